What follows belongs to an exercise in optimizing a design on an open flow for small area, a short achievable clock period and few clock cycles; a production flow would make more cautious choices.
Only simulation tests tie the RTL to the original design; equivalence was not proved.
Order is by start time. A run may have started before the one above it ended, and the first run may already hold edits.
Not every run is shown, and edits may drop behaviour that the tests do not exercise.
Power figures rest on the tool's default switching activity, not on a simulated workload.

==> design/flow/design.v <==
`timescale 1ps/1ps
module g_inv  (output wire y, input wire a);
  not U_INV (y, a);
endmodule
module g_and2 (output wire y, input wire a, b);
  and U_AND2 (y, a, b);
endmodule
module g_and3 (output wire y, input wire a, b, c);
  and U_AND3 (y, a, b, c);
endmodule
module g_and4 (output wire y, input wire a, b, c, d);
  and U_AND4 (y, a, b, c, d);
endmodule
module g_or2  (output wire y, input wire a, b);
  or U_OR2  (y, a, b);
endmodule
module g_or3  (output wire y, input wire a, b, c);
  or U_OR3  (y, a, b, c);
endmodule
module g_or4  (output wire y, input wire a, b, c, d);
  or U_OR4  (y, a, b, c, d);
endmodule
`timescale 1ps/1ps
module mux2_1(output logic y, input logic a,b,s);
  logic ns, a0, a1;
  g_inv  U0(ns, s);
  g_and2 U1(a0, a, ns);
  g_and2 U2(a1, b, s);
  g_or2  U3(y, a0, a1);
endmodule
module mux2_64(output logic [63:0] y,
               input  logic [63:0] a,b,
               input  logic        s);
  genvar i;
  generate for (i=0;i<64;i++) begin: loop
    mux2_1 M(y[i], a[i], b[i], s);
	end 
  endgenerate
endmodule
module mux2_32(
  output logic [31:0] out,
  input  logic [31:0] i0,
  input  logic [31:0] i1,
  input  logic        sel
);
  genvar b;
  generate
    for (b = 0; b < 32; b++) begin : MUXBITS
      mux2_1 M(.y (out[b]),.a (i0[b]),.b (i1[b]),.s (sel));
    end
  endgenerate
endmodule
`timescale 1ps/1ps
module mux32_1bit(output logic y, input logic [31:0] d, input logic [4:0] s);
  logic [15:0] L0; genvar i;
  generate for (i=0;i<16;i++) begin: G0
    mux2_1 M(L0[i], d[2*i], d[2*i+1], s[0]);
  end endgenerate
  logic [7:0] L1; 
  generate for (i=0;i<8;i++) begin: G1
    mux2_1 M(L1[i], L0[2*i], L0[2*i+1], s[1]);
  end endgenerate
  logic [3:0] L2; 
  generate for (i=0;i<4;i++) begin: G2
    mux2_1 M(L2[i], L1[2*i], L1[2*i+1], s[2]);
  end endgenerate
  logic [1:0] L3; 
  generate for (i=0;i<2;i++) begin: G3
    mux2_1 M(L3[i], L2[2*i], L2[2*i+1], s[3]);
  end endgenerate
  mux2_1 M4(y, L3[0], L3[1], s[4]);
endmodule
module mux32_64(output logic [63:0] y,
                input  logic [31:0][63:0] d,
                input  logic [4:0]        s);
  genvar n, k;
  generate
    for (n=0; n<64; n++) begin: B
      logic [31:0] slice;
      for (k=0; k<32; k++) begin: K
        assign slice[k] = d[k][n];
      end
      mux32_1bit M(y[n], slice, s);
    end
  endgenerate
endmodule
`timescale 1ps/1ps
module dec2to4(output logic [3:0] y, input logic en, input logic [1:0] a);
  logic na1,na0; 
  g_inv I1(na1,a[1]); 
  g_inv I0(na0,a[0]);
  g_and3 A0(y[0], en, na1, na0);
  g_and3 A1(y[1], en, na1, a[0]);
  g_and3 A2(y[2], en, a[1], na0);
  g_and3 A3(y[3], en, a[1], a[0]);
endmodule
module dec3to8(output logic [7:0] y, input logic en, input logic [2:0] a);
  logic na2,na1,na0;
  g_inv I2(na2,a[2]); 
  g_inv I1(na1,a[1]); 
  g_inv I0(na0,a[0]);
  g_and4 A0(y[0], en, na2,na1,na0);
  g_and4 A1(y[1], en, na2,na1,a[0] );
  g_and4 A2(y[2], en, na2,a[1] ,na0);
  g_and4 A3(y[3], en, na2,a[1] ,a[0] );
  g_and4 A4(y[4], en, a[2] ,na1,na0);
  g_and4 A5(y[5], en, a[2] ,na1,a[0] );
  g_and4 A6(y[6], en, a[2] ,a[1] ,na0);
  g_and4 A7(y[7], en, a[2] ,a[1] ,a[0] );
endmodule
module dec5to32(output logic [31:0] y, input logic en, input logic [4:0] a);
  logic [3:0] d_hi; logic [7:0] d_lo; 
  genvar i,j;
  dec2to4 DHI(d_hi, en,   a[4:3]);
  dec3to8 DLO(d_lo, 1'b1, a[2:0]);
	generate
	  for (i=0; i<4; i++) begin: HI
		 for (j=0; j<8; j++) begin: LO
			g_and2 A( y[i*8 + j], d_hi[i], d_lo[j] );
		 end
	  end
	endgenerate
endmodule
`timescale 1ps/1ps
module D_FF (q, d, reset, clk);
 output reg q;
 input d, reset, clk;
 always_ff @(posedge clk)
 if (reset)
 q <= 0;  
 else
 q <= d;  
endmodule
module reg1_en(output logic q,
               input  logic d, en, reset, clk);
  logic d_next;
  mux2_1 M(.y(d_next), .a(q), .b(d), .s(en));
  D_FF   F(.q(q), .d(d_next), .reset(reset), .clk(clk));
endmodule
module reg64_en(
  output logic [63:0] q,
  input  logic [63:0] d,
  input  logic        en,
  input  logic        reset,
  input  logic        clk);
  genvar i;
  generate
    for (i = 0; i < 64; i++) begin : G
      reg1_en R(q[i], d[i], en, reset, clk);
    end
  endgenerate
endmodule
module regN_en #(parameter int N = 1)(
  output logic [N-1:0] q,
  input  logic [N-1:0] d,
  input  logic         en,
  input  logic         reset,
  input  logic         clk);
  genvar i;
  generate
    for (i = 0; i < N; i++) begin : GEN_REGN
      reg1_en R(q[i], d[i], en, reset, clk);
    end
  endgenerate
endmodule
`timescale 1ps/1ps
module regfile(
  output logic [63:0] ReadData1,
  output logic [63:0] ReadData2,
  input  logic [63:0] WriteData,
  input  logic [4:0]  ReadRegister1,
  input  logic [4:0]  ReadRegister2,
  input  logic [4:0]  WriteRegister,
  input  logic        RegWrite,
  input  logic        clk
);
  wire reset = 1'b0;  
  logic [31:0] wen_raw, wen;
  dec5to32 DEC(wen_raw, RegWrite, WriteRegister);
  assign wen[30:0] = wen_raw[30:0];
  assign wen[31]   = 1'b0;
  logic [31:0][63:0] regs_q;
  assign regs_q[31] = 64'b0;
  genvar r;
  generate for (r=0;r<31;r++) begin: REGS
    reg64_en RX(regs_q[r], WriteData, wen[r], reset, clk);
  end endgenerate
  mux32_64 RD1(ReadData1, regs_q, ReadRegister1);
  mux32_64 RD2(ReadData2, regs_q, ReadRegister2);
endmodule
`timescale 1ps/1ps
module adder1bit (
    output logic sum,
    output logic cout,
    input  logic a, b, cin
);
    logic axb, g1, g2;
    xor U1(axb, a, b);
    xor U2(sum, axb, cin);
    and U3(g1, a, b);
    and U4(g2, axb, cin);
    or U5(cout, g1, g2);
endmodule
module Big_adder64(
  output logic [63:0] sum,
  output logic        cout,
  output logic        cin_msb,
  input  logic [63:0] a,
  input  logic [63:0] b,
  input  logic        cin
);
  logic [63:0] c;
  adder1bit FA0 (.sum(sum[0]),  .cout(c[0]),  .a(a[0]),  .b(b[0]),  .cin(cin));
  genvar i;
  generate
    for (i=1; i<63; i++) begin : G
      adder1bit FA (.sum(sum[i]), .cout(c[i]), .a(a[i]), .b(b[i]), .cin(c[i-1]));
    end
  endgenerate
  adder1bit FA63(.sum(sum[63]), .cout(cout), .a(a[63]), .b(b[63]), .cin(c[62]));
  assign cin_msb = c[62];
endmodule
`timescale 1ps / 1ps
    module
    or_reduce64(output logic out_or, input logic [63:0] din);
logic [31:0] l1;
logic [15:0] l2;
logic [7:0] l3;
logic [3:0] l4;
logic [1:0] l5;
genvar i;
generate for (i = 0; i < 32; i = i + 1) begin : L1 
or OR1(l1[i], din[2 * i], din[2 * i + 1]);
end endgenerate
    generate for (i = 0; i < 16; i = i + 1) begin : L2 
	 or OR2(l2[i], l1[2 * i], l1[2 * i + 1]);
end endgenerate
    generate for (i = 0; i < 8; i = i + 1) begin : L3 
	 or OR3(l3[i], l2[2 * i], l2[2 * i + 1]);
end endgenerate
    generate for (i = 0; i < 4; i = i + 1) begin : L4 
	 or OR4(l4[i], l3[2 * i], l3[2 * i + 1]);
end endgenerate
    generate for (i = 0; i < 2; i = i + 1) begin : L5 
	 or OR5(l5[i], l4[2 * i], l4[2 * i + 1]);
end endgenerate
    or OR6(out_or, l5[0], l5[1]);
endmodule
module alu (
    input  logic [63:0] A,
    input  logic [63:0] B,
    input  logic [2:0]  ALUControl,
    output logic [63:0] Result,
    output logic        Zero,
    output logic        Overflow,
    output logic        CarryOut,
    output logic        Negative
);
    logic n0, n1, n2;
    not N0(n0, ALUControl[0]);
    not N1(n1, ALUControl[1]);
    not N2(n2, ALUControl[2]);
    logic sel_b, sel_add, sel_sub, sel_and, sel_or, sel_xor;
    and D_B   (sel_b,   n2, n1, n0);                     
    and D_ADD (sel_add, n2, ALUControl[1], n0);          
    and D_SUB (sel_sub, n2, ALUControl[1], ALUControl[0]);  
    and D_AND (sel_and, ALUControl[2], n1, n0);          
    and D_OR  (sel_or,  ALUControl[2], n1, ALUControl[0]);  
    and D_XOR (sel_xor, ALUControl[2], ALUControl[1], n0);  
    logic sel_sum;   
    or S_SUM(sel_sum, sel_add, sel_sub);
    logic invert_b;
    assign invert_b = sel_sub;
    logic [63:0] and_ab, or_ab, xor_ab, b_pass;
    genvar i;
    generate
        for (i=0; i<64; i++) begin : GEN_LOGIC
            and GAND(and_ab[i], A[i], B[i]);
            or GOR (or_ab[i],  A[i], B[i]);
            xor GXR (xor_ab[i], A[i], B[i]);
            assign b_pass[i] = B[i];
        end
    endgenerate
    logic [64:0] c;
    logic [63:0] b_mod, sum;
    assign c[0] = sel_sub;  
    generate
        for (i=0; i<64; i++) begin : GEN_ADD
            xor XB(b_mod[i], B[i], invert_b);  
            adder1bit FA(.sum(sum[i]), .cout(c[i+1]), .a(A[i]), .b(b_mod[i]), .cin(c[i]));
        end
    endgenerate
    logic [63:0] b_sel, and_sel, or_sel, xor_sel, sum_sel;
    logic [63:0] or1, or2, or3;
    generate
        for (i=0; i<64; i++) begin : GEN_RES
            and SB(b_sel[i],   b_pass[i], sel_b);
            and SA(and_sel[i], and_ab[i], sel_and);
            and SO(or_sel[i],  or_ab[i],  sel_or);
            and SX(xor_sel[i], xor_ab[i], sel_xor);
            and SS(sum_sel[i], sum[i],    sel_sum);
            or O1(or1[i], b_sel[i], and_sel[i]);     
            or O2(or2[i], or_sel[i], xor_sel[i]);   
            or O3(or3[i], or1[i],   or2[i]);         
            or OR(Result[i], or3[i], sum_sel[i]);    
        end
    endgenerate
    logic carry_raw;
    assign carry_raw = c[64];
    and COG(CarryOut, carry_raw, sel_sum);
    logic ovf_core;
    xor OVX(ovf_core, c[63], c[64]);
    and OVG(Overflow, ovf_core, sel_sum);
    assign Negative = Result[63];
    logic any1;
    or_reduce64 RED(any1, Result);
    not ZN(Zero, any1);
endmodule
module shifter(
	input logic		[63:0]	value,
	input logic					direction,  
	input	logic		[5:0]		distance,
	output logic	[63:0]	result
	);
	always_comb begin
		if (direction == 0)
			result = value << distance;
		else
			result = value >> distance;
	end
endmodule
`timescale 1ns / 10ps
    module
    controller(input logic [31:0] instr, input logic N, Z, C, V,   
               output logic [2:0] alu_ctl, output logic do_setflags, output logic RegWrite,
               output logic Reg2Loc, output logic ALUSrc, output logic MemWrite,
               output logic MemToReg, output logic is_branch, output logic UncondBr,
               output logic IsCBZ, output logic IsLSR);
logic [10:0] op11;
assign op11 = instr [31:21];
logic [9:0] op10;
assign op10 = instr [31:22];
logic [7:0] op8;
assign op8 = instr [31:24];
logic [5:0] op6;
assign op6 = instr [31:26];
logic [3:0] cond;
assign cond = instr [3:0];
logic dec_ADDI;
assign dec_ADDI = (op10 == 10'b1001000100);   
logic dec_ADDS;
assign dec_ADDS = (op11 == 11'b10101011000);   
logic dec_SUBS;
assign dec_SUBS = (op11 == 11'b11101011000);   
logic dec_AND;
assign dec_AND = (op11 == 11'b10001010000);   
logic dec_EOR;
assign dec_EOR = (op11 == 11'b11001010000);   
logic dec_LSR;
assign dec_LSR = (op11 == 11'b11010011010);   
logic dec_LDUR;
assign dec_LDUR = (op11 == 11'b11111000010);   
logic dec_STUR;
assign dec_STUR = (op11 == 11'b11111000000);   
logic dec_B;
assign dec_B = (op6 == 6'b000101);   
logic dec_BLT;
assign dec_BLT = (op8 == 8'b01010100) && (cond == 4'b1011);   
logic dec_CBZ;
assign dec_CBZ = (op8 == 8'b10110100);   
always_comb begin
    alu_ctl = 3'b010;   
do_setflags = 1'b0;
RegWrite = 1'b0;
Reg2Loc = 1'b0;   
ALUSrc = 1'b0;    
MemWrite = 1'b0;
MemToReg = 1'b0;
is_branch = 1'b0;
UncondBr = 1'b0;
IsCBZ = 1'b0;
IsLSR = 1'b0;
if (dec_ADDI) begin RegWrite = 1'b1;
ALUSrc = 1'b1;      
alu_ctl = 3'b010;   
end else if (dec_ADDS) begin RegWrite = 1'b1;
do_setflags = 1'b1;
ALUSrc = 1'b0;   
alu_ctl = 3'b010;
end else if (dec_SUBS) begin RegWrite = 1'b1;
do_setflags = 1'b1;
ALUSrc = 1'b0;
alu_ctl = 3'b011;   
end else if (dec_AND) begin RegWrite = 1'b1;
ALUSrc = 1'b0;
alu_ctl = 3'b100;
end else if (dec_EOR) begin RegWrite = 1'b1;
ALUSrc = 1'b0;
alu_ctl = 3'b110;
end else if (dec_LSR) begin RegWrite = 1'b1;
IsLSR = 1'b1;   
end else if (dec_LDUR) begin RegWrite = 1'b1;
ALUSrc = 1'b1;      
MemToReg = 1'b1;    
alu_ctl = 3'b010;   
end else if (dec_STUR) begin RegWrite = 1'b0;
ALUSrc = 1'b1;   
MemWrite = 1'b1;
Reg2Loc = 1'b1;   
alu_ctl = 3'b010;
end else if (dec_B) begin is_branch = 1'b1;
UncondBr = 1'b1;                                
end else if (dec_BLT) begin is_branch = 1'b1;   
UncondBr = 1'b0;                                
end else if (dec_CBZ) begin IsCBZ = 1'b1;       
Reg2Loc = 1'b1;                                 
end end
    endmodule
module forwarding_unit(input logic [4 : 0] idex_rs1, input logic [4 : 0] idex_rs2,
                       input logic [4 : 0] exmem_rd, input logic [4 : 0] memwb_rd,
                       input logic exmem_regwrite, input logic memwb_regwrite,
                       input logic exmem_memread,   
                       output logic [1 : 0] forwardA, output logic [1 : 0] forwardB);
localparam logic [4:0] XZR_IDX = 5'd31;
always_comb begin
    forwardA = 2'b00;
forwardB = 2'b00;
if (exmem_regwrite && !exmem_memread && (exmem_rd != XZR_IDX))
  begin if (exmem_rd == idex_rs1) forwardA = 2'b10;
if (exmem_rd == idex_rs2) forwardB = 2'b10;
end
    if (memwb_regwrite && (memwb_rd != XZR_IDX))
        begin if ((memwb_rd == idex_rs1) && (forwardA == 2'b00)) forwardA = 2'b01;
if ((memwb_rd == idex_rs2) && (forwardB == 2'b00)) forwardB = 2'b01;
end end endmodule
`timescale 1ns / 10ps
    module
    pipecpu(input logic clk, input logic reset,
            output logic [63:0] imem_addr, input logic [31:0] imem_data,
            output logic [63:0] dmem_addr, output logic dmem_we, output logic dmem_re,
            output logic [63:0] dmem_wdata, input logic [63:0] dmem_rdata);
logic N_q, Z_q, C_q, V_q;
logic [63:0] pc_q_if, pc_next, pc_plus4_if;
logic [31:0] instr_if;
reg64_en PC_IF(.q(pc_q_if), .d(pc_next), .en(1'b1), .reset(reset), .clk(clk));
logic [63:0] PC_q;
logic [31:0] Instruction;
assign PC_q = pc_q_if;
assign Instruction = instr_if;
alu ADD_PC4(.A(pc_q_if), .B(64'd4), .ALUControl(3'b010), .Result(pc_plus4_if), .Zero(), .Overflow(),
            .CarryOut(), .Negative());
assign imem_addr = pc_q_if;
assign instr_if = imem_data;
logic [63:0] ifid_pc_q;
logic [31:0] ifid_instr_q;
logic ex_branch_taken;
logic [31:0] ifid_instr_next;
logic [31:0] nop_instr;
assign nop_instr = 32'h910003FF;
reg64_en IFID_PC(.q(ifid_pc_q), .d(pc_q_if), .en(1'b1), .reset(reset), .clk(clk));
mux2_32 IFID_FLUSH_MUX(.out(ifid_instr_next), .i0(instr_if), .i1(nop_instr), .sel(ex_branch_taken));
regN_en #(.N(32))IFID_IR(.q(ifid_instr_q), .d(ifid_instr_next), .en(1'b1), .reset(reset),
                         .clk(clk));
logic [63:0] pc_id;
logic [31:0] instr_id;
assign pc_id = ifid_pc_q;
assign instr_id = ifid_instr_q;
logic [4:0] Rd_id, Rn_id, Rm_id;
logic [5:0] Shamt_id;
logic [11:0] Imm12_id;
logic [18:0] CondAddr19_id;
logic [25:0] BrAddr26_id;
logic [8:0] DAddr9_id;
assign Rd_id = instr_id [4:0];
assign Rn_id = instr_id [9:5];
assign Rm_id = instr_id [20:16];
assign Shamt_id = instr_id [15:10];
assign Imm12_id = instr_id [21:10];
assign CondAddr19_id = instr_id [23:5];
assign BrAddr26_id = instr_id [25:0];
assign DAddr9_id = instr_id [20:12];
logic [63:0] SE_Imm12_id, SE_DAddr9_id, SE_CondAddr_id, SE_BrAddr_id;
assign SE_Imm12_id = {52'b0, Imm12_id};                                     
assign SE_DAddr9_id = {{55 {DAddr9_id[8]}}, DAddr9_id};                     
assign SE_CondAddr_id = {{45 {CondAddr19_id[18]}}, CondAddr19_id, 2'b00};   
assign SE_BrAddr_id = {{37 {BrAddr26_id[25]}}, BrAddr26_id, 2'b00};         
logic [2:0] ALUOp_id;
logic do_setflags_id;
logic RegWrite_id, Reg2Loc_id, ALUSrc_id;
logic MemWrite_id, MemToReg_id;
logic is_branch_id, UncondBr_id, IsCBZ_id, IsLSR_id;
controller CTRL_ID(.instr(instr_id), .N(N_q), .Z(Z_q), .C(C_q), .V(V_q), .alu_ctl(ALUOp_id),
                   .do_setflags(do_setflags_id), .RegWrite(RegWrite_id), .Reg2Loc(Reg2Loc_id),
                   .ALUSrc(ALUSrc_id), .MemWrite(MemWrite_id), .MemToReg(MemToReg_id),
                   .is_branch(is_branch_id), .UncondBr(UncondBr_id), .IsCBZ(IsCBZ_id),
                   .IsLSR(IsLSR_id));
logic [63:0] wb_write_data;
logic [4:0] wb_rd_addr;
logic wb_reg_write;
localparam logic [4:0] XZR_IDX = 5'd31;
logic [4:0] Aa_id, Ab_id;
logic aa_sel_id;
g_or2 OR_AA_ID(aa_sel_id, IsCBZ_id, is_branch_id);
genvar ia;
generate for (ia = 0; ia < 5; ia++) begin :
    GEN_AA_ID mux2_1 M_AA_ID(.y(Aa_id[ia]), .a(Rn_id[ia]), .b(XZR_IDX[ia]), .s(aa_sel_id));
end endgenerate
    genvar ib;
generate for (ib = 0; ib < 5; ib++) begin :
    GEN_AB_ID mux2_1 M_AB_ID(.y(Ab_id[ib]), .a(Rm_id[ib]), .b(Rd_id[ib]), .s(Reg2Loc_id));
end endgenerate
logic [63:0] Da_id,
    Db_id;
regfile RF(.ReadData1(Da_id), .ReadData2(Db_id), .WriteData(wb_write_data), .ReadRegister1(Aa_id),
           .ReadRegister2(Ab_id), .WriteRegister(wb_rd_addr), .RegWrite(wb_reg_write), .clk(clk));
logic idA_sel_wb, idB_sel_wb;
logic [63:0] idA_val, idB_val;
logic [4:0] xnor_a;
logic and_a_4, and_a_3, and_a_2, and_a_1, eq_a;
genvar xa;
generate for (xa = 0; xa < 5; xa++) begin :
    CMP_A xnor XNOR_A(xnor_a[xa], wb_rd_addr[xa], Aa_id[xa]);
end endgenerate
    and AND_A4(and_a_4, xnor_a[4], xnor_a[3]);
and AND_A3(and_a_3, xnor_a[2], xnor_a[1]);
and AND_A2(and_a_2, and_a_4, and_a_3);
and AND_A1(eq_a, and_a_2, xnor_a[0]);
logic [4:0] xnor_a_31;
logic and_a31_4, and_a31_3, and_a31_2, eq_a_31, not_eq_a_31;
genvar ya;
generate for (ya = 0; ya < 5; ya++) begin :
    CMP_A31 xnor XNOR_A31(xnor_a_31[ya], Aa_id[ya], XZR_IDX[ya]);
end endgenerate
    and AND_A31_4(and_a31_4, xnor_a_31[4], xnor_a_31[3]);
and AND_A31_3(and_a31_3, xnor_a_31[2], xnor_a_31[1]);
and AND_A31_2(and_a31_2, and_a31_4, and_a31_3);
and AND_A31_1(eq_a_31, and_a31_2, xnor_a_31[0]);
not NOT_A31(not_eq_a_31, eq_a_31);
and AND_BYPA(idA_sel_wb, wb_reg_write, eq_a, not_eq_a_31);
logic [4:0] xnor_b;
logic and_b_4, and_b_3, and_b_2, and_b_1, eq_b;
genvar xb;
generate for (xb = 0; xb < 5; xb++) begin :
    CMP_B xnor XNOR_B(xnor_b[xb], wb_rd_addr[xb], Ab_id[xb]);
end endgenerate
    and AND_B4(and_b_4, xnor_b[4], xnor_b[3]);
and AND_B3(and_b_3, xnor_b[2], xnor_b[1]);
and AND_B2(and_b_2, and_b_4, and_b_3);
and AND_B1(eq_b, and_b_2, xnor_b[0]);
logic [4:0] xnor_b_31;
logic and_b31_4, and_b31_3, and_b31_2, eq_b_31, not_eq_b_31;
genvar yb;
generate for (yb = 0; yb < 5; yb++) begin :
    CMP_B31 xnor XNOR_B31(xnor_b_31[yb], Ab_id[yb], XZR_IDX[yb]);
end endgenerate
    and AND_B31_4(and_b31_4, xnor_b_31[4], xnor_b_31[3]);
and AND_B31_3(and_b31_3, xnor_b_31[2], xnor_b_31[1]);
and AND_B31_2(and_b31_2, and_b31_4, and_b31_3);
and AND_B31_1(eq_b_31, and_b31_2, xnor_b_31[0]);
not NOT_B31(not_eq_b_31, eq_b_31);
and AND_BYPB(idB_sel_wb, wb_reg_write, eq_b, not_eq_b_31);
mux2_64 IDA_MUX(.y(idA_val), .a(Da_id), .b(wb_write_data), .s(idA_sel_wb));
mux2_64 IDB_MUX(.y(idB_val), .a(Db_id), .b(wb_write_data), .s(idB_sel_wb));
logic [63:0] idex_pc_q;
logic [63:0] idex_rs1_data_q, idex_rs2_data_q;
logic [63:0] idex_imm12_q, idex_daddr9_q, idex_condaddr_q, idex_braddr_q;
logic [5:0] idex_shamt_q;
logic [4:0] idex_rs1_addr_q, idex_rs2_addr_q, idex_rd_addr_q;
logic [2:0] idex_aluop_q;
logic idex_do_setflags_q;
logic idex_RegWrite_q, idex_Reg2Loc_q, idex_ALUSrc_q;
logic idex_MemWrite_q, idex_MemToReg_q;
logic idex_is_branch_q, idex_UncondBr_q, idex_IsCBZ_q, idex_IsLSR_q;
localparam logic ID_EX_EN = 1'b1;
reg64_en IDEX_PC(.q(idex_pc_q), .d(pc_id), .en(ID_EX_EN), .reset(reset), .clk(clk));
reg64_en IDEX_RS1(.q(idex_rs1_data_q), .d(idA_val), .en(ID_EX_EN), .reset(reset), .clk(clk));
reg64_en IDEX_RS2(.q(idex_rs2_data_q), .d(idB_val), .en(ID_EX_EN), .reset(reset), .clk(clk));
reg64_en IDEX_IMM12(.q(idex_imm12_q), .d(SE_Imm12_id), .en(ID_EX_EN), .reset(reset), .clk(clk));
reg64_en IDEX_DADDR9(.q(idex_daddr9_q), .d(SE_DAddr9_id), .en(ID_EX_EN), .reset(reset), .clk(clk));
reg64_en IDEX_COND19(.q(idex_condaddr_q), .d(SE_CondAddr_id), .en(ID_EX_EN), .reset(reset),
                     .clk(clk));
reg64_en IDEX_BR26(.q(idex_braddr_q), .d(SE_BrAddr_id), .en(ID_EX_EN), .reset(reset), .clk(clk));
regN_en #(.N(6))IDEX_SHAMT(.q(idex_shamt_q), .d(Shamt_id), .en(ID_EX_EN), .reset(reset), .clk(clk));
regN_en #(.N(5))IDEX_RS1A(.q(idex_rs1_addr_q), .d(Aa_id), .en(ID_EX_EN), .reset(reset), .clk(clk));
regN_en #(.N(5))IDEX_RS2A(.q(idex_rs2_addr_q), .d(Ab_id), .en(ID_EX_EN), .reset(reset), .clk(clk));
regN_en #(.N(5))IDEX_RDA(.q(idex_rd_addr_q), .d(Rd_id), .en(ID_EX_EN), .reset(reset), .clk(clk));
regN_en #(.N(3))IDEX_ALUOP(.q(idex_aluop_q), .d(ALUOp_id), .en(ID_EX_EN), .reset(reset), .clk(clk));
reg1_en IDEX_SETFL(.q(idex_do_setflags_q), .d(do_setflags_id), .en(ID_EX_EN), .reset(reset),
                   .clk(clk));
reg1_en IDEX_RW(.q(idex_RegWrite_q), .d(RegWrite_id), .en(ID_EX_EN), .reset(reset), .clk(clk));
reg1_en IDEX_R2L(.q(idex_Reg2Loc_q), .d(Reg2Loc_id), .en(ID_EX_EN), .reset(reset), .clk(clk));
reg1_en IDEX_AS(.q(idex_ALUSrc_q), .d(ALUSrc_id), .en(ID_EX_EN), .reset(reset), .clk(clk));
reg1_en IDEX_MW(.q(idex_MemWrite_q), .d(MemWrite_id), .en(ID_EX_EN), .reset(reset), .clk(clk));
reg1_en IDEX_MTR(.q(idex_MemToReg_q), .d(MemToReg_id), .en(ID_EX_EN), .reset(reset), .clk(clk));
reg1_en IDEX_BR(.q(idex_is_branch_q), .d(is_branch_id), .en(ID_EX_EN), .reset(reset), .clk(clk));
reg1_en IDEX_UBR(.q(idex_UncondBr_q), .d(UncondBr_id), .en(ID_EX_EN), .reset(reset), .clk(clk));
reg1_en IDEX_CBZ(.q(idex_IsCBZ_q), .d(IsCBZ_id), .en(ID_EX_EN), .reset(reset), .clk(clk));
reg1_en IDEX_LSR(.q(idex_IsLSR_q), .d(IsLSR_id), .en(ID_EX_EN), .reset(reset), .clk(clk));
logic [1:0] fwdA_sel, fwdB_sel;
logic [4:0] exmem_rd_addr_q, memwb_rd_addr_q;
logic exmem_RegWrite_q, memwb_RegWrite_q;
logic exmem_MemToReg_q;   
forwarding_unit FWD(.idex_rs1(idex_rs1_addr_q), .idex_rs2(idex_rs2_addr_q),
                    .exmem_rd(exmem_rd_addr_q), .memwb_rd(memwb_rd_addr_q),
                    .exmem_regwrite(exmem_RegWrite_q), .memwb_regwrite(memwb_RegWrite_q),
                    .exmem_memread(exmem_MemToReg_q), .forwardA(fwdA_sel), .forwardB(fwdB_sel));
logic [63:0] exmem_alu_y_q;
logic [63:0] memwb_alu_y_q;
logic [63:0] memwb_mem_y_q;
logic [63:0] memwb_shf_y_q;
logic memwb_MemToReg_q;
logic memwb_IsLSR_q;
logic exmem_IsLSR_q;
logic [63:0] exmem_shf_y_q;
logic [63:0] wb_from_mem_or_alu;
mux2_64 WB_MEMMUX(.y(wb_from_mem_or_alu), .a(memwb_alu_y_q), .b(memwb_mem_y_q),
                  .s(memwb_MemToReg_q));
mux2_64 WB_SHIFTMUX(.y(wb_write_data), .a(wb_from_mem_or_alu), .b(memwb_shf_y_q),
                    .s(memwb_IsLSR_q));
logic [63:0] ex_A_src0, ex_A_src;
logic [63:0] ex_B_src0, ex_B_src;
logic [63:0] exmem_fwd_value;
mux2_64 EXMEM_FWD_MUX(.y(exmem_fwd_value), .a(exmem_alu_y_q), .b(exmem_shf_y_q), .s(exmem_IsLSR_q));
mux2_64 FWD_A0(.y(ex_A_src0), .a(idex_rs1_data_q), .b(wb_write_data), .s(fwdA_sel[0]));
mux2_64 FWD_A1(.y(ex_A_src), .a(ex_A_src0), .b(exmem_fwd_value), .s(fwdA_sel[1]));
mux2_64 FWD_B0(.y(ex_B_src0), .a(idex_rs2_data_q), .b(wb_write_data), .s(fwdB_sel[0]));
mux2_64 FWD_B1(.y(ex_B_src), .a(ex_B_src0), .b(exmem_fwd_value), .s(fwdB_sel[1]));
logic memOp_ex;
logic [63:0] ExtImm_ex;
logic [63:0] ALU_B_ex;
g_or2 OR_MEMOP_EX(memOp_ex, idex_MemWrite_q, idex_MemToReg_q);
mux2_64 MUX_EXTIMM_EX(.y(ExtImm_ex), .a(idex_imm12_q), .b(idex_daddr9_q), .s(memOp_ex));
mux2_64 MUX_ALUB_EX(.y(ALU_B_ex), .a(ex_B_src), .b(ExtImm_ex), .s(idex_ALUSrc_q));
logic [63:0] ALU_Y_ex;
logic flagZ_ex, flagN_ex, flagV_ex, flagC_ex;
alu ALU_EX(.A(ex_A_src), .B(ALU_B_ex), .ALUControl(idex_aluop_q), .Result(ALU_Y_ex),
           .Zero(flagZ_ex), .Overflow(flagV_ex), .CarryOut(flagC_ex), .Negative(flagN_ex));
reg1_en FN(.q(N_q), .d(flagN_ex), .en(idex_do_setflags_q), .reset(reset), .clk(clk));
reg1_en FZ(.q(Z_q), .d(flagZ_ex), .en(idex_do_setflags_q), .reset(reset), .clk(clk));
reg1_en FC(.q(C_q), .d(flagC_ex), .en(idex_do_setflags_q), .reset(reset), .clk(clk));
reg1_en FV(.q(V_q), .d(flagV_ex), .en(idex_do_setflags_q), .reset(reset), .clk(clk));
logic [63:0] SHF_Y_ex;
shifter SHIFT_EX(.value(ex_A_src), .direction(1'b1), .distance(idex_shamt_q),
                 .result(SHF_Y_ex));   
logic [63:0] BrOffset_ex, PC_branch_ex;
mux2_64 MUX_BROFF_EX(.y(BrOffset_ex), .a(idex_condaddr_q), .b(idex_braddr_q), .s(idex_UncondBr_q));
alu ADD_BR_EX(.A(idex_pc_q), .B(BrOffset_ex), .ALUControl(3'b010), .Result(PC_branch_ex), .Zero(),
              .Overflow(), .CarryOut(), .Negative());
logic db_any_ex, db_is_zero_ex;
or_reduce64 OR_DB_EX(.out_or(db_any_ex), .din(ex_B_src));
g_inv INVZ_EX(db_is_zero_ex, db_any_ex);
logic nN_ex, nV_ex, tNV_ex, tVN_ex, cond_lt_ex;
g_inv INVN_EX(nN_ex, N_q);
g_inv INVV_EX(nV_ex, V_q);
g_and2 A1_EX(tNV_ex, N_q, nV_ex);
g_and2 A2_EX(tVN_ex, nN_ex, V_q);
g_or2 OX_EX(cond_lt_ex, tNV_ex, tVN_ex);
logic nUncondBr_ex, t_uncond_ex, t_cond_pre_ex, t_cond_ex, t_cbz_ex, t_or1_ex;
g_inv NUC_EX(nUncondBr_ex, idex_UncondBr_q);
g_and2 A_UNC_EX(t_uncond_ex, idex_is_branch_q, idex_UncondBr_q);
g_and2 A_PRE_EX(t_cond_pre_ex, idex_is_branch_q, nUncondBr_ex);
g_and2 A_COND_EX(t_cond_ex, t_cond_pre_ex, cond_lt_ex);
g_and2 A_CBZ_EX(t_cbz_ex, idex_IsCBZ_q, db_is_zero_ex);
g_or2 O1_EX(t_or1_ex, t_uncond_ex, t_cond_ex);
g_or2 O2_EX(ex_branch_taken, t_or1_ex, t_cbz_ex);
logic [63:0] exmem_pc_q;
logic [63:0] exmem_store_data_q;
logic exmem_MemWrite_q;
reg64_en EXMEM_PC(.q(exmem_pc_q), .d(idex_pc_q), .en(1'b1), .reset(reset), .clk(clk));
reg64_en EXMEM_ALU_Y(.q(exmem_alu_y_q), .d(ALU_Y_ex), .en(1'b1), .reset(reset), .clk(clk));
reg64_en EXMEM_STORE(.q(exmem_store_data_q), .d(ex_B_src), .en(1'b1), .reset(reset), .clk(clk));
reg64_en EXMEM_SHF(.q(exmem_shf_y_q), .d(SHF_Y_ex), .en(1'b1), .reset(reset), .clk(clk));
regN_en #(.N(5))EXMEM_RD(.q(exmem_rd_addr_q), .d(idex_rd_addr_q), .en(1'b1), .reset(reset),
                         .clk(clk));
reg1_en EXMEM_MW(.q(exmem_MemWrite_q), .d(idex_MemWrite_q), .en(1'b1), .reset(reset), .clk(clk));
reg1_en EXMEM_MTR(.q(exmem_MemToReg_q), .d(idex_MemToReg_q), .en(1'b1), .reset(reset), .clk(clk));
reg1_en EXMEM_LSR(.q(exmem_IsLSR_q), .d(idex_IsLSR_q), .en(1'b1), .reset(reset), .clk(clk));
reg1_en EXMEM_RW(.q(exmem_RegWrite_q), .d(idex_RegWrite_q), .en(1'b1), .reset(reset), .clk(clk));
logic [63:0] DMEM_Dout;
assign dmem_addr = exmem_alu_y_q;
assign dmem_we = exmem_MemWrite_q;
assign dmem_re = exmem_MemToReg_q;   
assign dmem_wdata = exmem_store_data_q;
assign DMEM_Dout = dmem_rdata;
reg64_en MEMWB_ALU_Y(.q(memwb_alu_y_q), .d(exmem_alu_y_q), .en(1'b1), .reset(reset), .clk(clk));
reg64_en MEMWB_MEM_Y(.q(memwb_mem_y_q), .d(DMEM_Dout), .en(1'b1), .reset(reset), .clk(clk));
reg64_en MEMWB_SHF_Y(.q(memwb_shf_y_q), .d(exmem_shf_y_q), .en(1'b1), .reset(reset), .clk(clk));
regN_en #(.N(5))MEMWB_RD(.q(memwb_rd_addr_q), .d(exmem_rd_addr_q), .en(1'b1), .reset(reset),
                         .clk(clk));
reg1_en MEMWB_MTR(.q(memwb_MemToReg_q), .d(exmem_MemToReg_q), .en(1'b1), .reset(reset), .clk(clk));
reg1_en MEMWB_LSR(.q(memwb_IsLSR_q), .d(exmem_IsLSR_q), .en(1'b1), .reset(reset), .clk(clk));
reg1_en MEMWB_RW(.q(memwb_RegWrite_q), .d(exmem_RegWrite_q), .en(1'b1), .reset(reset), .clk(clk));
assign wb_rd_addr = memwb_rd_addr_q;
assign wb_reg_write = memwb_RegWrite_q;
mux2_64 MUX_NPC(.y(pc_next), .a(pc_plus4_if), .b(PC_branch_ex), .s(ex_branch_taken));
endmodule
==> design/flow/run.sh <==
#!/bin/bash
# synth_recipe.tcl (not shown) runs the flow's synth.tcl, then flattens the netlist and writes it again
# the make line also repeats each setting of config.mk as NAME=value (left out here)
make -C /OpenROAD-flow-scripts/flow DESIGN_CONFIG=/design/flow/config.mk WORK_HOME=/design/flow/orfs CLKGATE_MAP_FILE= SYNTH_SCRIPT=/design/flow/synth_recipe.tcl finish
==> design/flow/config.mk <==
export PLATFORM = sky130hd
export DESIGN_NAME = pipecpu
export DESIGN_NICKNAME = pipecpu
export VERILOG_FILES = /design/flow/design.v
export SDC_FILE = /design/flow/constraint.sdc
export NUM_CORES = 4
export LEC_CHECK = 0
export CAP_MARGIN = 20
export CORE_MARGIN = 2
export CORE_UTILIZATION = 40
export SLEW_MARGIN = 20
==> design/flow/constraint.sdc <==
create_clock -name core_clock -period 28.0 [get_ports {clk}]
set_input_delay 5.6000 -clock core_clock [delete_from_list [all_inputs] [get_ports {clk}]]
set_output_delay 5.6000 -clock core_clock [all_outputs]
set_load 0.01 [all_outputs]
==> results.cfg, run 1 <==
[outcome]
status = no timing/DRC/antenna violations

[timing]
slew_violations = 0
relSlewSlack = 0.158
fin_crit_sh = 0.979
finalHoldViolations = 0
clock.fmax_ghz = 0.0365
max_slew.worst_pin.slew_ns = 1.26
clock_skew_ns = 0.0531
fin_crit_ns = 27.41
layout_setup_ws_ns = 0.589
setup_violations = 0

[synthesis]
synth_seq_cells = 2787
synth_most_common_cell = edfxtp_1
synth_area_per_cell_um2 = 13.0
yosys-top-cells-area = edfxtp_1, dfxtp_1, mux4_2
yosysSeqAreaShare = 0.560
synth_flop_cell = edfxtp_1
yosysUniqueCellTypes = 89
synth_edf_count = 1984
synthAdderAreaFrac = 0.0357
synth_xor_area_frac = 0.00635
synth-compound-area-share = 0.116
synth_top_area_share = 0.441
synthMuxAreaShare = 0.160
synth_cells = 10400
yosys.area.top_type = edfxtp_1
synth-async-reset-ratio = 0
synthSimpleGateAreaFrac = 0.0778
yosys_warnings = 4
yosys-top-cells-count = edfxtp_1, nand2_1, dfxtp_1, mux2i_1, clkbuf_1
synth_area_mm2 = 0.135
synth_top_family_by_area = multiplexers

[detailed_routing]
drc_errors = 0
first_pass_iters = 9
drt-total-wl_um = 616000
drtIter0Drc = 17500
routedWlPerCell_um = 40.8
num_vias = 103000
viasPerCell = 6.80
ant_nets = 0

[clock_network]
cts_setup_buffers = 0
cts_tree = done
clk_latency_ns = 0.96
cts_sinks = 2787
cts_buffers = 301
cts_root_buffer = clkbuf_16
h-tree-depth = 5
clk_pin_slew_worst_paths_ns = 0.06
clock_path_buffers = 4

[global_routing]
grt_pass1_wl_um = 831000
grt_pass1_vias = 98300
grt_overflow = 0
antenna_found_initial = 86
grt_max_degree = 160
gr-usage-all-layers = 0.350

[place]
portBuffers = 291
gp_congestion = 1.01
dpl.cell_count = 14500
place_ws_ns = -0.213
dp_hpwl_um = 388000

[setup_path]
cpMaxStageDelayCell = or3_2
path_common_cell = fa_1
cp.arrival_ns = 28.26
cp_max_fo = 4
end_kind = register
crit_type = reg -> reg
cpPeakStageDelay_ns = 0.53
worst_setup_path_start_kind = register
crit_required_ns = 28.85

[floorplan]
fp.dieW_um = 585
fp.dieH_um = 585
die_area_mm2 = 0.343
initial_core_util = 0.402
io_pins = 292
rows = 213
fp.coreArea_mm2 = 0.336

[final_layout]
fill_cells = 29800
finalNonFillerCells = 15100
multi_input_area_mm2 = 0.0545
final_nets = 10700
fin_util = 0.455
regArea_mm2 = 0.0757
layout-drive-gt1-share = 0.180
areaGrowthSynthToFinish_pct = 13.2

[power_and_ir_drop]
powerDensity_mw_per_mm2 = 65.6
ir_drop_mv = 0.0540
p_sw_mw = 2.77
leakagePower_nw = 53.0
internal-power_mw = 7.26
sequentialPowerShare = 0.457
switching_share = 0.277
combPwrFrac = 0.129
clkPwrFrac = 0.414

[run]
max_cap_violations = 0

[min_path]
hold_path_class = reg -> reg
## cell usage in the layout, fill, tap and decap left out, types with 178 or more instances in the layout
cell / instances
edfxtp_1: 1984
nand2_1: 958
dfxtp_1: 787
mux2i_1: 704
mux4_2: 492
buf_4: 393
o21ai_0: 385
nor2b_1: 368
clkbuf_16: 308
mux2_2: 296
clkdlybuf4s50_1: 290
nor2_1: 289
a221oi_1: 257
a21oi_1: 255
ha_1: 189
o22ai_1: 178
## routing by layer
| metal | up-vias | wire length, um | track usage |
|---|---|---|---|
| li1 | 40100 | - | - |
| met1 | 51600 | 223000 | 0.453 |
| met2 | 8837 | 256000 | 0.504 |
| met3 | 2186 | 89000 | 0.115 |
| met4 | 50 | 47100 | 0.218 |
| met5 | - | 423 | 0.00210 |
## power groups by stage
| stage | Combinational, mW | Sequential [mW] | Clock, mW |
|---|---|---|---|
| after floorplan | 0.700 | 4.60 | 0 |
| after global placement | 1.23 | 4.67 | 0 |
| after detailed placement | 1.23 | 4.67 | 0 |
| after CTS | 1.24 | 4.58 | 4.16 |
| after global routing | 1.32 | 4.58 | 4.31 |
| final | 1.29 | 4.59 | 4.15 |
## critical path, delay by kind of cell, from the launching register on
family | cells | cell delay (ns)
flip-flops | 1 | 0.38
XOR/XNOR | 1 | 0.13
AND/OR/NAND/NOR | 4 | 0.86
buffers and inverters | 4 | 0.45
adder cells (fa/ha/maj) | 63 | 24.47
AO/OA/AOI/OAI | 7 | 0.97
## through the flow
step	area, um^2	power (mW)	hold slack, ns	TNS [ns]
2_1_floorplan	135000	5.29	0.414	0
3_3_place_gp	143000	5.89	0.418	-0.354
3_5_place_dp	143000	5.90	0.424	-0.375
4_1_cts	153000	9.98	0.429	0
5_1_grt	153000	10.2	0.445	-0.0506
6_report	153000	10.0	0.435	0
## cell families after synthesis
kind of cell | after synthesis
flops | 2787
simple gates | 2217
xor+xnor | 98
fa+ha+maj | 312
mux | 1507
buf+inv | 1241
compound gates | 2209
## final cells by class
| cell class | instances | area share |
|---|---|---|
| Antenna cell | 49 | 0.000801 |
| Clock buffer | 398 | 0.0546 |
| Clock inverter | 151 | 0.0113 |
| Inverter | 163 | 0.00411 |
| Multi-Input combinational cell | 6343 | 0.356 |
| Sequential cell | 2787 | 0.495 |
| Tap cell | 4515 | 0.0369 |
| Timing Repair Buffer | 708 | 0.0414 |
## worst paths after layout
path,start,to,slack [ns],depth (start not counted)
max,IDEX_RS2A.GEN_REGN[0].R.F.q,register,0.59,79
min,IFID_PC.G[23].R.F.q,IDEX_PC.G[23].R.F.q,0.43,1
max reg2reg,IDEX_RS2A.GEN_REGN[0].R.F.q,register,0.59,79
min reg2reg,IFID_PC.G[23].R.F.q,IDEX_PC.G[23].R.F.q,0.43,1
## timing repair
item,in CTS,in global routing
gates resized for setup,7,35
hold endpoints to repair,0,0
setup endpoints to repair,2,6
hold buffers,0,0
pin swaps,0,4
Testbench counts, summed over its fixed seeds: cycles 38,388.
==> inputs of run 2 (changes only) <==
==> design/flow/design.v (replaced) <==
module pipecpu(input logic clk, input logic reset,
               output logic [63:0] imem_addr, input logic [31:0] imem_data,
               output logic [63:0] dmem_addr, output logic dmem_we, output logic dmem_re,
               output logic [63:0] dmem_wdata, input logic [63:0] dmem_rdata);
  logic [61:0] pcw;
  assign imem_addr = {pcw, 2'b00};
  logic [31:0] iw;
  assign iw = imem_data;
  logic f_addi, f_adds, f_subs, f_and, f_eor, f_lsr, f_ldur, f_stur, f_b, f_blt, f_cbz;
  assign f_addi = (iw[31:22] == 10'b1001000100);
  assign f_adds = (iw[31:21] == 11'b10101011000);
  assign f_subs = (iw[31:21] == 11'b11101011000);
  assign f_and  = (iw[31:21] == 11'b10001010000);
  assign f_eor  = (iw[31:21] == 11'b11001010000);
  assign f_lsr  = (iw[31:21] == 11'b11010011010);
  assign f_ldur = (iw[31:21] == 11'b11111000010);
  assign f_stur = (iw[31:21] == 11'b11111000000);
  assign f_b    = (iw[31:26] == 6'b000101);
  assign f_blt  = (iw[31:24] == 8'b01010100) & (iw[3:0] == 4'b1011);
  assign f_cbz  = (iw[31:24] == 8'b10110100);
  logic [4:0] f_ra, f_rb, f_rd;
  assign f_ra = iw[9:5];
  assign f_rb = (iw[31:24] == 8'b11111000 || iw[31:24] == 8'b10110100) ? iw[4:0] : iw[20:16];
  assign f_rd = iw[4:0];
  logic f_wen;
  assign f_wen = (f_addi | f_adds | f_subs | f_and | f_eor | f_lsr | f_ldur) & (f_rd != 5'd31);
  logic        x_wen, x_ldur, x_stur, x_b, x_blt, x_cbz, x_setf, x_sub, x_and, x_eor, x_lsr, x_useimm;
  logic [4:0]  x_ra, x_rb, x_rd;
  logic        x_fwa, x_fwb;
  logic [12:0] x_imm;     
  logic [5:0]  x_sh;
  logic [27:0] x_offm1;   
  logic f_fwa, f_fwb;
  assign f_fwa = x_wen & ~x_ldur & (x_rd == f_ra);
  assign f_fwb = x_wen & ~x_ldur & (x_rd == f_rb);
  logic [27:0] f_off26m1, f_off19m1;
  dec28 D26(.x({{2{iw[25]}}, iw[25:0]}), .y(f_off26m1));
  dec28 D19(.x({{9{iw[23]}}, iw[23:5]}), .y(f_off19m1));
  always_ff @(posedge clk) begin
    if (reset) begin
      x_wen <= 1'b0; x_ldur <= 1'b0; x_stur <= 1'b0;
      x_b <= 1'b0; x_blt <= 1'b0; x_cbz <= 1'b0; x_setf <= 1'b0;
    end else begin
      x_wen  <= f_wen;
      x_ldur <= f_ldur;
      x_stur <= f_stur;
      x_b    <= f_b;
      x_blt  <= f_blt;
      x_cbz  <= f_cbz;
      x_setf <= f_adds | f_subs;
    end
  end
  always_ff @(posedge clk) begin
    x_sub    <= f_subs;
    x_and    <= f_and;
    x_eor    <= f_eor;
    x_lsr    <= f_lsr;
    x_useimm <= f_addi | f_ldur | f_stur;
    x_fwa    <= f_fwa;
    x_fwb    <= f_fwb;
    x_ra     <= f_fwa ? 5'd31 : f_ra;
    x_rb     <= f_fwb ? 5'd31 : f_rb;
    x_rd     <= f_rd;
    x_imm    <= f_addi ? {1'b0, iw[21:10]} : {{4{iw[20]}}, iw[20:12]};
    x_sh     <= iw[15:10];
    x_offm1  <= f_b ? f_off26m1 : f_off19m1;
  end
  logic [63:0] regs [0:30];
  logic [63:0] a, b, a_n, b_n;
  assign a = ~a_n;
  assign b = ~b_n;
  logic [63:0] wb_data;
  logic [4:0]  m_rd;
  logic        m_wen, m_load, m_store, m_wbld;
  logic [63:0] m_res, m_sdata;
  logic [31:0] sel_a, sel_b;
  always_comb begin
    for (int i = 0; i < 31; i++) begin
      sel_a[i] = (x_ra == i[4:0]);
      sel_b[i] = (x_rb == i[4:0]);
    end
    sel_a[31] = x_fwa;
    sel_b[31] = x_fwb;
  end
  genvar k, j;
  for (k = 0; k < 64; k++) begin : RD
    logic [31:0] col;
    for (j = 0; j < 31; j++) begin : C
      assign col[j] = regs[j][k];
    end
    assign col[31] = m_res[k];
    rdsl RA(.sel(sel_a), .d(col), .yn(a_n[k]));
    rdsl RB(.sel(sel_b), .d(col), .yn(b_n[k]));
  end
  assign wb_data = m_wbld ? dmem_rdata : m_res;
  always_ff @(posedge clk) begin
    for (int i = 0; i < 31; i++)
      if (m_wen && m_rd == i[4:0]) regs[i] <= wb_data;
  end
  logic [63:0] opb, addb, p, g, cy, sum, res;
  logic        lt_q;
  assign opb  = x_useimm ? {{51{x_imm[12]}}, x_imm} : b;
  assign addb = opb ^ {64{x_sub}};
  assign p    = a ^ addb;
  assign g    = a & addb;
  logic [63:0] gc;
  logic        g0;
  assign g0 = g[0] | (p[0] & x_sub);
  pfx64 PFX(.g({g[63:1], g0}), .p(p), .c(gc));
  assign cy = {gc[62:0], x_sub};    
  assign sum = p ^ cy;
  logic [63:0] shr;
  shr64 SHR(.x(a), .sh(x_sh), .y(shr));
  always_comb begin
    if (x_and)      res = g;
    else if (x_eor) res = p;
    else if (x_lsr) res = shr;
    else            res = sum;
  end
  logic ovf;
  assign ovf = (a[63] == addb[63]) & (sum[63] != a[63]);
  logic taken;
  assign taken = x_b | (x_blt & lt_q) | (x_cbz & (b == 64'd0));
  logic [27:0] lo_seq, lo_tgt;
  logic        c_seq, c_tgt, up_t, dn_t;
  logic [33:0] ones_below, zeros_below, hi_seq, hi_tgt;
  inc28 INC(.a(pcw[27:0]), .s(lo_seq), .co(c_seq));
  add28 TGT(.a(pcw[27:0]), .b(x_offm1), .s(lo_tgt), .co(c_tgt));
  always_comb begin
    ones_below[0]  = 1'b1;
    zeros_below[0] = 1'b1;
    for (int i = 1; i < 34; i++) begin
      ones_below[i]  = ones_below[i-1] & pcw[28+i-1];
      zeros_below[i] = zeros_below[i-1] & ~pcw[28+i-1];
    end
  end
  assign up_t   = c_tgt & ~x_offm1[27];
  assign dn_t   = x_offm1[27] & ~c_tgt;
  assign hi_seq = pcw[61:28] ^ ({34{c_seq}} & ones_below);
  assign hi_tgt = pcw[61:28] ^ (({34{up_t}} & ones_below) | ({34{dn_t}} & zeros_below));
  always_ff @(posedge clk) begin
    if (reset) begin
      pcw     <= 62'd0;
      lt_q    <= 1'b0;
      m_wen   <= 1'b0;
      m_load  <= 1'b0;
      m_wbld  <= 1'b0;
      m_store <= 1'b0;
    end else begin
      pcw     <= taken ? {hi_tgt, lo_tgt} : {hi_seq, lo_seq};
      if (x_setf) lt_q <= sum[63] ^ ovf;
      m_wen   <= x_wen;
      m_load  <= x_ldur;
      m_wbld  <= x_ldur & x_wen;
      m_store <= x_stur;
    end
  end
  always_ff @(posedge clk) begin
    m_rd    <= x_rd;
    m_res   <= res;
    m_sdata <= b;
  end
  assign dmem_addr  = m_res;
  assign dmem_we    = m_store;
  assign dmem_re    = m_load;
  assign dmem_wdata = m_sdata;
endmodule
module ao222n(input logic s0, d0, s1, d1, s2, d2, output logic yn);
  assign yn = ~((s0 & d0) | (s1 & d1) | (s2 & d2));
endmodule
module rdsl(input logic [31:0] sel, input logic [31:0] d, output logic yn);
  logic [10:0] t;
  genvar i;
  for (i = 0; i < 10; i++) begin : G
    ao222n A(.s0(sel[3*i]), .d0(d[3*i]), .s1(sel[3*i+1]), .d1(d[3*i+1]),
             .s2(sel[3*i+2]), .d2(d[3*i+2]), .yn(t[i]));
  end
  assign t[10] = ~((sel[30] & d[30]) | (sel[31] & d[31]));
  assign yn = ~(~&t[3:0] | ~&t[7:4] | ~&t[10:8]);
endmodule
module mx2n(input logic a, b, s, output logic yn);
  assign yn = ~(s ? b : a);
endmodule
module shr64(input logic [63:0] x, input logic [5:0] sh, output logic [63:0] y);
  logic [63:0] st [0:6];
  assign st[0] = x;
  genvar l, i;
  for (l = 0; l < 6; l++) begin : L
    for (i = 0; i < 64; i++) begin : B
      if (i + (1 << l) < 64) begin : M
        mx2n U(.a(st[l][i]), .b(st[l][i + (1 << l)]), .s(sh[l]), .yn(st[l+1][i]));
      end else begin : Z
        if (l % 2 == 0) begin : E
          assign st[l+1][i] = ~(st[l][i] & ~sh[l]);
        end else begin : O
          assign st[l+1][i] = ~(st[l][i] | sh[l]);
        end
      end
    end
  end
  assign y = st[6];
endmodule
module dec28(input logic [27:0] x, output logic [27:0] y);
  assign y = x - 28'd1;
endmodule
module inc28(input logic [27:0] a, output logic [27:0] s, output logic co);
  assign {co, s} = {1'b0, a} + 29'd1;
endmodule
module add28(input logic [27:0] a, b, output logic [27:0] s, output logic co);
  assign {co, s} = {1'b0, a} + {1'b0, b};
endmodule
module pfx64(input logic [63:0] g, p, output logic [63:0] c);
  always_comb begin
    logic [63:0] gg, pp, gn, pn;
    gg = g;
    pp = p;
    for (int l = 0; l < 6; l++) begin
      gn = gg;
      pn = pp;
      for (int i = 0; i < 64; i++)
        if ((i >> l) & 1) begin
          gn[i] = gg[i] | (pp[i] & gg[((i >> l) << l) - 1]);
          pn[i] = pp[i] & pp[((i >> l) << l) - 1];
        end
      gg = gn;
      pp = pn;
    end
    c = gg;
  end
endmodule
==> design/flow/flow/run.sh (new file) <==
#!/bin/bash
set -euo pipefail
MARGIN=$(cat flow/margin.txt)
bash standard.sh "SETUP_SLACK_MARGIN=$MARGIN" \
  "BUFFER_PORTS_ARGS=-buffer_cell sky130_fd_sc_hd__buf_2" \
  "CTS_ARGS=-sink_clustering_enable -repair_clock_nets -dont_use_dummy_load -sink_clustering_size 25 -sink_clustering_max_diameter 90" \
  finish > flow_standard.log 2>&1
==> design/flow/flow/margin.txt (new file) <==
21
==> design/flow/standard.sh (new file) <==
#!/bin/bash
# synth_recipe.tcl (not shown) runs the flow's synth.tcl, then flattens the netlist and writes it again
# the make line also repeats each setting of config.mk as NAME=value (left out here)
make -C /OpenROAD-flow-scripts/flow DESIGN_CONFIG=/design/flow/config.mk WORK_HOME=/design/flow/orfs CLKGATE_MAP_FILE= SYNTH_SCRIPT=/design/flow/synth_recipe.tcl "${@:-finish}"
--- a/design/flow/config.mk
+++ b/design/flow/config.mk
@@ -10,2 +10,4 @@
 export CORE_UTILIZATION = 40
 export SLEW_MARGIN = 20
+export SYNTH_HIERARCHICAL = 1
+export SYNTH_MINIMUM_KEEP_SIZE = 0
removed: design/flow/run.sh
==> run 2 against run 1 <==
Compared with the run above:
- utilization is 0.66 points lower
- clock skew increased by 0.073 ns
- cell area down 27%
- largest cell class unchanged
- still clean on timing, DRC and antenna
- clock power is 57% lower
==> results.cfg, run 2 <==
[floorplan]
rows = 184
fp.dieH_um = 506
io_pins = 292
die_area_mm2 = 0.256
initial_core_util = 0.401
fp.dieW_um = 506
fp.coreArea_mm2 = 0.251

[timing]
relSlewSlack = 0.195
slew_violations = 0
rsz0062_at_grt = true
max_slew.worst_pin.slew_ns = 1.21
fin_tns_setup_ns = 0
setup_violations = 0
fin_crit_ns = 7.04
clock.fmax_ghz = 0.142
clock_skew_ns = 0.126
finalHoldViolations = 0
fin_crit_sh = 0.252

[detailed_routing]
viasPerCell = 7.56
first_pass_iters = 14
ant_nets = 0
drc_errors = 0
routedWlPerCell_um = 41.8
drt-total-wl_um = 446000
drtIter0Drc = 20200
num_vias = 80900

[clock_network]
clk_pin_slew_worst_paths_ns = 0.10
hold_buffers = 0
cts_sinks = 2260
clock_path_buffers = 3
cts_root_buffer = clkbuf_16
cts_buffers = 112
clk_latency_ns = 0.87
h-tree-depth = 3
cts_tree = done

[global_routing]
grt_pass1_vias = 77800
grt_max_degree = 83
grt_overflow = 0
gr-usage-all-layers = 0.334
antenna_found_initial = 32
grt_pass1_wl_um = 605000

[power_and_ir_drop]
power.total_mw = 7.64
leakagePower_nw = 37.2
ir_drop_mv = 0.0612
powerDensity_mw_per_mm2 = 67.9

[synthesis]
synth_area_per_cell_um2 = 14.8
yosys_warnings = 12
synth_cells = 6820
synth_area_mm2 = 0.101

[setup_path]
crit_required_ns = 22.40
worst_setup_path_start_kind = register
end_kind = output pin
crit_type = reg -> out
cp_max_fo = 4
cp.arrival_ns = 1.44
reg2reg_depth = 21

[place]
dp_hpwl_um = 273000
portBuffers = 289
gp_congestion = 0.986

[final_layout]
final_nets = 7519
final_common_cell = edfxtp_1
top_register = regs
fin_util = 0.448
areaGrowthSynthToFinish_pct = 11.7
final_cell_mix = edfxtp_1, a222oi_1, mux2i_1
largestRegisters = regs (1984), m_res (64), m_sdata (64)
layout-drive-gt1-share = 0.181
largest_reg_flops = 1984

[outcome]
status = no timing/DRC/antenna violations

[run]
max_cap_violations = 0

[min_path]
hold_path_class = reg -> reg
whs_path_depth = 0
## run 2: cell count changes in the layout (fill, tap and decap cells not counted), moves of 157 or more
cell	previous run	this run
mux4_2	492	0
clkdlybuf4s50_1	290	0
nor2b_1	368	20
buf_2	1	231
o22ai_1	178	3
clkbuf_16	308	112
a222oi_1	61	1280
nand4_1	85	303
dfxtp_1	787	124
mux2i_1	704	342
nand2_1	958	311
o21ai_0	385	228
a221oi_1	257	12
## run 2: worst max-delay path: stages, from the launching register on
cell     delay, ns
dfxtp_2       0.34
buf_12        0.14
buf_6         0.12
## run 2: power breakdown
part | leakage [nW] | internal, mW | total (mW) | switching [mW]
clock network | 1.38 | 0.710 | 1.77 | 1.06
registers | 20.2 | 4.18 | 4.35 | 0.167
logic | 15.6 | 0.441 | 1.52 | 1.08
## run 2: area by class of cell
| type | instances | area [um^2] |
|---|---|---|
| antenna | 22 | 55.1 |
| clock buffer | 112 | 2800 |
| fill | 22200 | 138000 |
| inverter | 176 | 661 |
| multi-input combinational | 4180 | 34800 |
| sequential | 2260 | 65500 |
| tap | 3348 | 4190 |
| timing repair buffer | 593 | 4320 |
## run 2: worst paths after layout
check            from           end  slack (ns)
max          m_res[1]  dmem_addr[1]       20.96
min           x_rd[2]       m_rd[2]        0.40
max reg2reg   x_ra[0]     m_res[63]       21.05
min reg2reg   x_rd[2]       m_rd[2]        0.40
## run 2: repair_timing
action | 4_1_cts | 5_1_grt
buffers inserted | 52 | 7
setup endpoints to repair | 170 | 45
pin swaps | 5 | 3
gates resized for setup | 299 | 28
## run 2: metrics by stage
stage / cell area (um^2) / hold WS [ns] / std cells / setup slack [ns]
after floorplan: 101000 / 0.373 / 6821 / 20.50
after global placement: 108000 / 0.424 / 10500 / 19.99
after detailed placement: 108000 / 0.425 / 10500 / 20.07
after CTS: 112000 / 0.409 / 10700 / 20.90
after global routing: 112000 / 0.413 / 10700 / 20.88
final: 112000 / 0.403 / 10700 / 20.96
## run 2: per-layer routing
metal / track usage / vias to the layer above / part of all wire
li1: - / 31300 / -
met1: 0.418 / 40000 / 0.34
met2: 0.496 / 7802 / 0.43
met3: 0.106 / 1778 / 0.15
met4: 0.220 / 24 / 0.078
met5: 0.000563 / - / 0.00036
Testbench counts for the RTL of run 2, summed over its fixed seeds: cycles 35,905.
==> inputs of run 3 (changes only) <==
--- a/design/flow/design.v
+++ b/design/flow/design.v
@@ -28,13 +28,9 @@
   logic [4:0]  x_ra, x_rb, x_rd;
   logic        x_fwa, x_fwb;
-  logic [12:0] x_imm;     
-  logic [5:0]  x_sh;
-  logic [27:0] x_offm1;   
+  logic [25:0] x_iw;      
+  logic        x_addi;
   logic f_fwa, f_fwb;
   assign f_fwa = x_wen & ~x_ldur & (x_rd == f_ra);
   assign f_fwb = x_wen & ~x_ldur & (x_rd == f_rb);
-  logic [27:0] f_off26m1, f_off19m1;
-  dec28 D26(.x({{2{iw[25]}}, iw[25:0]}), .y(f_off26m1));
-  dec28 D19(.x({{9{iw[23]}}, iw[23:5]}), .y(f_off19m1));
   always_ff @(posedge clk) begin
     if (reset) begin
@@ -62,7 +58,6 @@
     x_rb     <= f_fwb ? 5'd31 : f_rb;
     x_rd     <= f_rd;
-    x_imm    <= f_addi ? {1'b0, iw[21:10]} : {{4{iw[20]}}, iw[20:12]};
-    x_sh     <= iw[15:10];
-    x_offm1  <= f_b ? f_off26m1 : f_off19m1;
+    x_iw     <= iw[25:0];
+    x_addi   <= f_addi;
   end
   logic [63:0] regs [0:30];
@@ -100,4 +95,6 @@
   logic [63:0] opb, addb, p, g, cy, sum, res;
   logic        lt_q;
+  logic [12:0] x_imm;     
+  assign x_imm = x_addi ? {1'b0, x_iw[21:10]} : {{4{x_iw[20]}}, x_iw[20:12]};
   assign opb  = x_useimm ? {{51{x_imm[12]}}, x_imm} : b;
   assign addb = opb ^ {64{x_sub}};
@@ -111,5 +108,5 @@
   assign sum = p ^ cy;
   logic [63:0] shr;
-  shr64 SHR(.x(a), .sh(x_sh), .y(shr));
+  shr64 SHR(.x(a), .sh(x_iw[15:10]), .y(shr));
   always_comb begin
     if (x_and)      res = g;
@@ -125,4 +122,6 @@
   logic        c_seq, c_tgt, up_t, dn_t;
   logic [33:0] ones_below, zeros_below, hi_seq, hi_tgt;
+  logic [27:0] x_offm1;
+  dec28 DEC(.x(x_b ? {{2{x_iw[25]}}, x_iw[25:0]} : {{9{x_iw[23]}}, x_iw[23:5]}), .y(x_offm1));
   inc28 INC(.a(pcw[27:0]), .s(lo_seq), .co(c_seq));
   add28 TGT(.a(pcw[27:0]), .b(x_offm1), .s(lo_tgt), .co(c_tgt));
@@ -208,5 +207,29 @@
 endmodule
 module add28(input logic [27:0] a, b, output logic [27:0] s, output logic co);
-  assign {co, s} = {1'b0, a} + {1'b0, b};
+  logic [27:0] p, g, c;
+  assign p = a ^ b;
+  assign g = a & b;
+  pfx28 PFX(.g(g), .p(p), .c(c));
+  assign s  = p ^ {c[26:0], 1'b0};
+  assign co = c[27];
+endmodule
+module pfx28(input logic [27:0] g, p, output logic [27:0] c);
+  always_comb begin
+    logic [27:0] gg, pp, gn, pn;
+    gg = g;
+    pp = p;
+    for (int l = 0; l < 5; l++) begin
+      gn = gg;
+      pn = pp;
+      for (int i = 0; i < 28; i++)
+        if ((i >> l) & 1) begin
+          gn[i] = gg[i] | (pp[i] & gg[((i >> l) << l) - 1]);
+          pn[i] = pp[i] & pp[((i >> l) << l) - 1];
+        end
+      gg = gn;
+      pp = pn;
+    end
+    c = gg;
+  end
 endmodule
 module pfx64(input logic [63:0] g, p, output logic [63:0] c);
--- a/design/flow/config.mk
+++ b/design/flow/config.mk
@@ -8,5 +8,5 @@
 export CAP_MARGIN = 20
 export CORE_MARGIN = 2
-export CORE_UTILIZATION = 40
+export CORE_UTILIZATION = 55
 export SLEW_MARGIN = 20
 export SYNTH_HIERARCHICAL = 1
==> run 3 against run 2 <==
Compared with the run above:
- still clean on timing, DRC and antenna
- flip-flop and latch count down 25
- via count down 2.6%
- clock skew down 0.055 ns
- wire length down 3.6%
- sequential share of layout area up 1.3 points
- global-route usage up 12 points
- setup slack better by 0.0098 ns
- largest power group unchanged
==> results.cfg, run 3 <==
[setup_path]
end_kind = output pin
crit_type = reg -> out
crit_required_ns = 22.40
critical_path_buf_inv_count = 1
worst_setup_path_start_kind = register
cpPeakStageDelay_ns = 0.46
path_cells = buf_6
r2r_slack_ns = 20.99
cpMaxStageDelayCell = dfxtp_4
cp_max_fo = 4
r2r-start = x_ra[4]
reg2reg_depth = 24
critPathTopFamily = flip-flops
cp.arrival_ns = 1.43
reg2reg_to = m_res[62]

[final_layout]
largestRegisters = regs (1984), m_res (64), m_sdata (64)
top_register = regs
final_nets = 7311
areaGrowthSynthToFinish_pct = 10.3
layout-drive-gt1-share = 0.179
final_common_cell = edfxtp_1
fin_area_mm2 = 0.109
final_cell_mix = edfxtp_1, a222oi_1, mux2i_1
largest_reg_flops = 1984
regArea_mm2 = 0.0650
fill_cells = 13600
multi_input_area_mm2 = 0.0337

[outcome]
status = no timing/DRC/antenna violations

[min_path]
min_from = x_iw[2]
whs_path_depth = 0
min_to = m_rd[2]
hold_path_class = reg -> reg

[detailed_routing]
num_vias = 78700
drc_errors = 0
drtIter0Drc = 19400
first_pass_iters = 11
viasPerCell = 8.30
ant_nets = 0
routedWlPerCell_um = 45.4
drt-total-wl_um = 431000

[clock_network]
clk_latency_ns = 0.83
hold_buffers = 0
clk_pin_slew_worst_paths_ns = 0.10
cts_buffers = 105
cts_tree = done
cts_root_buffer = clkbuf_16
h-tree-depth = 3
clock_path_buffers = 3
cts_sinks = 2235

[power_and_ir_drop]
ir_drop_mv = 0.0939
powerDensity_mw_per_mm2 = 68.0
leakagePower_nw = 36.7

[timing]
setup_violations = 0
finalHoldViolations = 0
hold_slack_ns = 0.462
slew_violations = 0
clock_skew_ns = 0.0707
fin_crit_sh = 0.251
fin_tns_setup_ns = 0
relSlewSlack = 0.174
fin_crit_ns = 7.03
clock.fmax_ghz = 0.142
max_slew.worst_pin.slew_ns = 1.24
rsz0062_at_grt = true

[global_routing]
gr-usage-all-layers = 0.453
grt_pass1_wl_um = 581000
grt_overflow = 0
grt_pass1_vias = 74000
grt_max_degree = 95
antenna_found_initial = 25

[synthesis]
synth_area_mm2 = 0.0989
synth_cells = 6606
synth_area_per_cell_um2 = 15.0
yosys_warnings = 13

[floorplan]
rows = 155
die_area_mm2 = 0.183
initial_core_util = 0.554
fp.dieW_um = 428
fp.coreArea_mm2 = 0.179
io_pins = 292
fp.dieH_um = 428

[run]
max_cap_violations = 0

[place]
gp_congestion = 1.00
place_area_mm2 = 0.105
portBuffers = 289
dp_hpwl_um = 262000
-- run 3: where the power goes --
part / internal (mW) / switching (mW) / total [mW]
clock network: 0.668 / 1.03 / 1.69
logic: 0.400 / 1.03 / 1.43
registers: 4.14 / 0.148 / 4.28
-- run 3: cell type report --
type / instances / area share
antenna: 11 / 0.000253
clock buffer: 105 / 0.0241
inverter: 170 / 0.00589
multi-input combinational: 4009 / 0.309
sequential: 2235 / 0.596
tap: 2355 / 0.0270
timing repair buffer: 596 / 0.0377
-- run 3: per-layer routing --
layer	GRT usage	vias to the layer above	share of wire
met5	0.00312	-	0.00032
met4	0.264	20	0.072
met3	0.180	1676	0.17
met2	0.654	7841	0.42
met1	0.580	38800	0.34
li1	-	30400	-
-- run 3: how the worst max path moves through the flow --
stage / from / to / slack [ns] / cells after the start
after global routing: x_ra[4] / m_res[62] / 20.97 / 24
final: m_res[57] / dmem_addr[57] / 20.97 / 1
after CTS: m_res[57] / dmem_addr[57] / 20.97 / 1
after global placement: imem_data[24] / x_fwb / 20.18 / 8
after floorplan: imem_data[30] / x_rb[0] / 20.93 / 8
after detailed placement: imem_data[24] / x_rb[3] / 20.31 / 8
-- run 3: metrics by stage --
stage | power (mW) | util | setup WS [ns] | instances
2_1_floorplan | 5.04 | - | 20.93 | 6607
3_5_place_dp | 5.62 | 0.590 | 20.31 | 9328
3_3_place_gp | 5.60 | 0.590 | 20.18 | 9328
5_1_grt | 7.56 | 0.610 | 20.97 | 9471
4_1_cts | 7.31 | 0.608 | 20.97 | 9459
6_report | 7.41 | 0.610 | 20.97 | 9481
-- run 3: timing repair --
action,CTS,global route
cloned,0,0
setup buffers,26,9
setup endpoints to repair,161,45
gates resized for setup,229,34
pin swaps,4,4
Testbench counts for the RTL of run 3, summed over its fixed seeds: cycles 35,905.
==> inputs of run 4 (changes only) <==
--- a/design/flow/design.v
+++ b/design/flow/design.v
@@ -26,5 +26,7 @@
   assign f_wen = (f_addi | f_adds | f_subs | f_and | f_eor | f_lsr | f_ldur) & (f_rd != 5'd31);
   logic        x_wen, x_ldur, x_stur, x_b, x_blt, x_cbz, x_setf, x_sub, x_and, x_eor, x_lsr, x_useimm;
-  logic [4:0]  x_ra, x_rb, x_rd;
+  logic [4:0]  x_rd;
+  logic [3:0]  x_ra_hi, x_rb_hi;    
+  logic [7:0]  x_ra_lo, x_rb_lo;    
   logic        x_fwa, x_fwb;
   logic [25:0] x_iw;      
@@ -55,6 +57,12 @@
     x_fwa    <= f_fwa;
     x_fwb    <= f_fwb;
-    x_ra     <= f_fwa ? 5'd31 : f_ra;
-    x_rb     <= f_fwb ? 5'd31 : f_rb;
+    for (int i = 0; i < 4; i++) begin
+      x_ra_hi[i] <= f_fwa ? (i == 3) : (f_ra[4:3] == i[1:0]);
+      x_rb_hi[i] <= f_fwb ? (i == 3) : (f_rb[4:3] == i[1:0]);
+    end
+    for (int i = 0; i < 8; i++) begin
+      x_ra_lo[i] <= f_fwa ? (i == 7) : (f_ra[2:0] == i[2:0]);
+      x_rb_lo[i] <= f_fwb ? (i == 7) : (f_rb[2:0] == i[2:0]);
+    end
     x_rd     <= f_rd;
     x_iw     <= iw[25:0];
@@ -72,6 +80,6 @@
   always_comb begin
     for (int i = 0; i < 31; i++) begin
-      sel_a[i] = (x_ra == i[4:0]);
-      sel_b[i] = (x_rb == i[4:0]);
+      sel_a[i] = x_ra_hi[i >> 3] & x_ra_lo[i & 7];
+      sel_b[i] = x_rb_hi[i >> 3] & x_rb_lo[i & 7];
     end
     sel_a[31] = x_fwa;
==> run 4 against run 3 <==
Compared with the run above:
- largest cell class unchanged
- via count increased by 2.9%
- clock skew increased by 0.017 ns
- still clean
- synthesized cell count increased by 0.59%
- largest power group unchanged
==> results.cfg, run 4 <==
[final_layout]
largestRegisters = regs (1984), m_res (64), m_sdata (64)
final_cell_mix = edfxtp_1, a222oi_1, mux2i_1
layout-drive-gt1-share = 0.180
top_register = regs
final_nets = 7357
final_common_cell = edfxtp_1
fin_area_mm2 = 0.109
fill_cells = 13900
areaGrowthSynthToFinish_pct = 9.62
largest_reg_flops = 1984

[place]
place_area_mm2 = 0.106
dp_hpwl_um = 276000
portBuffers = 289
gp_congestion = 1.01

[detailed_routing]
viasPerCell = 8.48
routedWlPerCell_um = 47.7
drc_errors = 0
ant_nets = 0
drtIter0Drc = 21400
drt-total-wl_um = 456000
first_pass_iters = 15
num_vias = 81000

[setup_path]
r2r-start = x_rb_hi[3]
worst_setup_path_start_kind = register
cp.arrival_ns = 7.84
end_kind = register
cp_max_fo = 29
crit_required_ns = 28.69
crit_type = reg -> reg
reg2reg_depth = 22
crit_start = x_rb_hi[3]

[synthesis]
synth_area_mm2 = 0.0995
synth_area_per_cell_um2 = 15.0
synth_cells = 6645
yosys_warnings = 13

[global_routing]
grt_pass1_wl_um = 607000
antenna_found_initial = 29
grt_max_degree = 100
gr-usage-all-layers = 0.478
grt_pass1_vias = 75700
grt_overflow = 0

[floorplan]
fp.coreArea_mm2 = 0.180
fp.dieH_um = 429
rows = 156
initial_core_util = 0.552
fp.dieW_um = 429
io_pins = 292
die_area_mm2 = 0.184

[timing]
clock.fmax_ghz = 0.140
max_slew.worst_pin.slew_ns = 1.24
setup_violations = 0
rsz0062_at_grt = true
relSlewSlack = 0.166
fin_crit_sh = 0.255
fin_crit_ns = 7.15
fin_tns_setup_ns = 0
clock_skew_ns = 0.0877
slew_violations = 0
finalHoldViolations = 0
hold_slack_ns = 0.467

[clock_network]
clk_latency_ns = 0.85
clock_path_buffers = 3
clk_pin_slew_worst_paths_ns = 0.11
cts_root_buffer = clkbuf_16
h-tree-depth = 3
cts_tree = done
hold_buffers = 0
cts_buffers = 107
cts_sinks = 2249

[min_path]
hold_path_class = reg -> reg
min_from = x_stur
whs_path_depth = 1

[outcome]
status = no timing/DRC/antenna violations

[run]
max_cap_violations = 0

[power_and_ir_drop]
ir_drop_mv = 0.0644
powerDensity_mw_per_mm2 = 68.8
leakagePower_nw = 36.8
[run 4: metal layers]
metal	track usage	part of all wire	vias up
li1	-	-	30600
met1	0.590	0.33	39700
met2	0.684	0.41	8534
met3	0.189	0.17	2137
met4	0.340	0.088	30
met5	0.0109	0.0010	-
[run 4: path summary, 6_finish.rpt]
| kind | to | slack, ns |
|---|---|---|
| worst max-delay path | m_res[63] | 20.85 |
| worst min-delay path | m_store | 0.47 |
| worst max register to register | m_res[63] | 20.85 |
| worst min register to register | m_store | 0.47 |
[run 4: timing repair]
action / CTS / global route
setup buffers: 37 / 2
pin swaps: 1 / 1
cloned: 0 / 0
setup endpoints to repair: 136 / 29
gates resized for setup: 225 / 10
[run 4: where the power goes]
part           switching (mW)  internal [mW]  leakage (nW)
Combinational            1.06          0.409          15.4
Sequential              0.144           4.16          20.2
Clock                    1.05          0.680          1.32
Total                    2.26           5.25          36.8
[run 4: layout make-up]
cell class              count  area (um^2)  share of cell area
inverters                 162          612             0.00561
flip-flops and latches   2249        65300               0.599
well taps                2370         2970              0.0272
clock buffers             107         2680              0.0245
multi-input cells        4048        33500               0.307
diodes                     21         52.6            0.000482
repair buffers            595         3950              0.0362
[run 4: per-stage QoR]
| stage | util | power, mW | cells | setup slack (ns) |
|---|---|---|---|---|
| 2_1_floorplan | - | 5.07 | 6646 | 20.60 |
| 3_3_place_gp | 0.586 | 5.65 | 9385 | 19.84 |
| 3_5_place_dp | 0.586 | 5.67 | 9385 | 19.90 |
| 4_1_cts | 0.605 | 7.39 | 9529 | 20.93 |
| 5_1_grt | 0.605 | 7.63 | 9532 | 20.95 |
| 6_report | 0.605 | 7.51 | 9552 | 20.85 |
[run 4: worst max-delay path, stage by stage (launching register included)]
cell	delay, ns
dfxtp_1	0.41
and2_4	0.28
buf_4	0.35
buf_4	0.47
a222oi_1	0.41
nand4_1	0.15
nor4_2	0.53
buf_4	0.26
a21oi_1	0.08
xnor2_1	0.16
ha_1	0.37
nand4_1	0.17
nor2_1	0.41
nand2_1	0.20
a31oi_2	0.40
o31ai_2	0.23
o31ai_2	0.50
a41oi_1	0.25
o21ai_0	0.56
nor2_1	0.07
o21ai_0	0.21
o21ai_0	0.13
mux2_2	0.30
Testbench counts for the RTL of run 4, summed over its fixed seeds: cycles 35,905.
==> inputs of run 5 (changes only) <==
--- a/design/flow/config.mk
+++ b/design/flow/config.mk
@@ -8,5 +8,5 @@
 export CAP_MARGIN = 20
 export CORE_MARGIN = 2
-export CORE_UTILIZATION = 55
+export CORE_UTILIZATION = 65
 export SLEW_MARGIN = 20
 export SYNTH_HIERARCHICAL = 1
==> run 5 against run 4 <==
Compared with the run above:
- worst hold slack got worse by 0.013 ns
- cell area fell by 0.95%
- register-to-register slack improved by 0.08 ns
- total power fell by 2.7%
- synthesized cell count did not move
- sequential power barely moved
- die area fell by 15%
- critical path depth fell by 2
- still clean
- clock power fell by 4%
- combinational power fell by 9%
- flip-flop and latch count did not move
- final cell count fell by 3.9%
==> results.cfg, run 5 <==
[outcome]
status = no timing/DRC/antenna violations

[synthesis]
yosys_warnings = 13
synth_area_per_cell_um2 = 15.0
synth_area_mm2 = 0.0995
synth_cells = 6645

[clock_network]
clk_pin_slew_worst_paths_ns = 0.10
cts_root_buffer = clkbuf_16
clk_latency_ns = 0.81
cts_tree = done
cts_sinks = 2249
clock_path_buffers = 3
hold_buffers = 0
cts_buffers = 102
h-tree-depth = 3

[detailed_routing]
drt-total-wl_um = 422000
viasPerCell = 8.92
first_pass_iters = 20
drc_errors = 0
num_vias = 81800
routedWlPerCell_um = 46.0
ant_nets = 0
drtIter0Drc = 23300

[global_routing]
grt_overflow = 0
grt_pass1_vias = 76400
grt_pass1_wl_um = 571000
gr-usage-all-layers = 0.524
grt_max_degree = 126
antenna_found_initial = 27

[place]
dpl.cell_count = 9028
gp_congestion = 1.06
portBuffers = 289
dp_hpwl_um = 255000
place_area_mm2 = 0.105

[floorplan]
fp.coreArea_mm2 = 0.152
fp.dieW_um = 395
io_pins = 292
fp.dieH_um = 395
die_area_mm2 = 0.156
initial_core_util = 0.655
rows = 143

[final_layout]
fill_cells = 10100
fin_area_mm2 = 0.108
areaGrowthSynthToFinish_pct = 8.58
finalNonFillerCells = 9175
largest_reg_flops = 1984
final_common_cell = edfxtp_1
top_register = regs
final_cell_mix = edfxtp_1, a222oi_1, mux2i_1
largestRegisters = regs (1984), m_res (64), m_sdata (64)
final_nets = 7310
layout-drive-gt1-share = 0.173
fin_util = 0.711

[timing]
fin_crit_ns = 7.06
hold_slack_ns = 0.454
setup_violations = 0
relSlewSlack = 0.148
max_slew.worst_pin.slew_ns = 1.28
finalHoldViolations = 0
clock_skew_ns = 0.108
fin_tns_setup_ns = 0
slew_violations = 0
clock.fmax_ghz = 0.142
rsz0062_at_grt = true
fin_crit_sh = 0.252

[setup_path]
r2r_slack_ns = 20.94
r2r-start = x_rb_hi[2]
reg2reg_depth = 20
reg2reg_to = lt_q
worst_setup_path_start_kind = register
crit_required_ns = 28.68
crit_type = reg -> reg
cp_max_fo = 32
end_kind = register
cp.arrival_ns = 7.75

[power_and_ir_drop]
ir_drop_mv = 0.0817
leakagePower_nw = 36.5
powerDensity_mw_per_mm2 = 67.6

[min_path]
min_to = m_store
min_from = x_stur
whs_path_depth = 1
hold_path_class = reg -> reg

[run]
max_cap_violations = 0
==> run 5: worst max path at each step <==
stage / from / depth (start not counted) / to / slack (ns)
after CTS: m_res[38] / 1 / dmem_addr[38] / 20.90
after detailed placement: imem_data[25] / 8 / x_rb_lo[3] / 19.96
after floorplan: imem_data[30] / 9 / x_rb_lo[3] / 20.60
final: x_rb_hi[2] / 20 / lt_q / 20.94
after global placement: imem_data[30] / 8 / x_rb_lo[3] / 19.89
after global routing: x_rb_hi[1] / 20 / lt_q / 20.94
==> run 5: repair_timing <==
item / in CTS / in global routing
pin swaps: 2 / 2
setup endpoints to repair: 114 / 56
gates resized for setup: 133 / 32
buffers inserted: 5 / 8
==> run 5: worst max-delay path, cell delays in order, from the launching register on <==
cell,delay (ns)
dfxtp_1,0.55
and2_4,0.51
buf_4,0.78
a222oi_1,0.33
nand4_1,0.29
nor4_2,0.06
buf_4,0.20
mux2i_1,0.18
xnor2_1,0.18
ha_1,0.37
a21oi_2,0.23
o211ai_1,0.14
a221oi_2,0.41
a31oi_1,0.23
o31ai_2,0.55
o31ai_2,0.27
a41oi_1,0.41
o21ai_0,0.23
mux2i_1,0.74
mux2i_1,0.16
nor2_1,0.11
==> run 5: through the flow <==
step	setup WS, ns	power (mW)
after floorplan	20.60	5.07
after global placement	19.89	5.56
after detailed placement	19.96	5.59
after CTS	20.90	7.16
after global routing	20.94	7.42
final	20.94	7.31
==> run 5: layer usage <==
layer | vias up | part of all wire | GRT usage
met1 | 39000 | 0.31 | 0.640
met2 | 9651 | 0.39 | 0.705
met4 | 27 | 0.10 | 0.413
met5 | - | 0.00084 | 0.0132
li1 | 30600 | - | -
met3 | 2565 | 0.20 | 0.256
==> run 5: power by group <==
group / switching (mW) / internal (mW)
Combinational: 0.972 / 0.368
Sequential: 0.160 / 4.15
Clock: 1.01 / 0.650
==> run 5: cell type report <==
| cell class | count | area (um^2) | share of cell area |
|---|---|---|---|
| clock buffer | 102 | 2550 | 0.0236 |
| multi-input combinational | 4048 | 33500 | 0.310 |
| antenna | 31 | 77.6 | 0.000718 |
| tap | 2030 | 2540 | 0.0235 |
| inverter | 162 | 611 | 0.00565 |
| sequential | 2249 | 65200 | 0.603 |
| timing repair buffer | 553 | 3560 | 0.0330 |
==> inputs of run 6 (changes only) <==
==> design/flow/flow/margin.txt (replaced) <==
21.4
--- a/design/flow/config.mk
+++ b/design/flow/config.mk
@@ -8,5 +8,5 @@
 export CAP_MARGIN = 20
 export CORE_MARGIN = 2
-export CORE_UTILIZATION = 65
+export CORE_UTILIZATION = 55
 export SLEW_MARGIN = 20
 export SYNTH_HIERARCHICAL = 1
==> run 6 against run 5 <==
Compared with the run above:
- non-clock buffer count rose by 133
- combinational power rose by 15%
- sequential power barely moved
- total power rose by 3.4%
- clock skew fell by 0.023 ns
- die area rose by 18%
- utilization fell by 9.4 points
- largest power group unchanged
- count of clock-buffer cells in the layout rose by 6
- cell area rose by 2.9%
- synthesized cell count did not move
- critical endpoint is now dmem_addr[47]
==> results.cfg, run 6 <==
[synthesis]
synth_area_per_cell_um2 = 15.0
yosys_warnings = 13
synth_area_mm2 = 0.0995
synth_cells = 6645

[timing]
setup_violations = 0
finalHoldViolations = 0
layout_setup_ws_ns = 20.92
max_slew.worst_pin.slew_ns = 1.27
rsz0062_at_grt = true
fin_crit_ns = 7.08
fin_crit_sh = 0.253
relSlewSlack = 0.150
clock.fmax_ghz = 0.141
fin_tns_setup_ns = 0
clock_skew_ns = 0.0841
slew_violations = 0
hold_slack_ns = 0.463

[global_routing]
antenna_found_initial = 17
grt_max_degree = 103
grt_pass1_wl_um = 589000
grt_overflow = 0
gr-usage-all-layers = 0.459
grt_pass1_vias = 75500

[clock_network]
cts_tree = done
hold_buffers = 0
cts_sinks = 2249
clk_pin_slew_worst_paths_ns = 0.07
clk_latency_ns = 0.86
cts_buffers = 108
cts_root_buffer = clkbuf_16
clock_path_buffers = 3
h-tree-depth = 3

[detailed_routing]
drc_errors = 0
first_pass_iters = 12
routedWlPerCell_um = 45.5
num_vias = 79900
viasPerCell = 8.29
ant_nets = 0
drtIter0Drc = 19800
drt-total-wl_um = 439000

[outcome]
status = no timing/DRC/antenna violations

[setup_path]
critical_path_buf_inv_count = 1
crit_type = reg -> out
path_cells = buf_6
cpMaxStageDelayCell = dfxtp_4
crit_start = m_res[47]
cpPeakStageDelay_ns = 0.48
cp_max_fo = 3
critPathTopFamily = flip-flops
r2r-start = x_rb_hi[2]
cp.arrival_ns = 1.48
worst_setup_path_start_kind = register
r2r_slack_ns = 21.22
end_kind = output pin
crit_required_ns = 22.40

[place]
gp_congestion = 0.999
portBuffers = 289
place_area_mm2 = 0.105
dp_hpwl_um = 265000
place_ws_ns = 19.89

[final_layout]
multi_input_area_mm2 = 0.0338
largest_reg_flops = 1984
fin_area_mm2 = 0.111
final_common_cell = edfxtp_1
final_cell_mix = edfxtp_1, a222oi_1, buf_4
layout-drive-gt1-share = 0.198
fill_cells = 13800
final_nets = 7451
areaGrowthSynthToFinish_pct = 11.8
largestRegisters = regs (1984), m_res (64), m_sdata (64)
top_register = regs
regArea_mm2 = 0.0654

[floorplan]
fp.dieW_um = 429
initial_core_util = 0.552
fp.dieH_um = 429
die_area_mm2 = 0.184
rows = 156
fp.coreArea_mm2 = 0.180
io_pins = 292

[power_and_ir_drop]
leakagePower_nw = 37.7
ir_drop_mv = 0.0877
internal-power_mw = 5.33
powerDensity_mw_per_mm2 = 67.9
p_sw_mw = 2.23
power.total_mw = 7.56
combPwrFrac = 0.204
switching_share = 0.295
clkPwrFrac = 0.228
sequentialPowerShare = 0.569

[min_path]
min_from = x_stur
hold_path_class = reg -> reg

[run]
max_cap_violations = 0
==> run 6: through the flow <==
stage | util | instances
after floorplan | - | 6646
after global placement | 0.585 | 9367
after detailed placement | 0.585 | 9367
after CTS | 0.614 | 9604
after global routing | 0.617 | 9628
final | 0.617 | 9636
==> run 6: area by class of cell <==
cell class	instances	share of cell area
Antenna cell	11	0.000248
Clock buffer	108	0.0243
Inverter	162	0.00549
Multi-Input combinational cell	4050	0.304
Sequential cell	2249	0.588
Tap cell	2370	0.0267
Timing Repair Buffer	686	0.0510
==> run 6: path summary, 6_finish.rpt <==
| check | end | cells after the start |
|---|---|---|
| setup / recovery | dmem_addr[47] | 1 |
| hold / removal | m_store | 1 |
| setup reg to reg | pcw[61] | 14 |
| hold reg to reg | m_store | 1 |
==> run 6: power groups by stage <==
stage          registers [mW]  clock network, mW  logic, mW
2_1_floorplan            4.26                  0      0.805
3_3_place_gp             4.36                  0       1.25
3_5_place_dp             4.36                  0       1.28
4_1_cts                  4.28               1.71       1.45
5_1_grt                  4.29               1.82       1.60
6_report                 4.30               1.72       1.54
==> run 6: repair_timing <==
item | in CTS | in global routing
setup endpoints to repair | 227 | 241
gates resized for setup | 478 | 79
pin swaps | 12 | 13
buffers inserted | 129 | 18
cloned | 0 | 2
==> run 6: per-layer routing <==
metal  vias up  wire [um]  GRT usage
li1      30800          -          -
met1     39200     144000      0.575
met2      7915     183000      0.667
met3      1920      70700      0.151
met4        12      40900      0.340
met5         -         62          0
==> inputs of run 7 (changes only) <==
--- a/design/flow/design.v
+++ b/design/flow/design.v
@@ -25,5 +25,5 @@
   logic f_wen;
   assign f_wen = (f_addi | f_adds | f_subs | f_and | f_eor | f_lsr | f_ldur) & (f_rd != 5'd31);
-  logic        x_wen, x_ldur, x_stur, x_b, x_blt, x_cbz, x_setf, x_sub, x_and, x_eor, x_lsr, x_useimm;
+  logic        x_wen, x_ldur, x_stur, x_b, x_blt, x_cbz, x_setf, x_sub, x_and, x_eor, x_lsr, x_sum, x_useimm;
   logic [4:0]  x_rd;
   logic [3:0]  x_ra_hi, x_rb_hi;    
@@ -54,4 +54,5 @@
     x_eor    <= f_eor;
     x_lsr    <= f_lsr;
+    x_sum    <= ~(f_and | f_eor | f_lsr);
     x_useimm <= f_addi | f_ldur | f_stur;
     x_fwa    <= f_fwa;
@@ -117,12 +118,7 @@
   logic [63:0] shr;
   shr64 SHR(.x(a), .sh(x_iw[15:10]), .y(shr));
-  always_comb begin
-    if (x_and)      res = g;
-    else if (x_eor) res = p;
-    else if (x_lsr) res = shr;
-    else            res = sum;
-  end
-  logic ovf;
-  assign ovf = (a[63] == addb[63]) & (sum[63] != a[63]);
+  assign res = ({64{x_and}} & g) | ({64{x_eor}} & p) | ({64{x_lsr}} & shr) | ({64{x_sum}} & sum);
+  logic lt;
+  assign lt = p[63] ? sum[63] : a[63];
   logic taken;
   assign taken = x_b | (x_blt & lt_q) | (x_cbz & (b == 64'd0));
@@ -156,5 +152,5 @@
     end else begin
       pcw     <= taken ? {hi_tgt, lo_tgt} : {hi_seq, lo_seq};
-      if (x_setf) lt_q <= sum[63] ^ ovf;
+      if (x_setf) lt_q <= lt;
       m_wen   <= x_wen;
       m_load  <= x_ldur;
==> design/flow/flow/margin.txt (replaced) <==
21
==> run 7 against run 6 <==
Compared with the run above:
- synthesized area fell by 0.54%
- die area decreased by 0.53%
- sequential power barely moved
- clock power hardly changed
- cell area is 2.5% lower
- first-iteration DRC count increased by 4.2%
- largest cell class unchanged
- flip-flop and latch count rose by 1
- via count is 1.2% lower
- non-clock buffer count shrank 114
==> results.cfg, run 7 <==
[place]
dpl.cell_count = 9213
portBuffers = 289
place_area_mm2 = 0.105
place_ws_ns = 19.57
dp_hpwl_um = 258000
gp_congestion = 1.02

[timing]
fin_crit_ns = 7.04
setup_violations = 0
clock_skew_ns = 0.0624
max_slew.worst_pin.slew_ns = 1.28
slew_violations = 0
relSlewSlack = 0.146
fin_crit_sh = 0.252
rsz0062_at_grt = true
fin_tns_setup_ns = 0
clock.fmax_ghz = 0.142
hold_slack_ns = 0.418
finalHoldViolations = 0
layout_setup_ws_ns = 20.96

[setup_path]
worst_setup_path_start_kind = register
crit_required_ns = 22.40
crit_type = reg -> out
end_kind = output pin
cpPeakStageDelay_ns = 0.46
path_cells = buf_6
cp_max_fo = 4
cpMaxStageDelayCell = dfxtp_4
cp.arrival_ns = 1.44
critPathTopFamily = flip-flops
critical_path_buf_inv_count = 1

[clock_network]
cts_buffers = 107
clock_path_buffers = 3
cts_root_buffer = clkbuf_16
cts_sinks = 2250
h-tree-depth = 3
clk_pin_slew_worst_paths_ns = 0.10
cts_tree = done
hold_buffers = 0
clk_latency_ns = 0.85

[floorplan]
rows = 155
fp.dieW_um = 428
initial_core_util = 0.554
die_area_mm2 = 0.183
fp.dieH_um = 428
fp.coreArea_mm2 = 0.179
io_pins = 292

[global_routing]
grt_pass1_wl_um = 593000
grt_overflow = 0
antenna_found_initial = 24
grt_pass1_vias = 75500
grt_max_degree = 71
gr-usage-all-layers = 0.465

[power_and_ir_drop]
powerDensity_mw_per_mm2 = 69.2
sequentialPowerShare = 0.576
ir_drop_mv = 0.0652
combPwrFrac = 0.194
internal-power_mw = 5.26
p_sw_mw = 2.24
power.total_mw = 7.51
clkPwrFrac = 0.230
leakagePower_nw = 37.0
switching_share = 0.299

[synthesis]
yosys_warnings = 13
synth_area_per_cell_um2 = 15.2
synth_area_mm2 = 0.0990
synth_cells = 6523

[final_layout]
finalNonFillerCells = 9394
top_register = regs
areaGrowthSynthToFinish_pct = 9.56
fin_util = 0.607
layout-drive-gt1-share = 0.173
final_nets = 7217
fin_area_mm2 = 0.108
final_cell_mix = edfxtp_1, a222oi_1, nand2_1
largest_reg_flops = 1984
final_common_cell = edfxtp_1
largestRegisters = regs (1984), m_res (64), m_sdata (64)

[detailed_routing]
num_vias = 79000
viasPerCell = 8.41
first_pass_iters = 14
routedWlPerCell_um = 46.9
drt-total-wl_um = 440000
drc_errors = 0
drtIter0Drc = 20600
ant_nets = 0

[min_path]
hold_path_class = reg -> reg

[outcome]
status = no timing/DRC/antenna violations

[run]
max_cap_violations = 0
run 7: cell count changes in the layout (fill, tap and decap cells not counted), moves of 63 or more:
cell / before / now
buf_4: 370 / 292
buf_2: 130 / 248
o21ai_0: 158 / 29
buf_6: 169 / 29
a222oi_1: 1280 / 1343
xor2_1: 58 / 124
nand2_1: 273 / 416
nor2_1: 240 / 124
run 7: repair_timing:
item,4_1_cts,5_1_grt
endpoints found under the setup margin,138,48
buffers inserted,50,6
pin swaps,2,1
resized for setup,263,19
run 7: area by class of cell:
class,instances,area (um^2)
Multi-Input combinational cell,3927,32900
Tap cell,2355,2950
Inverter,165,623
Timing Repair Buffer,572,3820
Antenna cell,18,45.0
Fill cell,13800,70200
Clock buffer,107,2680
Sequential cell,2250,65400
run 7: routing by layer:
| layer | global-route usage | routed length (um) | vias up |
|---|---|---|---|
| met2 | 0.670 | 186000 | 7960 |
| met5 | 0.00364 | 187 | - |
| met1 | 0.580 | 144000 | 38900 |
| met4 | 0.327 | 37200 | 18 |
| met3 | 0.173 | 72900 | 1953 |
| li1 | - | - | 30100 |
run 7: power groups by stage:
stage               registers, mW  logic (mW)  clock network [mW]
finish                       4.33        1.46                1.72
global route                 4.32        1.51                1.81
CTS                          4.32        1.38                1.70
detailed placement           4.38        1.29                   0
global placement             4.38        1.26                   0
floorplan                    4.29       0.803                   0
run 7: final timing paths:
| kind | startpoint | end | slack [ns] | cells after the start |
|---|---|---|---|---|
| min | x_iw[4] | m_rd[4] | 0.42 | 0 |
| max reg2reg | x_rb_hi[0] | lt_q | 21.03 | 20 |
| min reg2reg | x_iw[4] | m_rd[4] | 0.42 | 0 |
| max | m_res[38] | dmem_addr[38] | 20.96 | 1 |
Testbench counts for the RTL of run 7, summed over its fixed seeds: cycles 35,905.
==> inputs of run 8 (changes only) <==
==> design/flow/flow/margin.txt (replaced) <==
21.15
==> run 8 against run 7 <==
Compared with the run above:
- synthesized cell count stayed put
- sequential share of layout area fell by 0.82 points
- clock power is essentially flat
- utilization grew 0.90 points
- worst hold slack improved by 0.025 ns
- via count rose by 0.63%
- first-iteration DRC count increased by 0.72%
- global-route usage is essentially flat
- largest cell class unchanged
- critical endpoint is now dmem_addr[37]
- count of clock-buffer cells in the layout up 1
- sequential power barely moved
- synthesized area stayed put
==> results.cfg, run 8 <==
[clock_network]
clk_latency_ns = 0.85
h-tree-depth = 3
cts_sinks = 2250
cts_root_buffer = clkbuf_16
clk_pin_slew_worst_paths_ns = 0.09
clock_path_buffers = 3
cts_tree = done
cts_buffers = 108

[setup_path]
critPathTopFamily = flip-flops
cp_max_fo = 2
end_kind = output pin
cpPeakStageDelay_ns = 0.47
path_cells = buf_6
crit_type = reg -> out
critical_path_buf_inv_count = 1
cp.arrival_ns = 1.42
worst_setup_path_start_kind = register
crit_required_ns = 22.40
cpMaxStageDelayCell = dfxtp_4

[timing]
finalHoldViolations = 0
setup_violations = 0
fin_crit_sh = 0.251
clock_skew_ns = 0.0812
slew_violations = 0
relSlewSlack = 0.0960
max_slew.worst_pin.slew_ns = 1.34
fin_tns_setup_ns = 0
clock.fmax_ghz = 0.142
rsz0062_at_grt = true
fin_crit_ns = 7.02

[synthesis]
yosys_warnings = 13
synth_area_mm2 = 0.0990
synth_cells = 6523
synth_area_per_cell_um2 = 15.2

[global_routing]
use_met1 = 0.570
antenna_found_initial = 20
grt-busiest-layer = met2
grt_max_degree = 94
grt_pass1_vias = 75900
grt_use_met2 = 0.692
grt_overflow = 0
met3_usage = 0.157
gr-usage-all-layers = 0.465
grt_pass1_wl_um = 594000

[floorplan]
io_pins = 292
initial_core_util = 0.554
rows = 155
fp.coreArea_mm2 = 0.179
fp.dieH_um = 428
fp.dieW_um = 428
die_area_mm2 = 0.183

[detailed_routing]
first_pass_iters = 15
drc_errors = 0
ant_nets = 0
num_vias = 79500
viasPerCell = 8.38
drt-total-wl_um = 441000
drtIter0Drc = 20800
routedWlPerCell_um = 46.4

[power_and_ir_drop]
powerDensity_mw_per_mm2 = 69.1
ir_drop_mv = 0.0725
leakagePower_nw = 37.7

[final_layout]
multi_input_area_mm2 = 0.0330
top_register = regs
fin_util = 0.616
final_common_cell = edfxtp_1
final_cell_mix = edfxtp_1, a222oi_1, nand2_1
regArea_mm2 = 0.0654
final_nets = 7306
fill_cells = 13600
largestRegisters = regs (1984), m_res (64), m_sdata (64)
areaGrowthSynthToFinish_pct = 11.2
fin_area_mm2 = 0.110
largest_reg_flops = 1984
layout-drive-gt1-share = 0.187

[place]
gp_congestion = 0.969
portBuffers = 289
place_area_mm2 = 0.105
dp_hpwl_um = 259000

[outcome]
status = no timing/DRC/antenna violations

[run]
max_cap_violations = 0

[min_path]
hold_path_class = reg -> reg
==> run 8: layer usage <==
layer,vias up,share of wire
met5,-,0.00043
li1,30400,-
met2,7915,0.43
met3,1961,0.16
met1,39200,0.32
met4,22,0.087
==> run 8: timing repair <==
item,4_1_cts,5_1_grt
pin swaps,1,4
setup buffers,117,13
endpoints found under the setup margin,205,218
cloned,0,1
hold buffers,0,0
resized for setup,429,41
==> run 8: final timing paths <==
path | from | endpoint | slack [ns] | depth (start not counted)
max | m_res[37] | dmem_addr[37] | 20.98 | 1
min | x_stur | m_store | 0.44 | 1
max reg2reg | x_rb_hi[3] | lt_q | 21.10 | 19
min reg2reg | x_stur | m_store | 0.44 | 1
==> run 8: stage by stage <==
step           hold WS, ns  setup slack, ns  power, mW  instances
3_3_place_gp         0.451            19.73       5.64       9226
2_1_floorplan        0.382            20.52       5.09       6524
3_5_place_dp         0.436            19.87       5.66       9226
6_report             0.444            20.98       7.60       9489
4_1_cts              0.438            20.97       7.48       9451
5_1_grt              0.432            20.98       7.74       9469
==> run 8: final cells by class <==
class	instances	share of cell area
flip-flops and latches	2250	0.595
multi-input cells	3927	0.300
repair buffers	660	0.0479
well taps	2355	0.0268
clock buffers	108	0.0246
inverters	165	0.00566
diodes	24	0.000546
==> run 8: power by group <==
part           switching (mW)  internal, mW  total, mW
clock                    1.04         0.686       1.73
sequential              0.145          4.19       4.33
combinational            1.07         0.461       1.53
==> inputs of run 9 (changes only) <==
--- a/design/flow/design.v
+++ b/design/flow/design.v
@@ -119,8 +119,8 @@
   shr64 SHR(.x(a), .sh(x_iw[15:10]), .y(shr));
   assign res = ({64{x_and}} & g) | ({64{x_eor}} & p) | ({64{x_lsr}} & shr) | ({64{x_sum}} & sum);
-  logic lt;
-  assign lt = p[63] ? sum[63] : a[63];
+  logic m_setf, m_p63, m_a63, lt;
+  assign lt = m_setf ? (m_p63 ? m_res[63] : m_a63) : lt_q;
   logic taken;
-  assign taken = x_b | (x_blt & lt_q) | (x_cbz & (b == 64'd0));
+  assign taken = x_b | (x_blt & lt) | (x_cbz & (b == 64'd0));
   logic [27:0] lo_seq, lo_tgt;
   logic        c_seq, c_tgt, up_t, dn_t;
@@ -146,4 +146,5 @@
       pcw     <= 62'd0;
       lt_q    <= 1'b0;
+      m_setf  <= 1'b0;
       m_wen   <= 1'b0;
       m_load  <= 1'b0;
@@ -152,5 +153,6 @@
     end else begin
       pcw     <= taken ? {hi_tgt, lo_tgt} : {hi_seq, lo_seq};
-      if (x_setf) lt_q <= lt;
+      lt_q    <= lt;
+      m_setf  <= x_setf;
       m_wen   <= x_wen;
       m_load  <= x_ldur;
@@ -163,4 +165,6 @@
     m_res   <= res;
     m_sdata <= b;
+    m_p63   <= p[63];
+    m_a63   <= a[63];
   end
   assign dmem_addr  = m_res;
==> design/flow/flow/margin.txt (replaced) <==
21
==> run 9 against run 8 <==
Compared with the run above:
- still clean on timing, DRC and antenna
- utilization fell by 0.66 points
- sequential share of layout area rose by 0.57 points
- first-iteration DRC count rose by 1.5%
- highest routed layer unchanged
==> results.cfg, run 9 <==
[min_path]
min_to = m_setf
whs_path_depth = 1
hold_path_class = reg -> reg
min_from = x_setf

[detailed_routing]
wl_met2_um = 187000
ant_nets = 0
dr_wl_met3_um = 75600
dr.max_layer_used = met5
first_pass_iters = 15
viasPerCell = 8.50
met1_length_um = 148000
drt-total-wl_um = 446000
num_vias = 79800
routedWlPerCell_um = 47.5
drc_errors = 0
drtIter0Drc = 21100

[floorplan]
rows = 155
io_pins = 292
fp.dieW_um = 428
die_area_mm2 = 0.183
initial_core_util = 0.554
fp.dieH_um = 428
fp.coreArea_mm2 = 0.179

[clock_network]
cts_sinks = 2253
h-tree-depth = 3
cts_buffers = 106
clk_latency_ns = 0.85
clk_pin_slew_worst_paths_ns = 0.09
cts_root_buffer = clkbuf_16
clock_path_buffers = 3
cts_tree = done

[timing]
clock_skew_ns = 0.0880
clock.fmax_ghz = 0.139
max_slew.worst_pin.slew_ns = 1.28
fin_tns_setup_ns = 0
setup_violations = 0
fin_crit_ns = 7.21
relSlewSlack = 0.147
fin_crit_sh = 0.258
rsz0062_at_grt = true
hold_slack_ns = 0.449
slew_violations = 0
finalHoldViolations = 0

[setup_path]
worst_setup_path_start_kind = primary input
r2r-start = x_rb_hi[1]
cp_max_fo = 6
cp.arrival_ns = 7.90
crit_type = in -> reg
crit_required_ns = 28.69
reg2reg_to = pcw[33]
r2r_slack_ns = 21.01
reg2reg_depth = 14
end_kind = register

[synthesis]
synth_area_per_cell_um2 = 15.3
synth_area_mm2 = 0.0989
yosys_warnings = 13
synth_cells = 6471

[place]
portBuffers = 289
dp_hpwl_um = 262000
gp_congestion = 0.964

[power_and_ir_drop]
leakagePower_nw = 37.3
ir_drop_mv = 0.0759
powerDensity_mw_per_mm2 = 70.6

[global_routing]
grt_pass1_wl_um = 598000
grt_pass1_vias = 75600
grt_max_degree = 106
gr-usage-all-layers = 0.471
antenna_found_initial = 35
grt_overflow = 0

[final_layout]
largestRegisters = regs (1984), m_res (64), m_sdata (64)
largest_reg_flops = 1984
areaGrowthSynthToFinish_pct = 10.0
top_register = regs
layout-drive-gt1-share = 0.178
final_cell_mix = edfxtp_1, a222oi_1, mux2i_1
final_nets = 7192
final_common_cell = edfxtp_1

[outcome]
status = no timing/DRC/antenna violations

[run]
max_cap_violations = 0
[run 9: worst max path at each step]
stage	start	endpoint	slack, ns	cells past startpoint
after floorplan	imem_data[25]	x_rb_lo[1]	20.31	8
after global placement	imem_data[24]	x_rb_hi[1]	19.26	8
after global routing	imem_data[24]	x_rb_lo[7]	20.74	11
final	imem_data[24]	x_rb_lo[0]	20.79	11
after CTS	imem_data[25]	x_rb_lo[0]	20.76	9
after detailed placement	imem_data[24]	x_rb_lo[7]	19.40	8
[run 9: critical path, stage by stage]
cell,delay (ns)
buf_12,0.12
nand4bb_4,0.28
buf_12,0.18
o41ai_4,0.36
a221oi_4,0.13
xnor2_1,0.14
or4_4,0.51
a2111oi_4,0.22
buf_4,0.18
clkbuf_16,0.14
nor3_2,0.03
[run 9: layout make-up]
type | count | area, um^2
Fill cell | 13800 | 69800
Sequential cell | 2253 | 65400
Multi-Input combinational cell | 3882 | 33100
Timing Repair Buffer | 587 | 4060
Tap cell | 2355 | 2950
Clock buffer | 106 | 2650
Inverter | 168 | 634
Antenna cell | 31 | 77.6
[run 9: per-layer routing]
metal / global-route usage / vias to the layer above
met3: 0.184 / 2020
met2: 0.677 / 8294
met1: 0.589 / 39400
met4: 0.313 / 30
met5: 0.00286 / -
li1: - / 30100
[run 9: timing repair]
action                     4_1_cts  5_1_grt
pin swaps                       19        5
hold buffers                     0        0
buffers inserted                55        7
setup endpoints to repair      170       56
gates resized for setup        264       20
cloned                           1        0
[run 9: metrics by stage]
stage	power [mW]	util	setup WS, ns	area (um^2)	cells
after floorplan	5.19	-	20.31	99000	6472
after global placement	5.80	0.586	19.26	105000	9178
after detailed placement	5.83	0.586	19.40	105000	9181
after CTS	7.55	0.608	20.76	109000	9343
after global routing	7.82	0.609	20.74	109000	9355
final	7.68	0.609	20.79	109000	9382
[run 9: where the power goes]
group | internal, mW | leakage [nW] | switching (mW)
Combinational | 0.443 | 15.8 | 1.17
Sequential | 4.20 | 20.1 | 0.150
Clock | 0.674 | 1.31 | 1.05
Testbench counts for the RTL of run 9, summed over its fixed seeds: cycles 35,905.

## separate check: timing with driven ports
In the flow no input, the clock included, has a driving cell. The finished layouts below were timed again as built, in two steps.
Step 1 assumes that a clkbuf_16 drives the clock port and a buf_2 every other input.
Step 2 adds t to the input delays and takes it off the output delays; t is the mean of the earliest and latest rising clock arrival at the registers after step 1. Input paths then give back, and output paths get back, about the clock's delay inside the block.
Three values: no drivers, after step 1, after step 2; two values: the first two.
run | shift t [ns] | slack for setup (ns) | latest minus earliest clock arrival (ns) | worst data-port slew with drivers (ns) | cell pins on the clock port's net
run 1 | 1.038 | 0.589 / 0.589 / 0.589 | 0.054 / 0.055 | 0.26 | 1
run 2 | 0.910 | 20.956 / 20.849 / 20.111 | 0.126 / 0.126 | 0.11 | 1
run 3 | 0.885 | 20.966 / 20.875 / 20.278 | 0.071 / 0.071 | 0.15 | 1
run 4 | 0.905 | 20.853 / 20.826 / 20.294 | 0.088 / 0.088 | 0.09 | 1
run 5 | 0.852 | 20.937 / 20.875 / 20.402 | 0.112 / 0.112 | 0.22 | 1
run 6 | 0.908 | 20.925 / 20.834 / 20.296 | 0.085 / 0.084 | 0.20 | 1
run 7 | 0.908 | 20.957 / 20.866 / 20.254 | 0.064 / 0.065 | 0.22 | 1
run 8 | 0.899 | 20.981 / 20.892 / 20.453 | 0.084 / 0.083 | 0.11 | 1
run 9 | 0.901 | 20.786 / 20.806 / 19.905 | 0.088 / 0.088 | 0.11 | 1
After both steps setup and hold are still met in every run listed. The setup slack of run 9, which loses most, moves by +0.020 ns with the drivers and by -0.881 ns with both steps.
